Context: an optimization exercise on an open-source flow, tuned for small area. The choices shown serve that exercise and are no tape-out recipe.
RTL that was checked went through simulation tests only; none was proved equivalent to the original.
Order is by start time. A run may have started before the one above it ended, and the first run may already hold edits.
The series may have gaps, and a smaller design here may also do less where the tests do not look.
For run 2, only the layout was checked, not whether the RTL still works.

`run.sh`:
```
#!/bin/bash
# synth_recipe.tcl (not shown) runs the flow's synth.tcl, then flattens the netlist and writes it again
# the make line also repeats each setting of config.mk as NAME=value (left out here)
make -C /OpenROAD-flow-scripts/flow DESIGN_CONFIG=/design/flow/config.mk WORK_HOME=/design/flow/orfs CLKGATE_MAP_FILE= SYNTH_SCRIPT=/design/flow/synth_recipe.tcl finish
```
`config.mk`:
```
export PLATFORM = sky130hd
export DESIGN_NAME = axi_injector
export DESIGN_NICKNAME = axi_injector
export VERILOG_FILES = /design/flow/design.v
export SDC_FILE = /design/flow/constraint.sdc
export NUM_CORES = 4
export LEC_CHECK = 0
export CAP_MARGIN = 20
export CORE_MARGIN = 2
export CORE_UTILIZATION = 45
export SLEW_MARGIN = 20
```
`constraint.sdc`:
```
create_clock -name core_clock -period 12.0 [get_ports {control_pclock}]
set_input_delay 2.4000 -clock core_clock [delete_from_list [all_inputs] [get_ports {control_pclock}]]
set_output_delay 2.4000 -clock core_clock [all_outputs]
set_load 0.01 [all_outputs]
```
`design.v`:
```
module axi_injector (
  input          control_pclock,
  input          control_presetn,
  input          control_psel,
  input          control_penable,
  output         control_pready,
  input    [2:0] control_pprot,
  input   [31:0] control_paddr,
  input          control_pwrite,
  input   [31:0] control_pwdata,
  input    [7:0] control_pstrb,
  output  [31:0] control_prdata,
  output         control_pslverr,
  output  [23:0] data_awid,
  output  [47:0] data_awaddr,
  output   [7:0] data_awlen,
  output   [2:0] data_awsize,
  output   [1:0] data_awburst,
  output   [2:0] data_awprot,
  output   [3:0] data_awqos,
  output         data_awvalid,
  input          data_awready,
  output [255:0] data_wdata,
  output  [31:0] data_wstrb,
  output         data_wlast,
  output         data_wvalid,
  input          data_wready,
  input   [23:0] data_bid,
  input    [1:0] data_bresp,
  input          data_bvalid,
  output         data_bready,
  output  [23:0] data_arid,
  output  [47:0] data_araddr,
  output   [7:0] data_arlen,
  output   [2:0] data_arsize,
  output   [1:0] data_arburst,
  output   [2:0] data_arprot,
  output   [3:0] data_arqos,
  output         data_arvalid,
  input          data_arready,
  input   [23:0] data_rid,
  input  [255:0] data_rdata,
  input    [1:0] data_rresp,
  input          data_rlast,
  input          data_rvalid,
  output         data_rready
);
wire        apb_access = control_psel & control_penable;
wire        addr_hi_ok = (control_paddr[31:8] == 24'd0) & (control_paddr[1:0] == 2'd0);
wire  [5:0] word       = control_paddr[7:2];
wire        apb_write  = apb_access & control_pwrite & addr_hi_ok;
wire        apb_read   = apb_access & ~control_pwrite;
wire [31:0] wd         = control_pwdata;
logic [63:0] wsel;
always_comb begin
  wsel = 64'd0;
  wsel[word] = 1'b1;
end
wire [63:0] we = wsel & {64{apb_write}};
logic   [1:0] r_control;
logic   [2:0] r_mode;
logic  [47:0] r_rinc;
logic   [1:0] r_shift;
logic  [20:0] r_attr;
always_ff @(posedge control_pclock or negedge control_presetn) begin
  if (!control_presetn) begin
    r_control <= 2'd0;
    r_mode    <= 3'd0;
    r_rinc    <= 48'd0;
    r_shift   <= 2'd0;
    r_attr    <= 21'd0;
  end else begin
    if (we[5])  r_control      <= wd[1:0];
    if (we[9])  r_mode         <= wd[2:0];
    if (we[14]) r_rinc[31:0]   <= wd;
    if (we[15]) r_rinc[47:32]  <= wd[15:0];
    if (we[36]) r_shift        <= wd[1:0];
    if (we[38]) r_attr         <= wd[20:0];
  end
end
logic [63:0] wflag;
logic [31:0] wreg [0:63];
genvar gi;
generate
  for (gi = 0; gi < 64; gi = gi + 1) begin : g_word
    if ((gi >= 10 && gi <= 13) || (gi >= 16 && gi <= 35) || gi == 37) begin : g_flagged
      localparam int W = (gi == 21) ? 15 : ((gi <= 27 && gi[0]) ? 16 : 32);
      logic [W-1:0] q;
      always_ff @(posedge control_pclock or negedge control_presetn) begin
        if (!control_presetn) wflag[gi] <= 1'b0;
        else if (we[gi])      wflag[gi] <= 1'b1;
      end
      always_ff @(posedge control_pclock) begin
        if (we[gi]) q <= wd[W-1:0];
      end
      assign wreg[gi] = 32'(q);
    end else begin : g_plain
      assign wflag[gi] = 1'b0;
      assign wreg[gi]  = 32'd0;
    end
  end
endgenerate
wire  [47:0] q_rstart = {wreg[11][15:0], wreg[10]};
wire  [47:0] q_rstop  = {wreg[13][15:0], wreg[12]};
wire  [47:0] q_seed   = {wreg[17][15:0], wreg[16]};
wire  [47:0] q_fib    = {wreg[19][15:0], wreg[18]};
wire  [46:0] q_gal    = {wreg[21][14:0], wreg[20]};
wire  [47:0] q_lmask  = {wreg[23][15:0], wreg[22]};
wire  [47:0] q_fmask  = {wreg[25][15:0], wreg[24]};
wire  [47:0] q_ntr    = {wreg[27][15:0], wreg[26]};
wire  [31:0] q_dmask  = wreg[37];
function automatic [47:0] f48(input lo, input hi);
  f48 = {{16{hi}}, {32{lo}}};
endfunction
logic [1:0] req1, req2, req3;
logic       start3_q;
always_ff @(posedge control_pclock or negedge control_presetn) begin
  if (!control_presetn) begin
    req1     <= 2'b00;
    req2     <= 2'b00;
    req3     <= 2'b00;
    start3_q <= 1'b0;
  end else begin
    req1     <= ~r_control;
    req2     <= req1;
    req3     <= req2;
    start3_q <= (req3 == 2'b10);
  end
end
wire do_reset = (req2 == 2'b11);
wire do_start = (req2 == 2'b10);
wire do_pause = (req2 == 2'b01);
wire do_reset_d    = (req3 == 2'b11);
wire start_pulse_d = (req3 == 2'b10) & ~start3_q;
localparam [1:0] S_IDLE = 2'd0, S_ACTIVE = 2'd1, S_PAUSED = 2'd2, S_FINISHED = 2'd3;
logic [1:0] state, state_next;
logic       do_finish;
always_comb begin
  state_next = state;
  case (state)
    S_IDLE     : if (do_start) state_next = S_ACTIVE;
    S_PAUSED   : if (do_reset) state_next = S_IDLE;
                 else if (do_start) state_next = S_ACTIVE;
    S_ACTIVE   : if (do_reset) state_next = S_IDLE;
                 else if (do_pause) state_next = S_PAUSED;
                 else if (do_finish) state_next = S_FINISHED;
    default    : if (do_reset) state_next = S_IDLE;
  endcase
end
logic [1:0] state1, state2, state3;
logic       wait1, wait2, wait3;
logic       waiting;
always_ff @(posedge control_pclock or negedge control_presetn) begin
  if (!control_presetn) begin
    state  <= S_IDLE;
    state1 <= S_IDLE;
    state2 <= S_IDLE;
    state3 <= S_IDLE;
    wait1  <= 1'b0;
    wait2  <= 1'b0;
    wait3  <= 1'b0;
  end else begin
    state  <= state_next;
    state1 <= state;
    state2 <= state1;
    state3 <= state2;
    wait1  <= waiting;
    wait2  <= wait1;
    wait3  <= wait2;
  end
end
wire       active   = (state == S_ACTIVE);
wire       is_write = r_attr[0];
wire [7:0] len      = r_attr[8:1];
logic [23:0] tcount;
logic  [8:0] burst;
wire         burst_zero = (burst == 9'd0);
wire aw_valid = active & is_write & burst_zero;
wire w_valid  = active & is_write;
wire ar_valid = active & ~is_write;
wire aw_hs    = aw_valid & data_awready;
wire ar_hs    = ar_valid & data_arready;
wire addr_adv = aw_hs | ar_hs;
wire data_adv = w_valid & data_awready;
wire [23:0] tcount_next = tcount + {23'd0, addr_adv};
always_ff @(posedge control_pclock) begin
  if (do_reset) begin
    tcount <= 24'd0;
    burst  <= 9'd0;
  end else begin
    tcount <= tcount_next;
    if (w_valid) begin
      if (burst_zero) burst <= data_awready ? {1'b0, len} : {1'b0, len} + 9'd1;
      else if (data_awready) burst <= burst - 9'd1;
    end
  end
end
wire  [47:0] e_fmask = q_fmask | ~f48(wflag[24], wflag[25]);
wire  [47:0] e_fib   = q_fib   &  f48(wflag[18], wflag[19]);
wire  [46:0] e_gal   = q_gal   &  {{15{wflag[21]}}, {32{wflag[20]}}};
wire  [47:0] e_lmask = q_lmask &  f48(wflag[22], wflag[23]);
wire  [47:0] e_seed  = q_seed  &  f48(wflag[16], wflag[17]);
wire  [47:0] e_start = q_rstart & f48(wflag[10], wflag[11]);
logic [47:0] address;
wire  [47:0] gen_address = address & e_fmask;
wire         lfsr_fb     = ^(address & e_fib);
wire  [47:0] lfsr_next   = e_lmask & {lfsr_fb, ({47{lfsr_fb}} & e_gal) ^ address[47:1]};
always_ff @(posedge control_pclock) begin
  if (do_reset)      address <= r_mode[0] ? e_seed : e_start;
  else if (addr_adv) address <= r_mode[0] ? lfsr_next : address + r_rinc;
end
localparam [30:0] DATA_TAPS = 31'b0100011000000000000000000000000;
logic [255:0] data, data_next;
wire s_init = do_reset;
wire s_hold = ~do_reset & ~data_adv;
wire s_lfsr = ~do_reset & data_adv & r_mode[1];
wire s_rotr = ~do_reset & data_adv & ~r_mode[1] & r_shift[1];
wire s_rotl = ~do_reset & data_adv & ~r_mode[1] & ~r_shift[1];
wire s_right = s_lfsr | s_rotr;
generate
  for (gi = 0; gi < 256; gi = gi + 1) begin : g_data
    localparam int J = gi % 32;
    localparam int B = gi - J;
    wire init_bit = wreg[28 + gi/32][J] & wflag[28 + gi/32];
    wire left_bit = data[(gi + 255) % 256];
    wire rght_bit = data[(gi + 1) % 256];
    if (J == 31) begin : g_top
      assign data_next[gi] = (s_init & init_bit) | (s_hold & data[gi]) | (s_lfsr & data[B])
                           | (s_rotr & rght_bit) | (s_rotl & left_bit);
    end else if (DATA_TAPS[J]) begin : g_tap
      assign data_next[gi] = (s_init & init_bit) | (s_hold & data[gi]) | (s_lfsr & (data[B] ^ rght_bit))
                           | (s_rotr & rght_bit) | (s_rotl & left_bit);
    end else begin : g_plain
      assign data_next[gi] = (s_init & init_bit) | (s_hold & data[gi])
                           | (s_right & rght_bit) | (s_rotl & left_bit);
    end
  end
endgenerate
always_ff @(posedge control_pclock) data <= data_next;
wire [31:0] byte_en = {32{w_valid}} & (q_dmask | ~{32{wflag[37]}});
logic [255:0] wdata;
generate
  for (gi = 0; gi < 32; gi = gi + 1) begin : g_wdata
    assign wdata[gi*8 +: 8] = data[gi*8 +: 8] & {8{byte_en[gi]}};
  end
endgenerate
wire [47:0] ga = gen_address;
wire addr_lo_ge = ~wflag[12] | (ga[31:0] >= q_rstop[31:0]);
wire addr_hi_gt = wflag[13] ? (ga[47:32] >  q_rstop[47:32]) : (ga[47:32] != 16'd0);
wire addr_hi_eq = wflag[13] ? (ga[47:32] == q_rstop[47:32]) : (ga[47:32] == 16'd0);
wire addr_ge    = addr_hi_gt | (addr_hi_eq & addr_lo_ge);
wire cnt_hi_ok  = ~wflag[27] | (q_ntr[47:32] == 16'd0);
wire cnt_lo_ge  = ~wflag[26] | ((q_ntr[31:24] == 8'd0) & (tcount_next >= q_ntr[23:0]));
wire cnt_ge     = cnt_hi_ok & cnt_lo_ge;
assign do_finish = r_mode[2] ? cnt_ge : addr_ge;
assign data_awid    = aw_valid ? tcount : 24'd0;
assign data_awaddr  = {16'd0, aw_valid ? gen_address[31:0] : 32'd0};
assign data_awlen   = aw_valid ? r_attr[8:1]   : 8'd0;
assign data_awsize  = aw_valid ? r_attr[11:9]  : 3'd0;
assign data_awburst = aw_valid ? r_attr[13:12] : 2'd0;
assign data_awprot  = aw_valid ? r_attr[16:14] : 3'd0;
assign data_awqos   = aw_valid ? r_attr[20:17] : 4'd0;
assign data_awvalid = aw_valid;
assign data_wdata   = wdata;
assign data_wstrb   = {32{w_valid}};
assign data_wlast   = w_valid & (burst_zero ? (len == 8'd0) : (burst == 9'd1));
assign data_wvalid  = w_valid;
assign data_bready  = 1'b1;
assign data_arid    = ar_valid ? tcount : 24'd0;
assign data_araddr  = {16'd0, ar_valid ? gen_address[31:0] : 32'd0};
assign data_arlen   = ar_valid ? r_attr[8:1]   : 8'd0;
assign data_arsize  = ar_valid ? r_attr[11:9]  : 3'd0;
assign data_arburst = ar_valid ? r_attr[13:12] : 2'd0;
assign data_arprot  = ar_valid ? r_attr[16:14] : 3'd0;
assign data_arqos   = ar_valid ? r_attr[20:17] : 4'd0;
assign data_arvalid = ar_valid;
assign data_rready  = 1'b1;
logic [24:0] outstanding;
wire         resp_b = data_bvalid;
wire         resp_r = data_rvalid & data_rlast;
always_ff @(posedge control_pclock or negedge control_presetn) begin
  if (!control_presetn) outstanding <= 25'd0;
  else outstanding <= outstanding + {24'd0, addr_adv} - {24'd0, resp_b} - {24'd0, resp_r};
end
assign waiting = (outstanding != 25'd0);
wire count_en_d     = (state1 == S_ACTIVE) | wait1;
wire finish_pulse_d = ~wait1 & wait2;
logic [31:0] ts_counter;
logic [31:0] ts_start, ts_finish;
logic        ts_start_ok, ts_finish_ok;
always_ff @(posedge control_pclock) begin
  if (do_reset_d) ts_counter <= 32'd0;
  else            ts_counter <= ts_counter + {31'd0, count_en_d};
end
always_ff @(posedge control_pclock) begin
  if (start_pulse_d)  ts_start  <= ts_counter;
  if (finish_pulse_d) ts_finish <= ts_counter;
end
always_ff @(posedge control_pclock or negedge control_presetn) begin
  if (!control_presetn) begin
    ts_start_ok  <= 1'b0;
    ts_finish_ok <= 1'b0;
  end else if (do_reset_d) begin
    ts_start_ok  <= 1'b0;
    ts_finish_ok <= 1'b0;
  end else begin
    if (start_pulse_d)  ts_start_ok  <= 1'b1;
    if (finish_pulse_d) ts_finish_ok <= 1'b1;
  end
end
wire [63:0] rsel = wsel & {64{addr_hi_ok}};
logic [31:0] rdata;
always_comb begin
  rdata = 32'd0;
  rdata |= {32{rsel[0]}} & 32'hDEADBEEF;
  rdata |= {32{rsel[5]}} & 32'(r_control);
  rdata |= {32{rsel[6]}} & 32'({wait3, state3});
  rdata |= {32{rsel[7] & ts_start_ok}} & ts_start;
  rdata |= {32{rsel[8] & ts_finish_ok}} & ts_finish;
  rdata |= {32{rsel[9]}} & 32'(r_mode);
  rdata |= {32{rsel[14]}} & r_rinc[31:0];
  rdata |= {32{rsel[15]}} & 32'(r_rinc[47:32]);
  rdata |= {32{rsel[36]}} & 32'(r_shift);
  rdata |= {32{rsel[38]}} & 32'(r_attr);
  for (int k = 0; k < 64; k++) rdata |= {32{rsel[k] & wflag[k]}} & wreg[k];
  rdata |= {32{rsel[24] & ~wflag[24]}};
  rdata |= {32{rsel[25] & ~wflag[25]}} & 32'h0000FFFF;
  rdata |= {32{rsel[37] & ~wflag[37]}};
end
wire valid_addr = addr_hi_ok & (word <= 6'd38);
assign control_pready  = apb_access;
assign control_pslverr = apb_read & ~valid_addr;
assign control_prdata  = {32{apb_read}} & rdata;
endmodule
```
==> flow_summary.yaml, run 1 <==
floorplanning:
  dieArea_um2: 135000
  fp.dieW_um: 367
  io_pins: 906
  initial_utilization_pct: 45.2
  die_h_um: 367
  row_count: 133
  coreArea_um2: 131000
synth:
  synth_common_cells: "edfxtp_1, nand2_1, and2_1"
  synth_area_um2: 59200
  netlist_instances: 5246
  synth.most_common_cell: "edfxtp_1"
  synth_warnings: 31
  ys_ff_latch: 1250
  synth_top_area_share_pct: 39.7
  synth_ff_type: "edfxtp_1"
  synth_area_leaders: "edfxtp_1, dfxtp_1, dfrtp_1"
  ys_seq_area_share_pct: 56.7
  ys_types: 90
  async_flop_share_pct: 11.7
  synth_edf_count: 783
  yosysTopAreaCell: "edfxtp_1"
  synth.avg_cell_area_um2: 11.3
final_layout:
  fillers: 11572
  drive_above_1_share_pct: 8.73
  final_util_pct: 54.5
  nets: 6314
  area_growth_pct: 20.6
hold_path:
  hp-class: "reg2reg"
placed_design:
  pre_cts_ws_ps: 1570
  hpwl_um: 208000
  io_buffers: 551
  gp_congestion: 1.01
clock_tree:
  clk_pin_slew_ps: 50
  cts_tree: "built"
  post_cts_resized: 0
  cts_buffers: 138
  postCtsSetupRepairBufs: 0
  cts.sinks: 1250
  cts_max_level: 4
  hold_buffers: 0
  clockRootBuffer: "clkbuf_16"
  cts_buffer_depth: 3
  clk_latency_ps: 800
global_routing:
  grt_pass1_vias: 46883
  grt_first_pass_wirelength_um: 385000
  use_met1_pct: 54.8
  overflow: 0
  grtUsageTotal_pct: 41.0
  use_met3_pct: 10.6
  gr-max-usage-layer: "met2"
  grt_use_met2_pct: 59.5
  grt_max_degree: 185
  antenna_found_initial: 15
sta:
  drv_slew: 0
  finalCriticalPeriod_ps: 10700
  fin_tns_setup_ps: 0
  tightestPinTransition_ps: 1300
  finalWorstSetupSlack_ps: 1300
  setup_viol: 0
  finClkSkew_ps: 24.7
  fmax_mhz: 93.5
  hold_ws_ps: 347
  max_slew_margin_pct: 12.4
  fin_crit_sh_pct: 89.1
  rsz0062_at_grt: "false"
  hold_violations: 0
drt:
  drtIter0Drc: 9829
  drt-total-wl_um: 284000
  routedWlPerCell_um: 37.2
  ant_nets: 0
  first_pass_iters: 14
  vias: 50676
  drt-vias-per-instance: 6.64
  post-route-drc-count: 0
worst_setup_path:
  crit_arrival_ps: 8300
  reg2reg_setup_slack_ps: 5200
  r2r-end: "state[1]"
  reg2reg_depth: 24
  r2r-start: "state[0]"
  critPathRequiredTime_ps: 9600
  cp-end-kind: "output pin"
  path_class: "in2out"
  crit_end: "control_prdata[12]"
  crit_fanout: 19
  cp-startpoint: "control_paddr[9]"
  start_kind: "primary input"
outcome:
  outcome: "no timing/DRC/antenna violations"
flow_run:
  drv_cap: 0
-- state kept, by name, summed over array words and instances (netlist names), 25 cells and up --
name                count
g_word.g_flagged.q    671
ts_start               32
data                  256
r_rinc                 48
ts_finish              32
wflag                  25
outstanding            25
ts_counter             32
address                48
-- layer usage --
metal / vias to the layer above / routed length, um / share of wire, %
met4: 4 / 20600 / 7.2
met2: 4010 / 120000 / 42
met3: 663 / 35600 / 13
li1: 20847 / - / -
met1: 25152 / 107000 / 38
met5: - / 34 / 0.012
-- cells in the final DEF, fill, tap and decap left out, types with 29 or more instances in the layout --
master and n:
ha_1 167, nand2_1 691, clkbuf_16 141, conb_1 34, nor2_1 219, o21ai_0 131, a22oi_1 196, o211ai_1 40
dfxtp_1 321, a221oi_1 100, nand4_1 74, a222oi_1 278, xnor2_1 135, dfrtp_1 145, clkbuf_1 41, mux2_1 29
nand3_1 92, buf_4 152, a21oi_1 135, xor2_1 79, a22o_1 85, edfxtp_1 783, clkdlybuf4s50_1 549, o21a_1 55
and2_1 336, mux2_2 48, and3_1 85, inv_1 178, a21o_1 48
-- worst max-delay path: stages --
cell and delay [ps]:
clkdlybuf4s50_1 400, nor4_1 290, nand4_1 530, nor2_2 620, nand2_4 280, nor2_4 590
and3_1 890, buf_4 390, a22oi_1 150, nand3_1 190, a21oi_1 60, a21oi_1 790
clkdlybuf4s50_1 700
-- layout make-up --
| type | count | area, um^2 | share of cell area (%) |
|---|---|---|---|
| antenna | 9 | 22.5 | 0.0315 |
| clock buffer | 198 | 3900 | 5.46 |
| clock inverter | 58 | 631 | 0.883 |
| inverter | 181 | 681 | 0.953 |
| multi-input combinational | 3468 | 23600 | 33.1 |
| sequential | 1250 | 33600 | 47.0 |
| tap | 1755 | 2200 | 3.07 |
| timing repair buffer | 711 | 6810 | 9.52 |
-- worst min-delay path by stage --
stage	cells after the start	to	slack, ps	from
floorplan	0	req2[0]	330	req1[0]
global placement	0	state3[1]	330	state2[1]
detailed placement	0	req2[1]	330	req1[1]
CTS	0	req2[1]	350	req1[1]
global route	0	req2[0]	360	req1[0]
finish	0	req2[1]	350	req1[1]
-- through the flow --
step	instances	cell area (um^2)
floorplan	5278	59300
global placement	7360	66800
CTS	7619	71400
detailed placement	7363	66900
global route	7623	71400
finish	7630	71400
-- kinds of logic (layout without fill, tap and decap cells) --
family | count (synthesis) | after routing | synth area share, %
AO/OA/AOI/OAI | 1259 | 1259 | 16.7
XOR/XNOR | 216 | 216 | 3.24
adder cells (fa/ha/maj) | 170 | 170 | 3.63
buffers and inverters | 560 | 1148 | 4.14
flip-flops | 1250 | 1250 | 56.7
multiplexers | 79 | 79 | 1.50
other | 2 | 43 | 0.0127
AND/OR/NAND/NOR | 1710 | 1710 | 14.1
Power of run 1 is not shown: the default activity estimate is doubtful for this run.
==> run 2: changes to the inputs <==
--- a/design.v
+++ b/design.v
@@ -58,25 +58,11 @@
 end
 wire [63:0] we = wsel & {64{apb_write}};
-logic   [1:0] r_control;
-logic   [2:0] r_mode;
-logic  [47:0] r_rinc;
-logic   [1:0] r_shift;
-logic  [20:0] r_attr;
+logic [1:0] r_control;
 always_ff @(posedge control_pclock or negedge control_presetn) begin
-  if (!control_presetn) begin
-    r_control <= 2'd0;
-    r_mode    <= 3'd0;
-    r_rinc    <= 48'd0;
-    r_shift   <= 2'd0;
-    r_attr    <= 21'd0;
-  end else begin
-    if (we[5])  r_control      <= wd[1:0];
-    if (we[9])  r_mode         <= wd[2:0];
-    if (we[14]) r_rinc[31:0]   <= wd;
-    if (we[15]) r_rinc[47:32]  <= wd[15:0];
-    if (we[36]) r_shift        <= wd[1:0];
-    if (we[38]) r_attr         <= wd[20:0];
-  end
+  if (!control_presetn) r_control <= 2'd0;
+  else if (we[5])       r_control <= wd[1:0];
 end
+wire [31:0] wd_zero = wd & {32{apb_write}};
+wire [31:0] wd_ones = wd | {32{~apb_write}};
 logic [63:0] wflag;
 logic [31:0] wreg [0:63];
@@ -84,6 +70,8 @@
 generate
   for (gi = 0; gi < 64; gi = gi + 1) begin : g_word
-    if ((gi >= 10 && gi <= 13) || (gi >= 16 && gi <= 35) || gi == 37) begin : g_flagged
-      localparam int W = (gi == 21) ? 15 : ((gi <= 27 && gi[0]) ? 16 : 32);
+    if (gi >= 9 && gi <= 38) begin : g_flagged
+      localparam int W = (gi == 9) ? 3 : (gi == 36) ? 2 : (gi == 38) ? 21 : (gi == 21) ? 15
+                       : ((gi <= 27 && gi[0]) ? 16 : 32);
+      localparam bit ONES = (gi == 24 || gi == 25 || gi == 37);
       logic [W-1:0] q;
       always_ff @(posedge control_pclock or negedge control_presetn) begin
@@ -92,5 +80,5 @@
       end
       always_ff @(posedge control_pclock) begin
-        if (we[gi]) q <= wd[W-1:0];
+        if (we[gi] | (~wflag[gi] & ~apb_write)) q <= ONES ? wd_ones[W-1:0] : wd_zero[W-1:0];
       end
       assign wreg[gi] = 32'(q);
@@ -101,16 +89,17 @@
   end
 endgenerate
-wire  [47:0] q_rstart = {wreg[11][15:0], wreg[10]};
-wire  [47:0] q_rstop  = {wreg[13][15:0], wreg[12]};
-wire  [47:0] q_seed   = {wreg[17][15:0], wreg[16]};
-wire  [47:0] q_fib    = {wreg[19][15:0], wreg[18]};
-wire  [46:0] q_gal    = {wreg[21][14:0], wreg[20]};
-wire  [47:0] q_lmask  = {wreg[23][15:0], wreg[22]};
-wire  [47:0] q_fmask  = {wreg[25][15:0], wreg[24]};
-wire  [47:0] q_ntr    = {wreg[27][15:0], wreg[26]};
-wire  [31:0] q_dmask  = wreg[37];
-function automatic [47:0] f48(input lo, input hi);
-  f48 = {{16{hi}}, {32{lo}}};
-endfunction
+wire   [2:0] r_mode   = wreg[9][2:0];
+wire  [47:0] r_rstart = {wreg[11][15:0], wreg[10]};
+wire  [47:0] r_rstop  = {wreg[13][15:0], wreg[12]};
+wire  [47:0] r_rinc   = {wreg[15][15:0], wreg[14]};
+wire  [47:0] r_seed   = {wreg[17][15:0], wreg[16]};
+wire  [47:0] r_fib    = {wreg[19][15:0], wreg[18]};
+wire  [46:0] r_gal    = {wreg[21][14:0], wreg[20]};
+wire  [47:0] r_lmask  = {wreg[23][15:0], wreg[22]};
+wire  [47:0] r_fmask  = {wreg[25][15:0], wreg[24]};
+wire  [47:0] r_ntr    = {wreg[27][15:0], wreg[26]};
+wire   [1:0] r_shift  = wreg[36][1:0];
+wire  [31:0] r_dmask  = wreg[37];
+wire  [20:0] r_attr   = wreg[38][20:0];
 logic [1:0] req1, req2, req3;
 logic       start3_q;
@@ -196,25 +185,24 @@
   end
 end
-wire  [47:0] e_fmask = q_fmask | ~f48(wflag[24], wflag[25]);
-wire  [47:0] e_fib   = q_fib   &  f48(wflag[18], wflag[19]);
-wire  [46:0] e_gal   = q_gal   &  {{15{wflag[21]}}, {32{wflag[20]}}};
-wire  [47:0] e_lmask = q_lmask &  f48(wflag[22], wflag[23]);
-wire  [47:0] e_seed  = q_seed  &  f48(wflag[16], wflag[17]);
-wire  [47:0] e_start = q_rstart & f48(wflag[10], wflag[11]);
-logic [47:0] address;
-wire  [47:0] gen_address = address & e_fmask;
-wire         lfsr_fb     = ^(address & e_fib);
-wire  [47:0] lfsr_next   = e_lmask & {lfsr_fb, ({47{lfsr_fb}} & e_gal) ^ address[47:1]};
-always_ff @(posedge control_pclock) begin
-  if (do_reset)      address <= r_mode[0] ? e_seed : e_start;
-  else if (addr_adv) address <= r_mode[0] ? lfsr_next : address + r_rinc;
-end
+logic [47:0] address, address_next;
+wire  [47:0] gen_address = address & r_fmask;
+wire         lfsr_fb     = ^(address & r_fib);
+wire  [47:0] lfsr_next   = r_lmask & {lfsr_fb, ({47{lfsr_fb}} & r_gal) ^ address[47:1]};
+wire  [47:0] address_sum = address + r_rinc;
+wire a_seed  = do_reset & r_mode[0];
+wire a_start = do_reset & ~r_mode[0];
+wire a_lfsr  = ~do_reset & addr_adv & r_mode[0];
+wire a_sum   = ~do_reset & addr_adv & ~r_mode[0];
+wire a_hold  = ~do_reset & ~addr_adv;
+assign address_next = ({48{a_seed}} & r_seed) | ({48{a_start}} & r_rstart) | ({48{a_lfsr}} & lfsr_next)
+                    | ({48{a_sum}} & address_sum) | ({48{a_hold}} & address);
+always_ff @(posedge control_pclock) address <= address_next;
 localparam [30:0] DATA_TAPS = 31'b0100011000000000000000000000000;
-logic [255:0] data, data_next;
-wire s_init = do_reset;
-wire s_hold = ~do_reset & ~data_adv;
-wire s_lfsr = ~do_reset & data_adv & r_mode[1];
-wire s_rotr = ~do_reset & data_adv & ~r_mode[1] & r_shift[1];
-wire s_rotl = ~do_reset & data_adv & ~r_mode[1] & ~r_shift[1];
+logic [255:0] ndata, ndata_next;
+wire s_init  = do_reset;
+wire s_hold  = ~do_reset & ~data_adv;
+wire s_lfsr  = ~do_reset & data_adv & r_mode[1];
+wire s_rotr  = ~do_reset & data_adv & ~r_mode[1] & r_shift[1];
+wire s_rotl  = ~do_reset & data_adv & ~r_mode[1] & ~r_shift[1];
 wire s_right = s_lfsr | s_rotr;
 generate
@@ -222,36 +210,27 @@
     localparam int J = gi % 32;
     localparam int B = gi - J;
-    wire init_bit = wreg[28 + gi/32][J] & wflag[28 + gi/32];
-    wire left_bit = data[(gi + 255) % 256];
-    wire rght_bit = data[(gi + 1) % 256];
+    wire init_bit = wreg[28 + gi/32][J];
+    wire left_bit = ndata[(gi + 255) % 256];
+    wire rght_bit = ndata[(gi + 1) % 256];
+    wire moved;
     if (J == 31) begin : g_top
-      assign data_next[gi] = (s_init & init_bit) | (s_hold & data[gi]) | (s_lfsr & data[B])
-                           | (s_rotr & rght_bit) | (s_rotl & left_bit);
+      assign moved = (s_hold & ndata[gi]) | (s_lfsr & ndata[B]) | (s_rotr & rght_bit) | (s_rotl & left_bit);
     end else if (DATA_TAPS[J]) begin : g_tap
-      assign data_next[gi] = (s_init & init_bit) | (s_hold & data[gi]) | (s_lfsr & (data[B] ^ rght_bit))
-                           | (s_rotr & rght_bit) | (s_rotl & left_bit);
+      assign moved = (s_hold & ndata[gi]) | (s_lfsr & ~(ndata[B] ^ rght_bit)) | (s_rotr & rght_bit) | (s_rotl & left_bit);
     end else begin : g_plain
-      assign data_next[gi] = (s_init & init_bit) | (s_hold & data[gi])
-                           | (s_right & rght_bit) | (s_rotl & left_bit);
+      assign moved = (s_hold & ndata[gi]) | (s_right & rght_bit) | (s_rotl & left_bit);
     end
+    assign ndata_next[gi] = moved | (s_init & ~init_bit);
   end
 endgenerate
-always_ff @(posedge control_pclock) data <= data_next;
-wire [31:0] byte_en = {32{w_valid}} & (q_dmask | ~{32{wflag[37]}});
+always_ff @(posedge control_pclock) ndata <= ndata_next;
+wire [31:0] byte_en = {32{w_valid}} & r_dmask;
 logic [255:0] wdata;
 generate
   for (gi = 0; gi < 32; gi = gi + 1) begin : g_wdata
-    assign wdata[gi*8 +: 8] = data[gi*8 +: 8] & {8{byte_en[gi]}};
+    assign wdata[gi*8 +: 8] = ~ndata[gi*8 +: 8] & {8{byte_en[gi]}};
   end
 endgenerate
-wire [47:0] ga = gen_address;
-wire addr_lo_ge = ~wflag[12] | (ga[31:0] >= q_rstop[31:0]);
-wire addr_hi_gt = wflag[13] ? (ga[47:32] >  q_rstop[47:32]) : (ga[47:32] != 16'd0);
-wire addr_hi_eq = wflag[13] ? (ga[47:32] == q_rstop[47:32]) : (ga[47:32] == 16'd0);
-wire addr_ge    = addr_hi_gt | (addr_hi_eq & addr_lo_ge);
-wire cnt_hi_ok  = ~wflag[27] | (q_ntr[47:32] == 16'd0);
-wire cnt_lo_ge  = ~wflag[26] | ((q_ntr[31:24] == 8'd0) & (tcount_next >= q_ntr[23:0]));
-wire cnt_ge     = cnt_hi_ok & cnt_lo_ge;
-assign do_finish = r_mode[2] ? cnt_ge : addr_ge;
+assign do_finish = r_mode[2] ? ({24'd0, tcount_next} >= r_ntr) : (gen_address >= r_rstop);
 assign data_awid    = aw_valid ? tcount : 24'd0;
 assign data_awaddr  = {16'd0, aw_valid ? gen_address[31:0] : 32'd0};
@@ -318,9 +297,4 @@
   rdata |= {32{rsel[7] & ts_start_ok}} & ts_start;
   rdata |= {32{rsel[8] & ts_finish_ok}} & ts_finish;
-  rdata |= {32{rsel[9]}} & 32'(r_mode);
-  rdata |= {32{rsel[14]}} & r_rinc[31:0];
-  rdata |= {32{rsel[15]}} & 32'(r_rinc[47:32]);
-  rdata |= {32{rsel[36]}} & 32'(r_shift);
-  rdata |= {32{rsel[38]}} & 32'(r_attr);
   for (int k = 0; k < 64; k++) rdata |= {32{rsel[k] & wflag[k]}} & wreg[k];
   rdata |= {32{rsel[24] & ~wflag[24]}};
==> flow/run.sh (new file) <==
#!/bin/bash
# Own layout flow: the standard ORFS flow (same synthesis passes and
# registers, same floorplan, power grid, tap cells, placement, CTS and
# routing), with these changes:
#  - ABC maps the logic with an area-oriented script (flow/abc_area.script),
#  - port buffers are buf_1 cells,
#  - CTS inserts no dummy loads and uses larger sink clusters,
#  - Yosys does not map adders to full-adder cells (ABC maps them).
# Every tool writes its full output to a log in this folder (make_*.log) or
# under orfs/logs/.
set -euo pipefail
W=$(pwd)

# Synthesis: synth_recipe.tcl, sourcing ORFS's synth.tcl with only the ABC
# script replaced.
sed -e "s#^\([[:space:]]*\)log_cmd abc {\*}\$abc_args#\1lset abc_args 1 $W/flow/abc_area.script\n\1log_cmd abc {*}\$abc_args#" \
  "$FLOW_HOME/scripts/synth.tcl" > "$W/own_synth_body.tcl"
grep -q "lset abc_args 1" "$W/own_synth_body.tcl"
sed -e "s#source \$::env(SCRIPTS_DIR)/synth.tcl#source $W/own_synth_body.tcl#" \
  "$W/synth_recipe.tcl" > "$W/own_synth.tcl"
grep -q "own_synth_body" "$W/own_synth.tcl"

export BUFFER_PORTS_ARGS="-buffer_cell sky130_fd_sc_hd__buf_1"
export CTS_ARGS="-sink_clustering_enable -repair_clock_nets -dont_use_dummy_load -buf_list sky130_fd_sc_hd__clkbuf_16 -sink_clustering_size 24 -sink_clustering_max_diameter 100"

make -C "$FLOW_HOME" DESIGN_CONFIG="$W/config.mk" WORK_HOME="$W/orfs" CLKGATE_MAP_FILE= \
  SYNTH_SCRIPT="$W/own_synth.tcl" ADDER_MAP_FILE= finish > "$W/make_finish.log" 2>&1

R="$W/orfs/results/$FLOW_PLATFORM/axi_injector/base"
: # left out here: write the final layout as DEF
test -s "$W/out/final.def"
==> flow/abc_area.script (new file) <==
strash
dc2
&get -n
&deepsyn -T 60
&put
strash
&get -n
&dch -f
&nf -R 1000
&put
strash
&get -n
&dch -f
&nf -R 1000
&put
strash
&get -n
&dch -f
&nf -R 1000
&put
strash
&get -n
&dch -f
&nf -R 1000
&put
strash
&get -n
&dch -f
&nf -R 1000
&put
==> standard.sh (new file) <==
#!/bin/bash
# synth_recipe.tcl (not shown) runs the flow's synth.tcl, then flattens the netlist and writes it again
# the make line also repeats each setting of config.mk as NAME=value (left out here)
make -C /OpenROAD-flow-scripts/flow DESIGN_CONFIG=/design/flow/config.mk WORK_HOME=/design/flow/orfs CLKGATE_MAP_FILE= SYNTH_SCRIPT=/design/flow/synth_recipe.tcl "${@:-finish}"
removed: run.sh
==> run 2 against run 1 <==
Now fails the layout checks on negative setup slack. Clock skew grew 37 ps. Die area decreased by 12%. Maximum frequency down 30%. Sequential cell count up 5. Cell area decreased by 16%. Count of clock-buffer cells in the layout fell by 140. Utilization shrank 2.9 points. Critical path type is now reg2reg. Largest cell class unchanged. Highest routed layer unchanged.
==> flow_summary.yaml, run 2 <==
global_routing:
  overflow: 0
  grt_first_pass_wirelength_um: 351000
  antenna_found_initial: 18
  grtUsageTotal_pct: 43.1
  grt_max_degree: 126
  grt_pass1_vias: 41884
outcome:
  checkFailReasons: "negative setup slack"
  outcome: "failed layout checks"
synth:
  ys_seq_area_share_pct: 64.3
  async_flop_share_pct: 6.14
  synth.most_common_cell: "edfxtp_1"
  synth.avg_cell_area_um2: 12.4
  ys_ff_latch: 1255
  synth_top_area_share_pct: 46.4
  synth_common_cells: "edfxtp_1, nor2_1, dfxtp_1"
  synth_ff_type: "edfxtp_1"
  synth_area_leaders: "edfxtp_1, dfxtp_1, a222oi_1"
  netlist_instances: 4235
  yosysTopAreaCell: "edfxtp_1"
  synth_edf_count: 809
  synth_warnings: 27
  synth_area_um2: 52300
  ys_types: 54
clock_tree:
  cts.sinks: 1255
  clk_latency_ps: 750
  clk_pin_slew_ps: 100
  clockRootBuffer: "clkbuf_16"
  cts_buffers: 58
  cts_tree: "built"
  hold_buffers: 0
  cts_max_level: 2
  cts_buffer_depth: 3
sta:
  fin_tns_setup_ps: -21220
  finalWorstSetupSlack_ps: -3200
  setup_viol: 12
  max_slew_margin_pct: 12.4
  tightestPinTransition_ps: 1310
  hold_violations: 0
  rsz0062_at_grt: "true"
  finClkSkew_ps: 61.8
  drv_slew: 0
  finalCriticalPeriod_ps: 15200
  fin_crit_sh_pct: 127
  fmax_mhz: 65.8
final_layout:
  seqCellArea_um2: 33600
  drive_above_1_share_pct: 8.00
  area_growth_pct: 14.1
  largest_register_ff_count: 745
  largestRegisters: "g_word.g_flagged.q: 745 flops, ndata: 256 flops, address: 48 flops"
  instances_no_fill: 6551
  final_cell_mix: "edfxtp_1, buf_1, nor2_1"
  final_common_cell: "edfxtp_1"
  fillers: 10386
  multiInputGateArea_um2: 18900
  nets: 5419
  largest-register: "g_word.g_flagged.q"
drt:
  vias: 47138
  drt-vias-per-instance: 7.20
  first_pass_iters: 15
  routedWlPerCell_um: 40.5
  ant_nets: 0
  drt-total-wl_um: 265000
  post-route-drc-count: 0
  drtIter0Drc: 10515
worst_setup_path:
  crit_arrival_ps: 15810
  cp_slowest_cell: "edfxtp_1"
  cpPeakStageDelay_ps: 470
  path_class: "reg2reg"
  critPathRequiredTime_ps: 12620
  start_kind: "register"
  crit_fanout: 3
  critPathMostFrequentCell: "maj3_2"
  cp-end-kind: "register"
  reg2reg_depth: 58
hold_path:
  hp-class: "reg2reg"
  min_path_cells: 0
placed_design:
  hpwl_um: 181000
  io_buffers: 551
  gp_congestion: 1.00
  pre_cts_ws_ps: -3260
  dp.cells: 6464
floorplanning:
  io_pins: 906
  coreArea_um2: 116000
  fp.dieW_um: 345
  dieArea_um2: 119000
  initial_utilization_pct: 45.2
  die_h_um: 345
  row_count: 125
flow_run:
  drv_cap: 0
## run 2: repair_timing
item,CTS,global route
pin swaps,37,34
setup buffers,12,13
cloned,0,0
gates resized for setup,11,12
endpoints found under the setup margin,12,13
## run 2: layout make-up
cell class / instances / area share, %
clock buffer: 58 / 2.43
timing repair buffer: 764 / 6.23
inverter: 18 / 0.113
sequential: 1255 / 56.3
tap: 1524 / 3.19
multi-input combinational: 2928 / 31.7
antenna: 4 / 0.0168
## run 2: layer usage
| metal | track usage, % | up-vias | share of wire [%] |
|---|---|---|---|
| li1 | - | 18653 | - |
| met2 | 61.4 | 4465 | 41 |
| met5 | 0 | - | 0.037 |
| met4 | 21.8 | 18 | 5.9 |
| met3 | 15.1 | 725 | 16 |
| met1 | 58.1 | 23277 | 37 |
## run 2: worst max-delay path, delay by kind of cell (launching register included)
kind                     cells  cell delay (ps)
adder cells (fa/ha/maj)     35            11760
AO/OA/AOI/OAI               13             1690
AND/OR/NAND/NOR              7              790
flip-flops                   1              470
XOR/XNOR                     2              330
buffers and inverters        1               50
## run 2: cells by family after synthesis
group / share of synthesized area, %
xor+xnor: 2.86
fa+ha+maj: 0.670
buf+inv: 1.08
compound gates: 18.8
flops: 64.3
simple gates: 12.3
mux: 0.0383
other cells: 0.0144
## run 2: path summary, 6_finish.rpt
path / start / end / slack (ps)
max in group asynchronous: control_presetn / wflag[21] / 9280
min reg2reg: req1[0] / req2[0] / 360
min in group asynchronous: control_presetn / state3[1] / 1710
max: g_word[14].g_flagged.q[1] / address[47] / -3200
max reg2reg: g_word[14].g_flagged.q[1] / address[47] / -3200
min: req1[0] / req2[0] / 360
## run 2: metrics by stage
step | hold WS, ps | util [%] | cell area (um^2)
after floorplan | 331 | - | 52600
after global placement | 331 | 50.1 | 57900
after detailed placement | 335 | 50.1 | 57900
after CTS | 357 | 51.4 | 59500
after global routing | 364 | 51.6 | 59700
final | 356 | 51.6 | 59700
Power of run 2 is not shown: the default activity estimate is doubtful for this run.
==> run 3: changes to the inputs <==
--- a/design.v
+++ b/design.v
@@ -59,10 +59,17 @@
 wire [63:0] we = wsel & {64{apb_write}};
 logic [1:0] r_control;
+logic       regs_valid;
 always_ff @(posedge control_pclock or negedge control_presetn) begin
-  if (!control_presetn) r_control <= 2'd0;
-  else if (we[5])       r_control <= wd[1:0];
+  if (!control_presetn) begin
+    r_control  <= 2'd0;
+    regs_valid <= 1'b0;
+  end else begin
+    regs_valid <= 1'b1;
+    if (we[5]) r_control <= wd[1:0];
+  end
 end
-wire [31:0] wd_zero = wd & {32{apb_write}};
-wire [31:0] wd_ones = wd | {32{~apb_write}};
+wire        load_write = apb_write & control_presetn;
+wire [31:0] wd_zero    = wd & {32{load_write}};
+wire [31:0] wd_ones    = wd | {32{~load_write}};
 logic [63:0] wflag;
 logic [31:0] wreg [0:63];
@@ -75,12 +82,9 @@
       localparam bit ONES = (gi == 24 || gi == 25 || gi == 37);
       logic [W-1:0] q;
-      always_ff @(posedge control_pclock or negedge control_presetn) begin
-        if (!control_presetn) wflag[gi] <= 1'b0;
-        else if (we[gi])      wflag[gi] <= 1'b1;
-      end
       always_ff @(posedge control_pclock) begin
-        if (we[gi] | (~wflag[gi] & ~apb_write)) q <= ONES ? wd_ones[W-1:0] : wd_zero[W-1:0];
+        if (we[gi] | ~control_presetn) q <= ONES ? wd_ones[W-1:0] : wd_zero[W-1:0];
       end
-      assign wreg[gi] = 32'(q);
+      assign wreg[gi]  = 32'(q);
+      assign wflag[gi] = regs_valid;
     end else begin : g_plain
       assign wflag[gi] = 1'b0;
==> run.sh (new file) <==
#!/bin/bash
# synth_recipe.tcl (not shown) runs the flow's synth.tcl, then flattens the netlist and writes it again
# the make line also repeats each setting of config.mk as NAME=value (left out here)
make -C /OpenROAD-flow-scripts/flow DESIGN_CONFIG=/design/flow/config.mk WORK_HOME=/design/flow/orfs CLKGATE_MAP_FILE= SYNTH_SCRIPT=/design/flow/synth_recipe.tcl finish
--- a/config.mk
+++ b/config.mk
@@ -9,3 +9,6 @@
 export CORE_MARGIN = 2
 export CORE_UTILIZATION = 45
+export CTS_BUF_LIST = sky130_fd_sc_hd__clkbuf_16
+export CTS_CLUSTER_DIAMETER = 100
+export CTS_CLUSTER_SIZE = 24
 export SLEW_MARGIN = 20
removed: flow/run.sh
removed: flow/abc_area.script
removed: standard.sh
==> run 3 against run 2 <==
The run now finishes clean. Cell area increased by 13%. Global-route usage increased by 0.86 points. Cell count increased by 14%. Utilization increased by 0.75 points. Non-clock buffer count decreased by 78. First-iteration DRC count decreased by 8.5%. Count of clock-buffer cells in the layout increased by 3. Synthesized cell count increased by 25%. Register-to-register slack improved by 9300 ps. Sequential share of layout area decreased by 7.6 points. Synthesized area increased by 11%.
==> flow_summary.yaml, run 3 <==
floorplanning:
  dieArea_um2: 132000
  coreArea_um2: 129000
  fp.dieW_um: 364
  initial_utilization_pct: 45.2
  die_h_um: 364
  io_pins: 906
  row_count: 132
sta:
  fmax_mhz: 94.6
  fin_tns_setup_ps: 0
  setup_viol: 0
  tightestPinTransition_ps: 1410
  drv_slew: 0
  finClkSkew_ps: 30.7
  finalCriticalPeriod_ps: 10570
  finalWorstSetupSlack_ps: 1430
  fin_crit_sh_pct: 88.1
  rsz0062_at_grt: "false"
  hold_violations: 0
  max_slew_margin_pct: 5.37
synth:
  synth_edf_count: 809
  yosysTopAreaCell: "edfxtp_1"
  synth_ff_type: "edfxtp_1"
  synth_common_cells: "edfxtp_1, a21oi_1, nor2_1"
  ys_seq_area_share_pct: 56.4
  async_flop_share_pct: 3.92
  synth.most_common_cell: "edfxtp_1"
  synth.avg_cell_area_um2: 11.0
  ys_types: 87
  synth_warnings: 2
  synth_area_um2: 58300
  synth_area_leaders: "edfxtp_1, dfxtp_1, a21oi_1"
  ys_ff_latch: 1226
  netlist_instances: 5304
  synth_top_area_share_pct: 41.7
placed_design:
  pre_cts_ws_ps: 1710
  gp_congestion: 1.06
  dp.cells: 7353
  hpwl_um: 225000
  io_buffers: 551
global_routing:
  grtUsageTotal_pct: 43.9
  grt_pass1_vias: 45578
  grt_first_pass_wirelength_um: 396000
  overflow: 0
  grt_max_degree: 230
  antenna_found_initial: 38
worst_setup_path:
  cp-end-kind: "output pin"
  cpPeakStageDelay_ps: 1120
  path_class: "in2out"
  r2r-start: "burst[4]"
  reg2reg_depth: 21
  crit_end: "control_prdata[0]"
  crit_arrival_ps: 8170
  critPathTopFamily: "simple AND/OR/NAND/NOR gates"
  critPathRequiredTime_ps: 9600
  path_cells: "clkdlybuf4s50_1 -> or4_1 -> nor3_1 -> and4_1 -> nand2_1 -> nor3_4 -> buf_4 -> a22oi_1 -> nand3_1 -> a221oi_1 -> and4_1 -> a41oi_1 -> clkdlybuf4s50_1"
  start_kind: "primary input"
  cp_slowest_cell: "nor3_4"
  r2r-end: "state[1]"
  cp-startpoint: "control_paddr[19]"
  path_buf_inv: 3
  crit_fanout: 17
  cp_num_cells: 13
  reg2reg_setup_slack_ps: 6060
final_layout:
  seqCellArea_um2: 32900
  largestRegisters: "g_word.g_flagged.q: 745 flops, ndata: 256 flops, address: 48 flops"
  drive_above_1_share_pct: 5.26
  area_growth_pct: 15.8
  largest_register_ff_count: 745
  fillers: 11608
  nets: 6239
  final_common_cell: "edfxtp_1"
  largest-register: "g_word.g_flagged.q"
  instances_no_fill: 7479
  multiInputGateArea_um2: 23400
  final_cell_mix: "edfxtp_1, a21oi_1, clkdlybuf4s50_1"
clock_tree:
  cts.sinks: 1226
  clk_latency_ps: 760
  post_cts_resized: 0
  clk_pin_slew_ps: 100
  cts_tree: "built"
  postCtsSetupRepairBufs: 0
  cts_buffers: 59
  cts_buffer_depth: 3
  clockRootBuffer: "clkbuf_16"
  cts_max_level: 2
  hold_buffers: 0
drt:
  first_pass_iters: 8
  routedWlPerCell_um: 40.0
  ant_nets: 0
  post-route-drc-count: 0
  drt-total-wl_um: 299000
  drtIter0Drc: 9620
  drt-vias-per-instance: 6.77
  vias: 50608
hold_path:
  hp-class: "reg2reg"
outcome:
  outcome: "no timing/DRC/antenna violations"
flow_run:
  drv_cap: 0
## run 3: cell types whose count changed in the layout (fill, tap and decap cells not counted), moves of 210 or more
| cell | previous run | this run |
|---|---|---|
| buf_1 | 550 | 0 |
| clkdlybuf4s50_1 | 0 | 550 |
| a21oi_1 | 158 | 640 |
| a222oi_1 | 366 | 99 |
| o21ai_0 | 298 | 80 |
| a221o_1 | 24 | 234 |
## run 3: metrics by stage
step / cell area, um^2 / util [%] / hold slack (ps)
2_1_floorplan: 58400 / - / 331
3_3_place_gp: 65600 / 50.9 / 334
3_5_place_dp: 65600 / 50.9 / 335
4_1_cts: 67400 / 52.3 / 357
5_1_grt: 67500 / 52.3 / 362
6_report: 67500 / 52.3 / 357
## run 3: kinds of logic after synthesis
logic type / after synthesis / share of synthesized area (%)
and+or+nand+nor: 1429 / 11.7
DFF: 1226 / 56.4
adders and majority gates: 170 / 3.69
muxes: 54 / 0.932
buffers and inverters: 580 / 4.37
other: 2 / 0.0129
AOI/OAI and AO/OA: 1628 / 19.6
xor gates and xnor gates: 215 / 3.26
## run 3: per-layer routing
| metal | GRT usage (%) | part of all wire, % | up-vias |
|---|---|---|---|
| met5 | 0.835 | 0.099 | - |
| met4 | 28.9 | 8.0 | 24 |
| met3 | 13.9 | 13 | 740 |
| met2 | 63.2 | 42 | 3882 |
| met1 | 56.8 | 37 | 25169 |
| li1 | - | - | 20793 |
## run 3: worst min-delay path by stage
stage	startpoint	endpoint	slack [ps]	cells after the start
final	state2[1]	state3[1]	360	0
after global routing	req1[1]	req2[1]	360	0
after CTS	state2[1]	state3[1]	360	0
after detailed placement	state2[1]	state3[1]	330	0
after global placement	req1[1]	req2[1]	330	0
after floorplan	req1[0]	req2[0]	330	0
## run 3: worst reg2reg max path, delay by kind of cell (launching register included)
family / cells / cell delay, ps
buf+inv: 1 / 460
flops: 1 / 370
xor+xnor: 1 / 90
simple gates: 9 / 2140
fa+ha+maj: 3 / 770
compound gates: 7 / 2070
## run 3: cell type report
class,count,share of cell area [%]
repair buffers,686,9.80
flip-flops and latches,1226,48.7
inverters,171,0.951
clock buffers,61,2.26
well taps,1742,3.23
multi-input cells,3531,34.6
diodes,13,0.0482
clock inverters,49,0.391
Power of run 3 is not shown: the default activity estimate is doubtful for this run.
==> run 4: changes to the inputs <==
--- a/design.v
+++ b/design.v
@@ -1,2 +1,9 @@
+module address_adder (
+  input  [47:0] a,
+  input  [47:0] b,
+  output [47:0] sum
+);
+assign sum = a + b;
+endmodule
 module axi_injector (
   input          control_pclock,
@@ -193,5 +200,10 @@
 wire         lfsr_fb     = ^(address & r_fib);
 wire  [47:0] lfsr_next   = r_lmask & {lfsr_fb, ({47{lfsr_fb}} & r_gal) ^ address[47:1]};
-wire  [47:0] address_sum = address + r_rinc;
+wire  [47:0] address_sum;
+address_adder address_adder (
+  .a   ( address     ),
+  .b   ( r_rinc      ),
+  .sum ( address_sum )
+);
 wire a_seed  = do_reset & r_mode[0];
 wire a_start = do_reset & ~r_mode[0];
==> flow/run.sh (new file) <==
#!/bin/bash
# Own layout flow: the standard ORFS flow (same synthesis passes and
# registers, same floorplan, power grid, tap cells, placement, CTS and
# routing), with these changes:
#  - ABC maps the top module with an area-oriented script
#    (flow/abc_area.script) and the address adder with flow/abc_arith.script,
#  - port buffers are buf_1 cells,
#  - CTS inserts no dummy loads and uses larger sink clusters,
#  - Yosys does not map adders to full-adder cells (ABC maps them),
#  - pass-through buffers from synthesis are buf_1 cells.
# Every tool writes its full output to a log in this folder (make_*.log) or
# under orfs/logs/.
set -euo pipefail
W=$(pwd)

sed -e "s#^\([[:space:]]*\)log_cmd abc {\*}\$abc_args#\1lset abc_args 1 $W/flow/abc_arith.script\n\1log_cmd abc {*}\$abc_args address_adder\n\1lset abc_args 1 $W/flow/abc_area.script\n\1log_cmd abc {*}\$abc_args axi_injector#" \
  "$FLOW_HOME/scripts/synth.tcl" > "$W/own_synth_body.tcl"
grep -q "lset abc_args 1" "$W/own_synth_body.tcl"
sed -e "s#source \$::env(SCRIPTS_DIR)/synth.tcl#source $W/own_synth_body.tcl#" \
  "$W/synth_recipe.tcl" > "$W/own_synth.tcl"
grep -q "own_synth_body" "$W/own_synth.tcl"

export BUFFER_PORTS_ARGS="-buffer_cell sky130_fd_sc_hd__buf_1"
export CTS_ARGS="-sink_clustering_enable -repair_clock_nets -dont_use_dummy_load -buf_list sky130_fd_sc_hd__clkbuf_16 -sink_clustering_size 20 -sink_clustering_max_diameter 100"

make -C "$FLOW_HOME" DESIGN_CONFIG="$W/config.mk" WORK_HOME="$W/orfs" CLKGATE_MAP_FILE= \
  SYNTH_SCRIPT="$W/own_synth.tcl" ADDER_MAP_FILE= \
  "MIN_BUF_CELL_AND_PORTS=sky130_fd_sc_hd__buf_1 A X" finish > "$W/make_finish.log" 2>&1

R="$W/orfs/results/$FLOW_PLATFORM/axi_injector/base"
: # left out here: write the final layout as DEF
test -s "$W/out/final.def"
==> flow/abc_area.script (new file) <==
strash
dc2
&get -n
&deepsyn -J 10 -T 300
&put
strash
&get -n
&dch -f
&nf -R 1000
&put
strash
&get -n
&dch -f
&nf -R 1000
&put
strash
&get -n
&dch -f
&nf -R 1000
&put
strash
&get -n
&dch -f
&nf -R 1000
&put
strash
&get -n
&dch -f
&nf -R 1000
&put
==> flow/abc_arith.script (new file) <==
strash
&get -n
&fraig -x
&put
scorr
dc2
strash
&get -n
&dch -f
&nf -R 1000
&put
strash
&get -n
&dch -f
&nf -R 1000
&put
==> standard.sh (new file) <==
#!/bin/bash
# synth_recipe.tcl (not shown) runs the flow's synth.tcl, then flattens the netlist and writes it again
# the make line also repeats each setting of config.mk as NAME=value (left out here)
make -C /OpenROAD-flow-scripts/flow DESIGN_CONFIG=/design/flow/config.mk WORK_HOME=/design/flow/orfs CLKGATE_MAP_FILE= SYNTH_SCRIPT=/design/flow/synth_recipe.tcl "${@:-finish}"
--- a/config.mk
+++ b/config.mk
@@ -9,6 +9,4 @@
 export CORE_MARGIN = 2
 export CORE_UTILIZATION = 45
-export CTS_BUF_LIST = sky130_fd_sc_hd__clkbuf_16
-export CTS_CLUSTER_DIAMETER = 100
-export CTS_CLUSTER_SIZE = 24
 export SLEW_MARGIN = 20
+export SYNTH_HIERARCHICAL = 1
removed: run.sh
==> run 4 against run 3 <==
Global-route usage shrank 0.66 points. Via count shrank 7.1%. Count of clock-buffer cells in the layout grew 10. Highest routed layer unchanged.
==> flow_summary.yaml, run 4 <==
synth:
  synth_edf_count: 809
  synth_ff_type: "edfxtp_1"
  synth_top_area_share_pct: 47.0
  ys_seq_area_share_pct: 63.7
  synth_warnings: 8
  netlist_instances: 4328
  synth_area_um2: 51700
  synth_area_leaders: "edfxtp_1, dfxtp_1, a222oi_1"
  ys_ff_latch: 1226
  synth.avg_cell_area_um2: 11.9
  synth.most_common_cell: "edfxtp_1"
  ys_types: 58
  async_flop_share_pct: 3.92
  synth_common_cells: "edfxtp_1, nand2_1, nor2_1"
  yosysTopAreaCell: "edfxtp_1"
clock_tree:
  cts_max_level: 3
  cts.sinks: 1226
  post_cts_resized: 0
  postCtsSetupRepairBufs: 0
  clk_latency_ps: 680
  cts_buffers: 71
  clk_pin_slew_ps: 90
  cts_tree: "built"
  clockRootBuffer: "clkbuf_16"
  cts_buffer_depth: 3
  hold_buffers: 0
final_layout:
  largestRegisters: "g_word.g_flagged.q: 745 flops, ndata: 256 flops, address: 48 flops"
  final_cell_mix: "edfxtp_1, buf_1, nand2_1"
  largest-register: "g_word.g_flagged.q"
  final_common_cell: "edfxtp_1"
  largest_register_ff_count: 745
  seqCellArea_um2: 32900
  multiInputGateArea_um2: 19100
  fillers: 10361
  finalInstanceArea_um2: 58700
  drive_above_1_share_pct: 4.96
  area_growth_pct: 13.6
  nets: 5421
drt:
  routedWlPerCell_um: 40.1
  post-route-drc-count: 0
  drt-vias-per-instance: 7.17
  vias: 47024
  ant_nets: 0
  first_pass_iters: 13
  drtIter0Drc: 10027
  drt-total-wl_um: 263000
floorplanning:
  fp.dieW_um: 343
  io_pins: 906
  row_count: 124
  initial_utilization_pct: 45.3
  dieArea_um2: 118000
  coreArea_um2: 114000
  die_h_um: 343
sta:
  finClkSkew_ps: 52.8
  drv_slew: 0
  hold_ws_ps: 354
  setup_viol: 0
  finalCriticalPeriod_ps: 11040
  hold_violations: 0
  fin_tns_setup_ps: 0
  tightestPinTransition_ps: 1320
  rsz0062_at_grt: "false"
  finalWorstSetupSlack_ps: 961
  fin_crit_sh_pct: 92.0
  max_slew_margin_pct: 12.1
  fmax_mhz: 90.6
worst_setup_path:
  r2r-end: "address[46]"
  cp_num_cells: 47
  r2r-start: "g_word[14].g_flagged.q[0]"
  cpPeakStageDelay_ps: 460
  cp-startpoint: "g_word[14].g_flagged.q[0]"
  crit_end: "address[46]"
  cp-end-kind: "register"
  cp_slowest_cell: "maj3_1"
  start_kind: "register"
  critPathRequiredTime_ps: 12550
  path_buf_inv: 1
  critPathTopFamily: "compound AO/OA/AOI/OAI gates"
  crit_fanout: 3
  reg2reg_depth: 47
  path_class: "reg2reg"
  reg2reg_setup_slack_ps: 960
  crit_arrival_ps: 11590
placed_design:
  pre_cts_ws_ps: 1370
  hpwl_um: 181000
  io_buffers: 551
  gp_congestion: 1.00
  placed_area_um2: 56900
outcome:
  outcome: "no timing/DRC/antenna violations"
global_routing:
  grtUsageTotal_pct: 43.3
  grt_first_pass_wirelength_um: 350000
  grt_max_degree: 157
  overflow: 0
  grt_pass1_vias: 42206
  antenna_found_initial: 23
hold_path:
  hp-class: "reg2reg"
flow_run:
  drv_cap: 0
## run 4: how the worst min path moves through the flow
stage | startpoint | end | slack (ps) | cells after the start
finish | state2[1] | state3[1] | 350 | 0
CTS | state2[1] | state3[1] | 350 | 0
floorplan | req1[0] | req2[0] | 330 | 0
global route | req1[1] | req2[1] | 370 | 0
global placement | req1[0] | req2[0] | 330 | 0
detailed placement | req1[0] | req2[0] | 330 | 0
## run 4: per-stage QoR
step / util, % / instances
after floorplan: - / 4361
after global placement: 49.9 / 6466
after detailed placement: 49.9 / 6466
after CTS: 51.4 / 6537
after global routing: 51.5 / 6544
final: 51.5 / 6554
## run 4: final cells by class
| cell class | count | share of cell area [%] |
|---|---|---|
| multi-input cells | 3053 | 32.6 |
| clock buffers | 71 | 3.03 |
| repair buffers | 659 | 4.97 |
| well taps | 1512 | 3.22 |
| diodes | 17 | 0.0725 |
| inverters | 16 | 0.102 |
| flip-flops and latches | 1226 | 56.0 |
## run 4: cell families (layout without fill, tap and decap cells)
logic type                 after synthesis  in the layout  synth area share (%)
and+or+nand+nor                       1476           1476                  12.7
xor gates and xnor gates               232            232                  3.93
buffers and inverters                   82            746                 0.596
other                                    2             52                0.0145
AOI/OAI and AO/OA                     1301           1301                  19.0
muxes                                    1              1                0.0218
adders and majority gates                8              8                 0.155
DFF                                   1226           1226                  63.7
## run 4: Yosys stat by module, one instance, submodules excluded
module | cells inside | flip-flops and latches
axi_injector | 4054 | 1226
address_adder | 274 | 0
## run 4: layer usage
metal  vias up  GRT usage [%]  part of all wire (%)
li1      18527              -                     -
met1     23154           58.6                    37
met2      4580           59.7                    40
met3       745           18.4                    17
met4        18           20.1                   5.4
met5         -         0.0801                 0.043
Power of run 4 is not shown: the default activity estimate is doubtful for this run.
==> run 5: changes to the inputs <==
--- a/design.v
+++ b/design.v
@@ -1,9 +1,2 @@
-module address_adder (
-  input  [47:0] a,
-  input  [47:0] b,
-  output [47:0] sum
-);
-assign sum = a + b;
-endmodule
 module axi_injector (
   input          control_pclock,
@@ -200,10 +193,5 @@
 wire         lfsr_fb     = ^(address & r_fib);
 wire  [47:0] lfsr_next   = r_lmask & {lfsr_fb, ({47{lfsr_fb}} & r_gal) ^ address[47:1]};
-wire  [47:0] address_sum;
-address_adder address_adder (
-  .a   ( address     ),
-  .b   ( r_rinc      ),
-  .sum ( address_sum )
-);
+wire  [47:0] address_sum = address + r_rinc;
 wire a_seed  = do_reset & r_mode[0];
 wire a_start = do_reset & ~r_mode[0];
==> flow/run.sh (replaced) <==
#!/bin/bash
# Own layout flow: the standard ORFS flow, synthesis included (the standard flow's
# synth_recipe.tcl, unchanged), with these changes after synthesis:
#  - port buffers are buf_1 cells,
#  - CTS inserts no dummy loads and uses larger sink clusters,
#  - pass-through buffers from synthesis are buf_1 cells.
# Every tool writes its full output to a log in this folder (make_*.log) or
# under orfs/logs/.
set -euo pipefail
W=$(pwd)

export BUFFER_PORTS_ARGS="-buffer_cell sky130_fd_sc_hd__buf_1"
export CTS_ARGS="-sink_clustering_enable -repair_clock_nets -dont_use_dummy_load -buf_list sky130_fd_sc_hd__clkbuf_16 -sink_clustering_size 20 -sink_clustering_max_diameter 100"

make -C "$FLOW_HOME" DESIGN_CONFIG="$W/config.mk" WORK_HOME="$W/orfs" CLKGATE_MAP_FILE= \
  SYNTH_SCRIPT="$W/synth_recipe.tcl" \
  "MIN_BUF_CELL_AND_PORTS=sky130_fd_sc_hd__buf_1 A X" finish > "$W/make_finish.log" 2>&1

R="$W/orfs/results/$FLOW_PLATFORM/axi_injector/base"
: # left out here: write the final layout as DEF
test -s "$W/out/final.def"
--- a/config.mk
+++ b/config.mk
@@ -10,3 +10,2 @@
 export CORE_UTILIZATION = 45
 export SLEW_MARGIN = 20
-export SYNTH_HIERARCHICAL = 1
removed: flow/abc_area.script
removed: flow/abc_arith.script
==> run 5 against run 4 <==
Clock skew grew 27 ps. Utilization shrank 1.4 points. Maximum frequency increased by 8.2%. Cell count is 12% higher. Highest routed layer unchanged.
==> flow_summary.yaml, run 5 <==
synth:
  synth.avg_cell_area_um2: 10.9
  synth_edf_count: 809
  synth_area_leaders: "edfxtp_1, dfxtp_1, a21oi_1"
  async_flop_share_pct: 3.92
  synth_ff_type: "edfxtp_1"
  ys_ff_latch: 1226
  yosysTopAreaCell: "edfxtp_1"
  netlist_instances: 5304
  synth_top_area_share_pct: 41.9
  synth_warnings: 2
  synth_area_um2: 58000
  synth.most_common_cell: "edfxtp_1"
  ys_seq_area_share_pct: 56.7
  ys_types: 87
  synth_common_cells: "edfxtp_1, a21oi_1, nor2_1"
global_routing:
  grt_use_met2_pct: 58.1
  grtUsageTotal_pct: 41.5
  grt_pass1_vias: 45318
  grt_first_pass_wirelength_um: 376000
  gr-max-usage-layer: "met2"
  use_met3_pct: 16.6
  use_met1_pct: 52.9
  grt_max_degree: 230
  overflow: 0
  antenna_found_initial: 30
worst_setup_path:
  path_class: "in2out"
  critPathRequiredTime_ps: 9600
  path_cells: "buf_1 -> inv_1 -> ha_1 -> nand2b_1 -> o31ai_4 -> buf_8 -> o21ba_2 -> a32oi_1 -> o32ai_1 -> nand2_1 -> o21a_1 -> buf_4 -> nand4_1 -> a2111oi_2 -> nor2_1 -> buf_1"
  critPathMostFrequentCell: "buf_1"
  crit_fanout: 13
  cpPeakStageDelay_ps: 790
  crit_arrival_ps: 7800
  cp-end-kind: "output pin"
  cp_slowest_cell: "nand2_1"
  start_kind: "primary input"
floorplanning:
  fp.dieW_um: 363
  initial_utilization_pct: 45.4
  coreArea_um2: 128000
  row_count: 131
  dieArea_um2: 132000
  io_pins: 906
  die_h_um: 363
final_layout:
  seqCellArea_um2: 32900
  final_common_cell: "edfxtp_1"
  largest_register_ff_count: 745
  multiInputGateArea_um2: 23300
  area_growth_pct: 10.1
  largest-register: "g_word.g_flagged.q"
  nets: 6247
  drive_above_1_share_pct: 5.18
  final_cell_mix: "edfxtp_1, a21oi_1, buf_1"
  largestRegisters: "g_word.g_flagged.q: 745 flops, ndata: 256 flops, address: 48 flops"
  fillers: 11715
drt:
  drt-vias-per-instance: 6.96
  routedWlPerCell_um: 38.6
  post-route-drc-count: 0
  ant_nets: 0
  vias: 51197
  drt-total-wl_um: 284000
  drtIter0Drc: 10002
  first_pass_iters: 11
clock_tree:
  cts_buffers: 71
  clk_pin_slew_ps: 80
  cts_buffer_depth: 3
  postCtsSetupRepairBufs: 0
  hold_buffers: 0
  cts.sinks: 1226
  clk_latency_ps: 710
  cts_tree: "built"
  cts_max_level: 3
  clockRootBuffer: "clkbuf_16"
  post_cts_resized: 0
sta:
  tightestPinTransition_ps: 1370
  finClkSkew_ps: 79.7
  fin_crit_sh_pct: 85.0
  finalCriticalPeriod_ps: 10200
  fmax_mhz: 98.1
  rsz0062_at_grt: "false"
  setup_viol: 0
  drv_slew: 0
  fin_tns_setup_ps: 0
  hold_violations: 0
  max_slew_margin_pct: 8.63
hold_path:
  hp-class: "reg2reg"
placed_design:
  io_buffers: 551
  gp_congestion: 1.13
  hpwl_um: 208000
outcome:
  outcome: "no timing/DRC/antenna violations"
flow_run:
  drv_cap: 0
run 5: worst max-delay path: cells and delay by family:
kind | cells | cell delay, ps
AOI/OAI and AO/OA | 6 | 2220
and+or+nand+nor | 4 | 1600
buffers and inverters | 5 | 1180
adders and majority gates | 1 | 380
run 5: cells by family (layout without fill, tap and decap cells):
kind of cell             after synthesis  count (layout)  share of synthesized area [%]
adder cells (fa/ha/maj)              170             170                           3.70
flip-flops                          1226            1226                           56.7
AND/OR/NAND/NOR                     1429            1429                           11.7
other                                  2              45                         0.0129
buffers and inverters                580             924                           3.96
multiplexers                          54              54                          0.936
XOR/XNOR                             215             215                           3.27
AO/OA/AOI/OAI                       1628            1628                           19.7
run 5: final timing paths:
kind	to	slack, ps	startpoint	depth (start not counted)
min reg2reg	req2[1]	350	req1[1]	0
min in group asynchronous	outstanding[21]	1870	control_presetn	1
max reg2reg	outstanding[23]	6060	burst[4]	23
max	control_prdata[7]	1800	control_paddr[2]	16
max in group asynchronous	r_control[1]	8720	control_presetn	2
min	req2[1]	350	req1[1]	0
run 5: cell type report:
type | instances | share of cell area [%]
Multi-Input combinational cell | 3531 | 36.5
Clock buffer | 71 | 2.78
Timing Repair Buffer | 682 | 4.94
Sequential cell | 1226 | 51.5
Tap cell | 1662 | 3.25
Inverter | 171 | 1.00
Antenna cell | 10 | 0.0392
run 5: metrics by stage:
step,worst slack [ps],instances,area (um^2),hold slack [ps],util (%)
CTS,1980,7336,63800,356,50.0
global route,1790,7343,63900,364,50.0
global placement,2140,7264,62000,334,48.6
floorplan,4560,5337,58100,331,-
detailed placement,2000,7265,62000,337,48.6
finish,1800,7353,63900,353,50.0
run 5: per-layer routing:
metal  part of all wire [%]  vias to the layer above  wire (um)
met5                  0.062                        -        175
met1                     36                    25265     102000
met2                     40                     4356     114000
met3                     16                      824      44200
met4                    8.1                       26      22900
li1                       -                    20726          -
Power of run 5 is not shown: the default activity estimate is doubtful for this run.
==> run 6: changes to the inputs <==
--- a/design.v
+++ b/design.v
@@ -1,2 +1,32 @@
+module injector_arith (
+  input  [47:0] address,
+  input  [47:0] range_increment,
+  input  [23:0] tcount,
+  input         addr_adv,
+  input  [47:0] gen_address,
+  input  [47:0] range_stop,
+  input  [47:0] number_transactions,
+  input         stop_on_count,
+  input  [24:0] outstanding,
+  input         resp_b,
+  input         resp_r,
+  input  [31:0] ts_counter,
+  input         count_en,
+  input  [47:0] lfsr_taps,
+  output        lfsr_feedback,
+  output [47:0] address_sum,
+  output [23:0] tcount_next,
+  output        do_finish,
+  output [24:0] outstanding_next,
+  output [31:0] ts_counter_inc
+);
+assign address_sum      = address + range_increment;
+assign lfsr_feedback    = ^(address & lfsr_taps);
+assign tcount_next      = tcount + {23'd0, addr_adv};
+assign do_finish        = stop_on_count ? ({24'd0, tcount_next} >= number_transactions)
+                                        : (gen_address >= range_stop);
+assign outstanding_next = outstanding + {24'd0, addr_adv} - {24'd0, resp_b} - {24'd0, resp_r};
+assign ts_counter_inc   = ts_counter + {31'd0, count_en};
+endmodule
 module axi_injector (
   input          control_pclock,
@@ -176,5 +206,5 @@
 wire addr_adv = aw_hs | ar_hs;
 wire data_adv = w_valid & data_awready;
-wire [23:0] tcount_next = tcount + {23'd0, addr_adv};
+wire [23:0] tcount_next;
 always_ff @(posedge control_pclock) begin
   if (do_reset) begin
@@ -191,7 +221,7 @@
 logic [47:0] address, address_next;
 wire  [47:0] gen_address = address & r_fmask;
-wire         lfsr_fb     = ^(address & r_fib);
+wire         lfsr_fb;
 wire  [47:0] lfsr_next   = r_lmask & {lfsr_fb, ({47{lfsr_fb}} & r_gal) ^ address[47:1]};
-wire  [47:0] address_sum = address + r_rinc;
+wire  [47:0] address_sum;
 wire a_seed  = do_reset & r_mode[0];
 wire a_start = do_reset & ~r_mode[0];
@@ -236,5 +266,33 @@
   end
 endgenerate
-assign do_finish = r_mode[2] ? ({24'd0, tcount_next} >= r_ntr) : (gen_address >= r_rstop);
+logic [24:0] outstanding;
+wire         resp_b = data_bvalid;
+wire         resp_r = data_rvalid & data_rlast;
+logic [31:0] ts_counter;
+wire [24:0] outstanding_next;
+wire [31:0] ts_counter_inc;
+wire        count_en_d;
+injector_arith arith (
+  .address             ( address          ),
+  .range_increment     ( r_rinc           ),
+  .tcount              ( tcount           ),
+  .addr_adv            ( addr_adv         ),
+  .gen_address         ( gen_address      ),
+  .range_stop          ( r_rstop          ),
+  .number_transactions ( r_ntr            ),
+  .stop_on_count       ( r_mode[2]        ),
+  .outstanding         ( outstanding      ),
+  .resp_b              ( resp_b           ),
+  .resp_r              ( resp_r           ),
+  .ts_counter          ( ts_counter       ),
+  .count_en            ( count_en_d       ),
+  .lfsr_taps           ( r_fib            ),
+  .lfsr_feedback       ( lfsr_fb          ),
+  .address_sum         ( address_sum      ),
+  .tcount_next         ( tcount_next      ),
+  .do_finish           ( do_finish        ),
+  .outstanding_next    ( outstanding_next ),
+  .ts_counter_inc      ( ts_counter_inc   )
+);
 assign data_awid    = aw_valid ? tcount : 24'd0;
 assign data_awaddr  = {16'd0, aw_valid ? gen_address[31:0] : 32'd0};
@@ -259,20 +317,16 @@
 assign data_arvalid = ar_valid;
 assign data_rready  = 1'b1;
-logic [24:0] outstanding;
-wire         resp_b = data_bvalid;
-wire         resp_r = data_rvalid & data_rlast;
 always_ff @(posedge control_pclock or negedge control_presetn) begin
   if (!control_presetn) outstanding <= 25'd0;
-  else outstanding <= outstanding + {24'd0, addr_adv} - {24'd0, resp_b} - {24'd0, resp_r};
+  else outstanding <= outstanding_next;
 end
 assign waiting = (outstanding != 25'd0);
-wire count_en_d     = (state1 == S_ACTIVE) | wait1;
+assign count_en_d   = (state1 == S_ACTIVE) | wait1;
 wire finish_pulse_d = ~wait1 & wait2;
-logic [31:0] ts_counter;
 logic [31:0] ts_start, ts_finish;
 logic        ts_start_ok, ts_finish_ok;
 always_ff @(posedge control_pclock) begin
   if (do_reset_d) ts_counter <= 32'd0;
-  else            ts_counter <= ts_counter + {31'd0, count_en_d};
+  else            ts_counter <= ts_counter_inc;
 end
 always_ff @(posedge control_pclock) begin
--- a/flow/run.sh
+++ b/flow/run.sh
@@ -1,5 +1,8 @@
 #!/bin/bash
-# Own layout flow: the standard ORFS flow, synthesis included (the standard flow's
-# synth_recipe.tcl, unchanged), with these changes after synthesis:
+# Own layout flow: the standard ORFS flow (same synthesis passes and
+# registers, same floorplan, power grid, tap cells, placement, CTS and
+# routing), with these changes:
+#  - ABC maps the top module with an area-oriented script
+#    (flow/abc_area.script) and the arithmetic module with ORFS's own script,
 #  - port buffers are buf_1 cells,
 #  - CTS inserts no dummy loads and uses larger sink clusters,
@@ -10,9 +13,16 @@
 W=$(pwd)
 
+sed -e "s#^\([[:space:]]*\)log_cmd abc {\*}\$abc_args#\1log_cmd abc {*}\$abc_args injector_arith\n\1lset abc_args 1 $W/flow/abc_area.script\n\1log_cmd abc {*}\$abc_args axi_injector#" \
+  "$FLOW_HOME/scripts/synth.tcl" > "$W/own_synth_body.tcl"
+grep -q "lset abc_args 1" "$W/own_synth_body.tcl"
+sed -e "s#source \$::env(SCRIPTS_DIR)/synth.tcl#source $W/own_synth_body.tcl#" \
+  "$W/synth_recipe.tcl" > "$W/own_synth.tcl"
+grep -q "own_synth_body" "$W/own_synth.tcl"
+
 export BUFFER_PORTS_ARGS="-buffer_cell sky130_fd_sc_hd__buf_1"
 export CTS_ARGS="-sink_clustering_enable -repair_clock_nets -dont_use_dummy_load -buf_list sky130_fd_sc_hd__clkbuf_16 -sink_clustering_size 20 -sink_clustering_max_diameter 100"
 
 make -C "$FLOW_HOME" DESIGN_CONFIG="$W/config.mk" WORK_HOME="$W/orfs" CLKGATE_MAP_FILE= \
-  SYNTH_SCRIPT="$W/synth_recipe.tcl" \
+  SYNTH_SCRIPT="$W/own_synth.tcl" \
   "MIN_BUF_CELL_AND_PORTS=sky130_fd_sc_hd__buf_1 A X" finish > "$W/make_finish.log" 2>&1
 
==> flow/abc_area.script (new file) <==
strash
dc2
&get -n
&deepsyn -J 10 -T 300
&put
strash
&get -n
&dch -f
&nf -R 1000
&put
strash
&get -n
&dch -f
&nf -R 1000
&put
strash
&get -n
&dch -f
&nf -R 1000
&put
strash
&get -n
&dch -f
&nf -R 1000
&put
strash
&get -n
&dch -f
&nf -R 1000
&put
--- a/config.mk
+++ b/config.mk
@@ -10,2 +10,3 @@
 export CORE_UTILIZATION = 45
 export SLEW_MARGIN = 20
+export SYNTH_HIERARCHICAL = 1
==> run 6 against run 5 <==
Still clean on timing, DRC and antenna. Maximum frequency is 7.5% higher. Non-clock buffer count shrank 22. Cell area decreased by 2.8%. Sequential cell count unchanged. Via count fell by 5.8%. Critical endpoint is now control_prdata[2].
==> flow_summary.yaml, run 6 <==
sta:
  drv_slew: 0
  max_slew_margin_pct: 17.4
  setup_viol: 0
  finalCriticalPeriod_ps: 9480
  hold_violations: 0
  tightestPinTransition_ps: 1230
  hold_ws_ps: 357
  fmax_mhz: 105
  fin_tns_setup_ps: 0
  fin_crit_sh_pct: 79.0
  rsz0062_at_grt: "false"
  finClkSkew_ps: 61.1
synth:
  synth_area_um2: 55000
  ys_types: 83
  async_flop_share_pct: 3.92
  synth_top_area_share_pct: 44.1
  synth_edf_count: 809
  synth.most_common_cell: "edfxtp_1"
  yosysTopAreaCell: "edfxtp_1"
  synth.avg_cell_area_um2: 11.8
  ys_seq_area_share_pct: 59.7
  synth_ff_type: "edfxtp_1"
  synth_warnings: 8
  netlist_instances: 4672
  synth_area_leaders: "edfxtp_1, dfxtp_1, a222oi_1"
  synth_common_cells: "edfxtp_1, nor2_1, nand2_1"
  ys_ff_latch: 1226
final_layout:
  final_common_cell: "edfxtp_1"
  final_cell_mix: "edfxtp_1, buf_1, nor2_1"
  largest_register_ff_count: 745
  largest-register: "g_word.g_flagged.q"
  drive_above_1_share_pct: 5.02
  largestRegisters: "g_word.g_flagged.q: 745 flops, ndata: 256 flops, address: 48 flops"
  fillers: 11025
  finalInstanceArea_um2: 62100
  nets: 5912
  area_growth_pct: 12.9
floorplanning:
  initial_utilization_pct: 45.3
  coreArea_um2: 122000
  io_pins: 906
  row_count: 128
  dieArea_um2: 125000
  fp.dieW_um: 354
  die_h_um: 354
global_routing:
  grt_pass1_vias: 44405
  grt_max_degree: 116
  grt_first_pass_wirelength_um: 354000
  antenna_found_initial: 18
  grtUsageTotal_pct: 40.3
  overflow: 0
worst_setup_path:
  start_kind: "primary input"
  cp-end-kind: "output pin"
  crit_arrival_ps: 7080
  path_class: "in2out"
  crit_fanout: 20
  critPathRequiredTime_ps: 9600
clock_tree:
  clockRootBuffer: "clkbuf_16"
  hold_buffers: 0
  cts.sinks: 1226
  cts_buffer_depth: 3
  clk_pin_slew_ps: 90
  post_cts_resized: 0
  clk_latency_ps: 690
  cts_max_level: 3
  cts_tree: "built"
  cts_buffers: 72
  postCtsSetupRepairBufs: 0
drt:
  post-route-drc-count: 0
  drtIter0Drc: 9481
  vias: 48227
  drt-vias-per-instance: 6.90
  drt-total-wl_um: 262000
  routedWlPerCell_um: 37.5
  ant_nets: 0
  first_pass_iters: 13
placed_design:
  placed_area_um2: 60300
  gp_congestion: 0.993
  io_buffers: 551
  hpwl_um: 177000
outcome:
  outcome: "no timing/DRC/antenna violations"
hold_path:
  hp-class: "reg2reg"
flow_run:
  drv_cap: 0
-- run 6: final timing paths --
kind | slack (ps) | start | end | cells after the start
max | 2520 | control_paddr[2] | control_prdata[2] | 15
min reg2reg | 360 | state2[1] | state3[1] | 0
max in group asynchronous | 8980 | control_presetn | outstanding[4] | 2
min in group asynchronous | 1740 | control_presetn | req1[1] | 1
min | 360 | state2[1] | state3[1] | 0
max reg2reg | 4100 | state[0] | state[1] | 20
-- run 6: cells by family after synthesis --
kind of cell,after synthesis,share of synthesized area (%)
multiplexers,1,0.0205
XOR/XNOR,226,3.60
buffers and inverters,256,1.77
AND/OR/NAND/NOR,1363,11.5
other,2,0.0136
AO/OA/AOI/OAI,1439,19.7
adder cells (fa/ha/maj),159,3.66
flip-flops,1226,59.7
-- run 6: layer usage --
| layer | track usage [%] | wire [um] | vias to the layer above |
|---|---|---|---|
| met1 | 52.9 | 96200 | 23757 |
| met4 | 20.6 | 15600 | 18 |
| met5 | 0 | 115 | - |
| met3 | 12.9 | 37800 | 755 |
| li1 | - | - | 19669 |
| met2 | 60.0 | 112000 | 4028 |
-- run 6: stage by stage --
stage,utilization (%),worst slack [ps],cells
5_1_grt,51.1,2380,6984
6_report,51.1,2520,6986
4_1_cts,51.1,2670,6982
3_3_place_gp,49.6,2790,6909
2_1_floorplan,-,-532,4705
3_5_place_dp,49.6,2650,6910
-- run 6: critical path: stages --
cell	delay (ps)
buf_1	270
clkinv_1	170
ha_1	280
nand2b_1	100
nor2_1	70
xnor2_1	170
nor3_1	650
nand2_1	430
nor2_4	1000
buf_4	460
a221oi_1	150
nand4_1	160
a2111oi_0	70
a41oi_1	450
buf_1	200
-- run 6: final cells by class --
cell class | count | area (um^2) | share of cell area [%]
Sequential cell | 1226 | 32900 | 52.9
Multi-Input combinational cell | 3223 | 21800 | 35.1
Timing Repair Buffer | 660 | 2920 | 4.70
Tap cell | 1625 | 2030 | 3.27
Clock buffer | 72 | 1800 | 2.90
Inverter | 176 | 661 | 1.06
Antenna cell | 4 | 10.0 | 0.0161
-- run 6: per-module statistics from Yosys, one instance, submodules excluded --
module,cells,copies in the design,cell area (um^2)
axi_injector,3625,1,47700
injector_arith,1047,1,7280
Power of run 6 is not shown: the default activity estimate is doubtful for this run.
==> run 7: changes to the inputs <==
--- a/flow/run.sh
+++ b/flow/run.sh
@@ -21,5 +21,5 @@
 
 export BUFFER_PORTS_ARGS="-buffer_cell sky130_fd_sc_hd__buf_1"
-export CTS_ARGS="-sink_clustering_enable -repair_clock_nets -dont_use_dummy_load -buf_list sky130_fd_sc_hd__clkbuf_16 -sink_clustering_size 20 -sink_clustering_max_diameter 100"
+export CTS_ARGS="-sink_clustering_enable -repair_clock_nets -dont_use_dummy_load -buf_list sky130_fd_sc_hd__clkbuf_16 -sink_clustering_size 24 -sink_clustering_max_diameter 100"
 
 make -C "$FLOW_HOME" DESIGN_CONFIG="$W/config.mk" WORK_HOME="$W/orfs" CLKGATE_MAP_FILE= \
==> run 7 against run 6 <==
Synthesized area is the same. Critical path type unchanged. Clock skew shrank 12 ps. Largest cell class unchanged. Non-clock buffer count grew 1. Still clean. Worst setup slack lost 32 ps. Synthesized cell count is the same.
==> flow_summary.yaml, run 7 <==
placed_design:
  placed_area_um2: 60300
  pre_cts_ws_ps: 2650
  hpwl_um: 177000
  dp.cells: 6910
  io_buffers: 551
  gp_congestion: 0.993
clock_tree:
  postCtsSetupRepairBufs: 0
  cts_max_level: 2
  hold_buffers: 0
  cts.sinks: 1226
  cts_buffer_depth: 3
  clk_latency_ps: 740
  cts_buffers: 58
  clk_pin_slew_ps: 100
  cts_tree: "built"
  post_cts_resized: 0
  clockRootBuffer: "clkbuf_16"
drt:
  first_pass_iters: 10
  drt-vias-per-instance: 6.93
  ant_nets: 0
  vias: 48375
  drtIter0Drc: 9488
  drt-total-wl_um: 262000
  post-route-drc-count: 0
  routedWlPerCell_um: 37.5
worst_setup_path:
  cp-end-kind: "output pin"
  crit_end: "control_prdata[2]"
  critPathRequiredTime_ps: 9600
  start_kind: "primary input"
  cp-startpoint: "control_paddr[2]"
  reg2reg_setup_slack_ps: 4100
  path_class: "in2out"
  r2r-end: "state[1]"
  reg2reg_depth: 20
  r2r-start: "state[0]"
  crit_arrival_ps: 7120
  crit_fanout: 20
final_layout:
  drive_above_1_share_pct: 4.77
  nets: 5899
  instances_no_fill: 6977
  largest_register_ff_count: 745
  largestRegisters: "g_word.g_flagged.q: 745 flops, ndata: 256 flops, address: 48 flops"
  area_growth_pct: 12.3
  largest-register: "g_word.g_flagged.q"
  fillers: 11049
  finalInstanceArea_um2: 61800
  final_cell_mix: "edfxtp_1, buf_1, nor2_1"
  final_common_cell: "edfxtp_1"
outcome:
  outcome: "no timing/DRC/antenna violations"
synth:
  synth_area_um2: 55000
  ys_seq_area_share_pct: 59.7
  synth_common_cells: "edfxtp_1, nor2_1, nand2_1"
  netlist_instances: 4672
  async_flop_share_pct: 3.92
  synth.most_common_cell: "edfxtp_1"
  synth_area_leaders: "edfxtp_1, dfxtp_1, a222oi_1"
  ys_types: 83
  synth_warnings: 8
  synth_edf_count: 809
  synth_ff_type: "edfxtp_1"
  yosysTopAreaCell: "edfxtp_1"
  ys_ff_latch: 1226
  synth.avg_cell_area_um2: 11.8
  synth_top_area_share_pct: 44.1
sta:
  finClkSkew_ps: 49.5
  fin_crit_sh_pct: 79.3
  finalCriticalPeriod_ps: 9520
  drv_slew: 0
  tightestPinTransition_ps: 1220
  fmax_mhz: 105
  max_slew_margin_pct: 18.3
  rsz0062_at_grt: "false"
  fin_tns_setup_ps: 0
  finalWorstSetupSlack_ps: 2480
  setup_viol: 0
  hold_violations: 0
global_routing:
  grt_pass1_vias: 44348
  overflow: 0
  grtUsageTotal_pct: 40.3
  grt_first_pass_wirelength_um: 354000
  antenna_found_initial: 22
  grt_max_degree: 116
hold_path:
  hp-class: "reg2reg"
floorplanning:
  die_h_um: 354
  fp.dieW_um: 354
  initial_utilization_pct: 45.3
  coreArea_um2: 122000
  dieArea_um2: 125000
  io_pins: 906
  row_count: 128
flow_run:
  drv_cap: 0
==> run 7: through the flow <==
| step | utilization [%] | hold slack (ps) |
|---|---|---|
| CTS | 50.8 | 360 |
| global route | 50.8 | 363 |
| detailed placement | 49.6 | 338 |
| floorplan | - | 331 |
| global placement | 49.6 | 334 |
| finish | 50.9 | 360 |
==> run 7: critical path, cell delays in order <==
cell       delay, ps
buf_1            280
clkinv_1         170
ha_1             270
nand2b_1         100
nor2_1            70
xnor2_1          170
nor3_1           650
nand2_1          440
nor2_4          1020
buf_4            460
a221oi_1         150
nand4_1          150
a2111oi_0         70
a41oi_1          460
buf_1            200
==> run 7: layout make-up <==
class	instances	area (um^2)	area share, %
clock buffers	58	1450	2.35
flip-flops and latches	1226	32900	53.2
diodes	8	20.0	0.0324
multi-input cells	3223	21800	35.3
well taps	1625	2030	3.29
repair buffers	661	2950	4.77
inverters	176	661	1.07
==> run 7: logic make-up after synthesis <==
kind of cell | count (synthesis) | synth area share [%]
xor gates and xnor gates | 226 | 3.60
AOI/OAI and AO/OA | 1439 | 19.7
DFF | 1226 | 59.7
adders and majority gates | 159 | 3.66
other | 2 | 0.0136
muxes | 1 | 0.0205
and+or+nand+nor | 1363 | 11.5
buffers and inverters | 256 | 1.77
==> run 7: worst min path at each step <==
stage / startpoint / end / cells after the start
after floorplan: req1[0] / req2[0] / 0
after global placement: state2[1] / state3[1] / 0
after detailed placement: state2[1] / state3[1] / 0
after CTS: state2[1] / state3[1] / 0
after global routing: state2[1] / state3[1] / 0
final: state2[1] / state3[1] / 0
==> run 7: layer usage <==
metal | up-vias | share of wire (%) | GRT usage (%) | wire, um
li1 | 19647 | - | - | -
met1 | 23715 | 37 | 52.8 | 96000
met2 | 4229 | 43 | 59.8 | 112000
met3 | 764 | 15 | 13.2 | 38200
met4 | 20 | 5.9 | 19.9 | 15500
met5 | - | 0.049 | 0 | 127
==> run 7: per-module statistics from Yosys (local to each module, per instance) <==
module | cells | flops+latches
axi_injector | 3625 | 1226
injector_arith | 1047 | 0
Power of run 7 is not shown: the default activity estimate is doubtful for this run.

-- afterwards: timing with drivers on the ports --
Ports are ideal in the flow. The routed layouts listed here were re-timed in OpenROAD. Step 1: set_driving_cell puts a clkbuf_16 on control_pclock and a buf_2 on each other input, an assumption about the parent block. Step 2 also shifts input and output timing later by t, the mid clock arrival at the registers, as if the neighbouring blocks saw the same clock. a / b / c = ideal / step 1 / step 2; a / b = the first two.
| run | shift t [ns] | setup slack, ns | pins driven straight from the clock port |
|---|---|---|---|
| run 1 | 0.877 | 1.303 / 1.280 / 1.280 | 1 |
| run 2 | 0.800 | -3.197 / -3.197 / -3.197 | 1 |
| run 3 | 0.826 | 1.425 / 1.404 / 1.404 | 1 |
| run 4 | 0.740 | 0.961 / 0.961 / 0.961 | 1 |
| run 5 | 0.758 | 1.801 / 1.771 / 1.771 | 1 |
| run 6 | 0.740 | 2.516 / 2.470 / 2.470 | 1 |
| run 7 | 0.798 | 2.484 / 2.438 / 2.438 | 1 |
